This is an optimization exercise on Yosys and OpenROAD, whose aim is small area, not a production implementation. Where RTL was checked, it was by simulation tests only, not by an equivalence proof against the original. Runs are listed by start time; runs that overlapped did not see each other's results, and the first one shown may already differ from the original design. Not every run is shown, and edits may drop behaviour that the tests do not exercise. Function not checked in run 1: the RTL went through the layout flow alone. In runs 3 to 13 the design's own scripts or RTL, not TritonCTS, make the clock network. The clock input has no modelled driver; a real chip could not lean on it and would need a root buffer or a full tree.

--- design/flow/design.v ---
module ssdd(in, out);
	input [3:0] in;
	output reg [6:0] out;
	always @(in)
		case (in)
			4'h0: out = 7'b1000000;
			4'h1: out = 7'b1111001;
			4'h2: out = 7'b0100100;
			4'h3: out = 7'b0110000;
			4'h4: out = 7'b0011001;
			4'h5: out = 7'b0010010;
			4'h6: out = 7'b0000010;
			4'h7: out = 7'b1111000;
			4'h8: out = 7'b0000000;
			4'h9: out = 7'b0011000;
			default: out = 7'bxxxxxxx;
		endcase
endmodule
module ssdd6(in, out);
	input [2:0] in;
	output reg [6:0] out;
	always @(in)
		case (in)
			3'd0: out = 7'b1000000;
			3'd1: out = 7'b1111001;
			3'd2: out = 7'b0100100;
			3'd3: out = 7'b0110000;
			3'd4: out = 7'b0011001;
			3'd5: out = 7'b0010010;
			default: out = 7'bxxxxxxx;
		endcase
endmodule
module clock_24hr(clk, rst, tick, sw0, sw1, sw2, sw3, btn0, btn1, btn2, ssd3, ssd2, ssd1, ssd0, alarm_set, leds);
	input clk;
	input rst;
	input tick;
	input sw0, sw1, sw2, sw3;
	input btn0, btn1, btn2;
	output [6:0] ssd0, ssd1, ssd2, ssd3;
	output alarm_set;
	output [9:0] leds;
	reg [6:0] cs;            
	reg [3:0] su;            
	reg [2:0] st;            
	reg [3:0] mu;            
	reg [2:0] mt;            
	reg [3:0] hu;            
	reg [1:0] ht;            
	reg [3:0] amu;
	reg [2:0] amt;
	reg [3:0] ahu;
	reg [1:0] aht;
	reg ring, o0, o1, en1, led;
	reg [1:0] y;             
	assign alarm_set = ~sw3;
	assign leds = {10{led}};
	wire cs_wrap = cs[6] & cs[5] & cs[1] & cs[0];    
	wire cs98    = cs[6] & cs[5] & cs[1] & ~cs[0];   
	wire [6:0] cs_n = cs_wrap ? 7'd0 : cs + 7'd1;
	wire su9 = su[3] & su[0];
	wire st5 = st[2] & st[0];
	wire c_s = cs_wrap & su9;             
	wire c_m = c_s & st5;                 
	wire [3:0] su_n = cs_wrap ? (su9 ? 4'd0 : su + 4'd1) : su;
	wire [2:0] st_n = c_s ? (st5 ? 3'd0 : st + 3'd1) : st;
	wire setm = y[1];
	wire add_m = setm & ~btn0 & o0;
	wire add_h = setm & (btn0 == o0) & ~btn1 & o1;
	wire o0_n = setm ? btn0 : o0;
	wire o1_n = (setm & (btn0 == o0)) ? btn1 : o1;
	function [6:0] incm;         
		input [6:0] m;
		begin
			if (m[3:0] == 4'd9) incm = {(m[6:4] == 3'd5) ? 3'd0 : m[6:4] + 3'd1, 4'd0};
			else incm = {m[6:4], m[3:0] + 4'd1};
		end
	endfunction
	function [5:0] inch;         
		input [5:0] h;
		begin
			if (h[5:4] == 2'd2 && h[3:0] == 4'd3) inch = 6'd0;
			else if (h[3:0] == 4'd9) inch = {h[5:4] + 2'd1, 4'd0};
			else inch = {h[5:4], h[3:0] + 4'd1};
		end
	endfunction
	wire tC = ~y[0];
	wire [6:0] tm0 = {mt, mu};
	wire [5:0] th0 = {ht, hu};
	wire tm0_wrap = (mt == 3'd5) & (mu == 4'd9);
	wire [6:0] tm1 = (tC & add_m) ? incm(tm0) : tm0;
	wire [5:0] th1 = (tC & ((add_m & tm0_wrap) | add_h)) ? inch(th0) : th0;
	wire tm1_wrap = (tm1[6:4] == 3'd5) & (tm1[3:0] == 4'd9);
	wire [6:0] tm2 = c_m ? incm(tm1) : tm1;
	wire [5:0] th2 = (c_m & tm1_wrap) ? inch(th1) : th1;
	wire aD = y[0];
	wire [6:0] am0 = {amt, amu};
	wire [5:0] ah0 = {aht, ahu};
	wire am0_wrap = (amt == 3'd5) & (amu == 4'd9);
	wire [6:0] am1 = (aD & add_m) ? incm(am0) : am0;
	wire [5:0] ah1 = (aD & ((add_m & am0_wrap) | add_h)) ? inch(ah0) : ah0;
	wire match = (st_n == 3'd0) & (su_n == 4'd0) & (tm2 == am1) & (th2 == ah1);
	wire ring_n = (ring | (sw3 & match)) & btn0 & btn1 & btn2;
	reg [1:0] Y;
	always @(*) begin
		case (y)
			2'd0: Y = sw0 ? 2'd1 : sw1 ? 2'd2 : sw2 ? 2'd3 : 2'd0;
			2'd1: Y = sw0 ? 2'd1 : 2'd0;
			2'd2: Y = sw1 ? 2'd2 : 2'd0;
			default: Y = sw2 ? 2'd3 : 2'd0;
		endcase
	end
	always @(posedge clk) begin
		en1 <= tick & cs98;
		if (rst) begin
			cs <= 7'd0; su <= 4'd0; st <= 3'd0; mu <= 4'd0; mt <= 3'd0; hu <= 4'd0; ht <= 2'd0;
			amu <= 4'd0; amt <= 3'd0; ahu <= 4'd0; aht <= 2'd0;
			ring <= 1'b0; o0 <= 1'b1; o1 <= 1'b1; y <= 2'd0; led <= 1'b0;
		end else begin
			if (en1) led <= ring & ~led;
			if (tick) begin
				cs <= cs_n;
				su <= su_n; st <= st_n;
				{mt, mu} <= tm2; {ht, hu} <= th2;
				{amt, amu} <= am1; {aht, ahu} <= ah1;
				ring <= ring_n;
				o0 <= o0_n; o1 <= o1_n;
				y <= Y;
			end
		end
	end
	reg [2:0] d3; reg [3:0] d2; reg [2:0] d1; reg [3:0] d0;
	always @(*) begin
		case (y)
			2'd1: begin d3 = mt; d2 = mu; d1 = st; d0 = su; end
			2'd3: begin d3 = {1'b0, aht}; d2 = ahu; d1 = amt; d0 = amu; end
			default: begin d3 = {1'b0, ht}; d2 = hu; d1 = mt; d0 = mu; end
		endcase
	end
	ssdd6 seg3 (d3, ssd3);
	ssdd  seg2 (d2, ssd2);
	ssdd6 seg1 (d1, ssd1);
	ssdd  seg0 (d0, ssd0);
endmodule
--- design/flow/run.sh ---
#!/bin/bash
# synth_recipe.tcl (not shown) runs the flow's synth.tcl, then flattens the netlist and writes it again
# the make line also repeats each setting of config.mk as NAME=value (left out here)
make -C /OpenROAD-flow-scripts/flow DESIGN_CONFIG=/design/flow/config.mk WORK_HOME=/design/flow/orfs CLKGATE_MAP_FILE= SYNTH_SCRIPT=/design/flow/synth_recipe.tcl finish
--- design/flow/config.mk ---
export PLATFORM = sky130hd
export DESIGN_NAME = clock_24hr
export DESIGN_NICKNAME = clock_24hr
export VERILOG_FILES = /design/flow/design.v
export SDC_FILE = /design/flow/constraint.sdc
export NUM_CORES = 4
export LEC_CHECK = 0
export ABC_AREA = 1
export CAP_MARGIN = 20
export CORE_MARGIN = 2
export CORE_UTILIZATION = 40
export SLEW_MARGIN = 20
--- design/flow/constraint.sdc ---
create_clock -name core_clock -period 600.0 [get_ports {clk}]
set_input_delay 120.0000 -clock core_clock [delete_from_list [all_inputs] [get_ports {clk}]]
set_output_delay 120.0000 -clock core_clock [all_outputs]
set_load 0.01 [all_outputs]
==> results.cfg, run 1 <==
[clocking]
cts-resized-gates = 0
clock_path_buffers = 2
root_buffer = clkbuf_16
post-cts-setup-buffers = 0
htreeDepth = 2
clkLatencyLatePin_ps = 300
numCtsBuffers = 5
cts_tree = built
cts_hold_buf = 0
cts_sinks = 47
path_clk_slew_ps = 80

[min_path]
hp-start = en1$_DFF_P_
hold_class = reg2reg
min_path_cells = 1

[timing]
final.setup_skew_ps = 10.5
grt_setup_unrepaired = false
fmax_mhz = 4.15
tns_ps = 0
hold_violations = 0
tightest_slew_ps = 1030
finalSetupViolCount = 0
worst_hold_slack_ps = 449
fin_crit_sh_pct = 40.2
min_period_ps = 241030
max_slew_margin_pct = 31.5
finalMaxSlewViolations = 0

[drt]
drt-initial-drc-count = 313
vias_per_cell = 5.26
vias = 4791
ant_nets = 0
routed_wl_um = 12400
drc = 0
firstDrtPassIters = 5
wire_per_inst_um = 13.6

[outcome]
status = complete, no violations

[global_routing]
antenna_found_initial = 0
grt_pass1_vias = 4374
grt_util_all_layers_pct = 20.4
grt_first_pass_wirelength_um = 21200
grt_max_degree = 45
grt.overflow.total = 0

[floorplanning]
row_count = 38
start_util_pct = 41.5
die_w_um = 111
io-pin-count = 49
die_area_um2 = 12300
die_h_um = 111
coreArea_um2 = 11000

[worst_setup_path]
path_common_cell = clkdlybuf4s50_1
r2r_slack_ps = 596580
critPathLaunch = sw3
cp-end-kind = output pin
r2r_cells = 17
critPathMaxStageDelay_ps = 520
crit_type = in2out
r2r_start = y[0]$_SDFFE_PP0P_
worstPathRequired_ps = 480000
cpLargestDelayFamily = buffers and inverters
path_cells = clkdlybuf4s50_1 > inv_1 > clkdlybuf4s50_1
crit_path_top_delay_cell = clkdlybuf4s50_1
r2r-end = ring$_SDFFE_PP0P_
cp.buffers_inverters = 3
setup.worst_path.end = alarm_set
worstSetupPathDepth = 3
worstPathMaxFanout = 2
cp-start-kind = primary input
critPathArrivalTime_ps = 121030

[layout]
fin_nets = 805
layout-drive-gt1-share_pct = 7.13
mostFrequentLayoutCell = nand2_1
final_cell_mix = 169 x nand2_1, 116 x inv_1, 70 x nand3_1
fin_cells = 911
area_growth_pct = 13.5
n_antenna_cell = 0

[synth]
syn_inst = 746
ys_warn_count = 3
ys_seq_area_share_pct = 20.7
async_reset_ff_share_pct = 0
avgSynthCellArea_um2 = 6.10
synth_edf_count = 0
syn_area_um2 = 4550
synth.ff_latch_count = 47
synth_cell_types = 47
syn-num-nets = 781
synth_top_flop_cell = dfxtp_1

[place]
port_buffers = 48
place.gp.congestion = 0.857
dp_cells = 903
dp_hpwl_um = 9580

[job]
cap_violations = 0
[flip-flops by register name, indices dropped and copies added, names as in the netlist, 2 cells and up]
register,cells
aht,2
ahu,4
amt,3
amu,4
cs,7
ht,2
hu,4
mt,3
mu,4
st,3
su,4
y,2
[final cells by class]
class,count,area (um^2)
timing repair buffer,50,495
tap,140,175
multi-input combinational,542,2940
clock buffer,5,125
inverter,124,470
clock inverter,3,23.8
sequential,47,941
fill,1136,5810
[kinds of logic (layout without fill, tap and decap cells)]
| logic type | after synthesis | in the layout | synth area share [%] |
|---|---|---|---|
| simple gates | 367 | 367 | 38.2 |
| buf+inv | 157 | 182 | 14.8 |
| compound gates | 144 | 144 | 18.3 |
| flops | 47 | 47 | 20.7 |
| fa+ha+maj | 25 | 25 | 6.87 |
| xor+xnor | 6 | 6 | 1.15 |
[metal layers]
metal / part of all wire, % / vias to the layer above / wire length [um] / global-route usage, %
met2: 45 / 119 / 5530 / 33.4
met4: 1.1 / 0 / 130 / 4.17
li1: - / 2480 / - / -
met3: 4.6 / 15 / 568 / 2.62
met5: 0 / - / 0 / 0
met1: 50 / 2177 / 6150 / 29.0
[worst reg2reg max path, stage by stage (launching register included)]
cell     delay (ps)
dfxtp_1         450
inv_1           620
nand3_1         370
nand2_1         170
nand2_1          60
inv_1            70
ha_1            250
nand2_4          70
nor2_4          130
nand2_1         170
nand3_1         210
or2_2           150
nand3_1          50
nor2_1          110
nand3_1          90
nor2_1          130
nand3_2         130
a21oi_2         120
[synthesized netlist by cell type (2+ instances only)]
library cell  count  area share (%)
a211oi_1          3            0.49
a21oi_1          52             5.7
a221oi_1          3            0.58
a22oi_1           8             1.3
buf_2             2            0.22
buf_4            15             2.5
clkbuf_1         12            0.99
clkinv_1          2            0.16
dfxtp_1          47              21
ha_1             25             6.9
inv_1           116             9.6
inv_2             5            0.41
nand2_1         169              14
nand2_2          12             1.6
nand2_4           4            0.99
nand3_1          70             7.7
nand3_2           2            0.44
nand3_4           3             1.2
nand3b_1          3            0.49
nand4_1          18             2.5
nor2_1           59             4.9
nor2_2            6            0.82
nor2_4            4            0.99
nor3_1           10             1.1
o211ai_1          7             1.2
o21a_1            7             1.2
o21ai_0          49             5.4
o21ai_1           2            0.22
o21bai_1          2            0.33
o22ai_1           6            0.82
or2_2             3            0.41
xor2_1            5            0.96
[worst min path at each step]
stage	endpoint	slack, ps
after global routing	led$_SDFFE_PP0P_	480
after detailed placement	led$_SDFFE_PP0P_	430
after CTS	led$_SDFFE_PP0P_	450
after floorplan	led$_SDFFE_PP0P_	420
final	led$_SDFFE_PP0P_	450
after global placement	led$_SDFFE_PP0P_	430
[metrics by stage]
stage          setup WS [ps]  cell area (um^2)  utilization [%]
6_report              358970              5170             47.1
5_1_grt               358930              5170             47.1
4_1_cts               358970              5170             47.1
3_5_place_dp          358970              5020             45.7
3_3_place_gp          359000              5020             45.7
2_1_floorplan         359930              4550                -
Power of run 1 is not shown: the default activity estimate is doubtful for this run.
==> run 2, diff against run 1 <==
--- a/design/flow/design.v
+++ b/design/flow/design.v
@@ -50,7 +50,7 @@
 	reg [2:0] amt;
 	reg [3:0] ahu;
 	reg [1:0] aht;
-	reg ring, o0, o1, en1, led;
+	reg rp, rs, o0, o1, en1, led;
 	reg [1:0] y;             
 	assign alarm_set = ~sw3;
 	assign leds = {10{led}};
@@ -84,22 +84,30 @@
 		end
 	endfunction
 	wire tC = ~y[0];
-	wire [6:0] tm0 = {mt, mu};
-	wire [5:0] th0 = {ht, hu};
-	wire tm0_wrap = (mt == 3'd5) & (mu == 4'd9);
-	wire [6:0] tm1 = (tC & add_m) ? incm(tm0) : tm0;
-	wire [5:0] th1 = (tC & ((add_m & tm0_wrap) | add_h)) ? inch(th0) : th0;
-	wire tm1_wrap = (tm1[6:4] == 3'd5) & (tm1[3:0] == 4'd9);
-	wire [6:0] tm2 = c_m ? incm(tm1) : tm1;
-	wire [5:0] th2 = (c_m & tm1_wrap) ? inch(th1) : th1;
+	wire [1:0] am_t = {1'b0, c_m} + {1'b0, tC & add_m};
+	wire [4:0] mus = mu + am_t;
+	wire mu_c = mus >= 5'd10;
+	wire [3:0] mu_n = mu_c ? mus - 5'd10 : mus[3:0];
+	wire mt5 = (mt == 3'd5);
+	wire mt_c = mu_c & mt5;
+	wire [2:0] mt_n = mu_c ? (mt5 ? 3'd0 : mt + 3'd1) : mt;
+	wire [1:0] ah_t = {1'b0, mt_c} + {1'b0, tC & add_h};
+	wire [4:0] hus = hu + ah_t;
+	wire h_wrap = (ht == 2'd2) & (hus >= 5'd4);
+	wire hu_c = hus >= 5'd10;
+	wire [3:0] hu_n = h_wrap ? hus - 5'd4 : hu_c ? hus - 5'd10 : hus[3:0];
+	wire [1:0] ht_n = h_wrap ? 2'd0 : hu_c ? ht + 2'd1 : ht;
+	wire [6:0] tm2 = {mt_n, mu_n};
+	wire [5:0] th2 = {ht_n, hu_n};
 	wire aD = y[0];
 	wire [6:0] am0 = {amt, amu};
 	wire [5:0] ah0 = {aht, ahu};
 	wire am0_wrap = (amt == 3'd5) & (amu == 4'd9);
 	wire [6:0] am1 = (aD & add_m) ? incm(am0) : am0;
 	wire [5:0] ah1 = (aD & ((add_m & am0_wrap) | add_h)) ? inch(ah0) : ah0;
-	wire match = (st_n == 3'd0) & (su_n == 4'd0) & (tm2 == am1) & (th2 == ah1);
-	wire ring_n = (ring | (sw3 & match)) & btn0 & btn1 & btn2;
+	wire nobtn = btn0 & btn1 & btn2;
+	wire match = (st == 3'd0) & (su == 4'd0) & ({mt, mu} == {amt, amu}) & ({ht, hu} == {aht, ahu});
+	wire ring = rp | (rs & match);
 	reg [1:0] Y;
 	always @(*) begin
 		case (y)
@@ -114,7 +122,7 @@
 		if (rst) begin
 			cs <= 7'd0; su <= 4'd0; st <= 3'd0; mu <= 4'd0; mt <= 3'd0; hu <= 4'd0; ht <= 2'd0;
 			amu <= 4'd0; amt <= 3'd0; ahu <= 4'd0; aht <= 2'd0;
-			ring <= 1'b0; o0 <= 1'b1; o1 <= 1'b1; y <= 2'd0; led <= 1'b0;
+			rp <= 1'b0; rs <= 1'b0; o0 <= 1'b1; o1 <= 1'b1; y <= 2'd0; led <= 1'b0;
 		end else begin
 			if (en1) led <= ring & ~led;
 			if (tick) begin
@@ -122,7 +130,7 @@
 				su <= su_n; st <= st_n;
 				{mt, mu} <= tm2; {ht, hu} <= th2;
 				{amt, amu} <= am1; {aht, ahu} <= ah1;
-				ring <= ring_n;
+				rp <= ring & nobtn; rs <= sw3 & nobtn;
 				o0 <= o0_n; o1 <= o1_n;
 				y <= Y;
 			end
--- a/design/flow/config.mk
+++ b/design/flow/config.mk
@@ -9,4 +9,5 @@
 export CAP_MARGIN = 20
 export CORE_MARGIN = 2
 export CORE_UTILIZATION = 40
+export CTS_BUF_LIST = sky130_fd_sc_hd__clkbuf_8
 export SLEW_MARGIN = 20
==> run 2 against run 1 <==
Still clean on timing, DRC and antenna. Area after synthesis is 23% lower. Wire length is 27% lower. Critical path depth did not move. Synthesized cell count down 28%. Via count shrank 28%. Flip-flop and latch count up 1. Global-route usage shrank 0.71 points. Clock-buffer cell count stayed put. Sequential share of layout area up 5.3 points. Non-clock buffer count fell by 1. Largest cell class unchanged.
==> results.cfg, run 2 <==
[clocking]
cts_sinks = 48
htreeDepth = 2
cts_hold_buf = 0
post-cts-setup-buffers = 0
clock_path_buffers = 2
path_clk_slew_ps = 100
cts-resized-gates = 0
clkLatencyLatePin_ps = 320
numCtsBuffers = 5
root_buffer = clkbuf_8
cts_tree = built

[layout]
max_flop_register = cs
layout-drive-gt1-share_pct = 5.07
fillCellCount = 872
n_antenna_cell = 0
largest_reg_flops = 7
mostFrequentLayoutCell = nand2_1
area_growth_pct = 17.0
final_cell_mix = 118 x nand2_1, 70 x inv_1, 64 x nor2_1
fin_nets = 603

[synth]
synth_edf_count = 0
yosys.area.top_type = dfxtp_1
syn-num-nets = 572
async_reset_ff_share_pct = 0
yosysTopAreaCellShare_pct = 27.5
ys_top_cells_by_area = dfxtp_1 28%, nand2_1 13%, inv_1 7.5%
avgSynthCellArea_um2 = 6.47
ys_seq_area_share_pct = 27.5
synth_commonest_cells = 118 x nand2_1, 70 x inv_1, 64 x nor2_1
ys_warn_count = 3
synthMostInstantiatedCell = nand2_1
synth_top_flop_cell = dfxtp_1
syn_area_um2 = 3490
synth_cell_types = 39
syn_inst = 540
synth.ff_latch_count = 48

[timing]
hold_violations = 0
finalSetupViolCount = 0
max_slew_margin_pct = 42.9
tns_ps = 0
fmax_mhz = 4.15
fin_crit_sh_pct = 40.2
min_period_ps = 241000
grt_setup_unrepaired = false
final.setup_skew_ps = 9.81
finalMaxSlewViolations = 0
tightest_slew_ps = 852

[floorplanning]
io-pin-count = 49
start_util_pct = 40.7
die_h_um = 97.5
coreArea_um2 = 8590
die_w_um = 97.5
die_area_um2 = 9500
row_count = 34

[global_routing]
grt_pass1_vias = 3385
grt_first_pass_wirelength_um = 15700
grt_max_degree = 36
grt_util_all_layers_pct = 19.7
antenna_found_initial = 0
grt.overflow.total = 0

[min_path]
hold_class = reg2reg

[place]
port_buffers = 48
dp_hpwl_um = 6860
place.gp.congestion = 0.901

[worst_setup_path]
worstPathRequired_ps = 480000
cp-end-kind = output pin
worstPathMaxFanout = 2
crit_type = in2out
critPathArrivalTime_ps = 121000
cp-start-kind = primary input

[drt]
drt-initial-drc-count = 130
wire_per_inst_um = 13.3
vias_per_cell = 5.07
firstDrtPassIters = 4
drc = 0
routed_wl_um = 9030
ant_nets = 0
vias = 3447

[outcome]
status = complete, no violations

[job]
cap_violations = 0
-- run 2: cell types whose count changed after synthesis, sizes merged, moves of 5 or more --
| cell | change |
|---|---|
| inv | -45 |
| o211ai | -6 |
| o21ai | -11 |
| clkbuf | -5 |
| ha | -5 |
| o221ai | +7 |
| nand4 | -6 |
| nor3b | +5 |
| a22oi | -6 |
| nand3 | -38 |
| nand2 | -64 |
| a21oi | -17 |
| o21a | -7 |
-- run 2: cell families after synthesis --
| kind of cell | share of synthesized area (%) |
|---|---|
| AO/OA/AOI/OAI | 16.1 |
| flip-flops | 27.5 |
| XOR/XNOR | 2.76 |
| buffers and inverters | 12.6 |
| AND/OR/NAND/NOR | 32.8 |
| adder cells (fa/ha/maj) | 8.31 |
-- run 2: layout make-up --
| cell class | count | area, um^2 | share of cell area [%] |
|---|---|---|---|
| clock buffers | 5 | 68.8 | 1.68 |
| clock inverters | 3 | 47.5 | 1.16 |
| inverters | 78 | 293 | 7.16 |
| multi-input cells | 389 | 2090 | 51.2 |
| flip-flops and latches | 48 | 961 | 23.5 |
| well taps | 108 | 135 | 3.31 |
| repair buffers | 49 | 488 | 11.9 |
-- run 2: worst paths after layout --
kind / startpoint / to / slack [ps] / cells after the start
worst max register to register: y[0]$_SDFFE_PP0P_ / ht[0]$_SDFFE_PP0P_ / 595150 / 25
worst max-delay path: sw3 / alarm_set / 359010 / 3
worst min register to register: rp$_SDFFE_PP0P_ / rp$_SDFFE_PP0P_ / 490 / 2
worst min-delay path: rp$_SDFFE_PP0P_ / rp$_SDFFE_PP0P_ / 490 / 2
-- run 2: layer usage --
layer | GRT usage, % | part of all wire, % | vias to the layer above
li1 | - | - | 1813
met1 | 25.4 | 47 | 1558
met2 | 34.1 | 48 | 63
met3 | 3.24 | 3.8 | 13
met4 | 5.56 | 1.5 | 0
met5 | 0 | 0 | -
-- run 2: worst max-delay path, cell delays in order --
cell and delay [ps]:
clkdlybuf4s50_1 400, inv_1 70, clkdlybuf4s50_1 530
-- run 2: per-stage QoR --
stage | util (%) | std cells | hold slack [ps] | setup slack [ps] | area [um^2]
floorplan | - | 540 | 448 | 359920 | 3490
global placement | 46.2 | 672 | 457 | 359010 | 3970
global route | 47.6 | 680 | 511 | 358950 | 4090
finish | 47.6 | 680 | 487 | 359010 | 4090
CTS | 47.6 | 680 | 490 | 359000 | 4090
detailed placement | 46.2 | 672 | 468 | 359000 | 3970
Power of run 2 is not shown: the default activity estimate is doubtful for this run.
==> run 3, diff against run 2 <==
==> design/flow/flow/run.sh (new file) <==
#!/bin/bash
# Own layout flow: the standard synthesis, then the combinational logic between
# the registers re-mapped by ABC for area (registers kept as they are, by name
# and cell), then the standard layout with single-size port buffers.
set -euo pipefail
W=$(pwd)
F=$W/flow
R=$W/orfs/results/$FLOW_PLATFORM/clock_24hr/base
LIB=$FLOW_HOME/platforms/sky130hd/lib/sky130_fd_sc_hd__tt_025C_1v80.lib
YOSYS=$FLOW_HOME/../tools/install/yosys/bin/yosys

# 1. standard synthesis (the standard flow's script, unchanged)
bash standard.sh "$R/1_2_yosys.v" > "$W/1_standard_synth.log" 2>&1
cp "$R/1_2_yosys.v" "$W/standard_1_2_yosys.v"

# 2. re-map the combinational cells; flip-flops stay as black boxes
DONT_USE=""
for c in $(sed -n '/^export DONT_USE_CELLS/,/^$/p' "$FLOW_HOME/platforms/sky130hd/config.mk" | grep -o 'sky130_fd_sc_hd__[a-z0-9_]*'); do
  DONT_USE="$DONT_USE -dont_use $c"
done
cat > "$W/remap.ys" <<EOY
read_liberty -ignore_miss_func $LIB
blackbox sky130_fd_sc_hd__dfxtp_1
read_verilog $W/standard_1_2_yosys.v
hierarchy -top $FLOW_TOP
flatten
opt_clean
tee -o $W/remap_before.txt stat -liberty $LIB
abc -script $F/remap.abc -liberty $LIB $DONT_USE
opt_clean
write_verilog -noattr -nohex -nodec $W/remapped_raw.v
design -reset
read_liberty -lib $LIB
read_verilog $W/remapped_raw.v
hierarchy -top $FLOW_TOP
setundef -zero
splitnets
opt_clean -purge
hilomap -singleton -hicell sky130_fd_sc_hd__conb_1 HI -locell sky130_fd_sc_hd__conb_1 LO
insbuf -buf sky130_fd_sc_hd__buf_1 A X
opt_clean -purge
check -assert -mapped
tee -o $W/remap_after.txt stat -liberty $LIB
write_verilog -noattr -nohex -nodec $W/remapped.v
EOY
"$YOSYS" -s "$W/remap.ys" > "$W/2_remap.log" 2>&1
cp "$W/remapped.v" "$R/1_2_yosys.v"

# 3. the standard placement from the re-mapped netlist, with single-size port buffers
export BUFFER_PORTS_ARGS="-buffer_cell sky130_fd_sc_hd__buf_1"
bash standard.sh place > "$W/3_place.log" 2>&1

# 4. clock buffers in place of CTS
RESULTS=$R CLKBUF=${CLKBUF:-sky130_fd_sc_hd__clkbuf_8} CLKBUF_N=${CLKBUF_N:-3} \
  openroad -no_init -exit "$F/clock.tcl" > "$W/4_clock.log" 2>&1
cp "$R/3_place.sdc" "$R/4_cts.sdc"

# 5. the rest of the standard flow
bash standard.sh finish > "$W/5_finish.log" 2>&1
==> design/flow/flow/clock.tcl (new file) <==
# Clock buffering in place of CTS: the flip-flops are split by position into
# CLKBUF_N groups, each driven by one CLKBUF cell fed from the clock port.
set R $::env(RESULTS)
read_db $R/3_place.odb
set block [ord::get_db_block]
set master [[ord::get_db] findMaster $::env(CLKBUF)]
set n $::env(CLKBUF_N)
set clk [$block findNet clk]
set lst {}
foreach it [$clk getITerms] {
  set inst [$it getInst]
  set box [$inst getBBox]
  lappend lst [list [expr {([$box xMin] + [$box xMax]) / 2}] [expr {([$box yMin] + [$box yMax]) / 2}] $it]
}
set lst [lsort -integer -index 0 $lst]
set per [expr {int(ceil([llength $lst] / double($n)))}]
for {set g 0} {$g < $n} {incr g} {
  set grp [lrange $lst [expr {$g * $per}] [expr {($g + 1) * $per - 1}]]
  if {[llength $grp] == 0} { continue }
  set grp [lsort -integer -index 1 $grp]
  set sx 0; set sy 0
  foreach e $grp { incr sx [lindex $e 0]; incr sy [lindex $e 1] }
  set cx [expr {$sx / [llength $grp]}]
  set cy [expr {$sy / [llength $grp]}]
  set net [odb::dbNet_create $block clknet_$g]
  $net setSigType CLOCK
  set buf [odb::dbInst_create $block $master clkbuf_$g]
  $buf setLocation $cx $cy
  $buf setPlacementStatus PLACED
  foreach e $grp {
    set it [lindex $e 2]
    $it disconnect
    $it connect $net
  }
  [$buf findITerm A] connect $clk
  [$buf findITerm X] connect $net
  puts "clock group $g: [llength $grp] sinks, buffer at $cx $cy"
}
global_connect
detailed_placement
check_placement -verbose
write_db $R/4_1_cts.odb
==> design/flow/flow/remap.abc (new file) <==
strash
balance
rewrite
refactor
balance
rewrite
rewrite -z
balance
refactor -z
rewrite -z
balance
&get -n
&deepsyn -T 60
&put
balance
rewrite
refactor
balance
rewrite
rewrite -z
balance
refactor -z
rewrite -z
balance
dch -f
amap
==> design/flow/standard.sh (new file) <==
#!/bin/bash
# synth_recipe.tcl (not shown) runs the flow's synth.tcl, then flattens the netlist and writes it again
# the make line also repeats each setting of config.mk as NAME=value (left out here)
make -C /OpenROAD-flow-scripts/flow DESIGN_CONFIG=/design/flow/config.mk WORK_HOME=/design/flow/orfs CLKGATE_MAP_FILE= SYNTH_SCRIPT=/design/flow/synth_recipe.tcl "${@:-finish}"
removed: design/flow/run.sh
==> run 3 against run 2 <==
Still clean on timing, DRC and antenna. Area after synthesis fell by 24%. Flip-flop and latch count did not move. First-iteration DRC count up 66%. Global-route usage down 0.32 points. Cell area fell by 30%. Synthesized cell count decreased by 28%. Hold slack got worse by 24 ps. Final cell count is 29% lower. Worst setup slack better by 740 ps. Die area is 23% lower. Maximum frequency increased by 0.31%. Wire length down 22%. Critical endpoint unchanged. Largest cell class unchanged.
==> results.cfg, run 3 <==
[worst_setup_path]
worstPathRequired_ps = 480000
cp.buffers_inverters = 3
cpLargestDelayFamily = buffers and inverters
worstSetupPathDepth = 3
r2r_start = y[0]$_SDFFE_PP0P_
crit_type = in2out
r2r_cells = 18
crit_path_top_delay_cell = buf_1
critPathLaunch = sw3
critPathArrivalTime_ps = 120260
critPathMaxStageDelay_ps = 120
r2r_slack_ps = 596070
path_common_cell = buf_1
worstPathMaxFanout = 2
cp-end-kind = output pin
cp-start-kind = primary input
r2r-end = aht[1]$_SDFFE_PP0P_
path_cells = buf_1 > clkinv_1 > buf_1

[layout]
area_growth_pct = 7.41
fin_nets = 417
final_cell_mix = 67 x nor2_1, 52 x clkinv_1, 48 x dfxtp_1, 48 x buf_1, 31 x nand2_1
n_antenna_cell = 0
mostFrequentLayoutCell = nor2_1
layout-drive-gt1-share_pct = 1.48
max_flop_register = cs
largest_reg_flops = 7

[global_routing]
grt.overflow.total = 0
antenna_found_initial = 0
grt_max_degree = 31
grt_first_pass_wirelength_um = 11900
grt_util_all_layers_pct = 19.4
grt_pass1_vias = 2468

[timing]
finalMaxSlewViolations = 0
max_slew_margin_pct = 54.0
hold_violations = 0
final.setup_skew_ps = 16.2
fin_crit_sh_pct = 40.0
setup_slack_ps = 359740
min_period_ps = 240260
tightest_slew_ps = 690
fmax_mhz = 4.16
tns_ps = 0
grt_setup_unrepaired = false
finalSetupViolCount = 0

[outcome]
status = complete, no violations

[place]
place.gp.congestion = 0.860
place_ws_ps = 359740
dp_hpwl_um = 5250
port_buffers = 48

[drt]
ant_nets = 0
drt-initial-drc-count = 216
drc = 0
routed_wl_um = 7020
wire_per_inst_um = 14.6
vias_per_cell = 5.61
vias = 2702
firstDrtPassIters = 5

[min_path]
min_path_cells = 1
hold_end = en1$_DFF_P_
hp-start = cs[0]$_SDFFE_PP0P_
hold_class = reg2reg

[floorplanning]
start_util_pct = 41.8
die_w_um = 85.7
io-pin-count = 49
row_count = 29
die_area_um2 = 7340
coreArea_um2 = 6390
die_h_um = 85.7

[clocking]
path_clk_slew_ps = 110
clkLatencyLatePin_ps = 170

[synth]
syn-num-nets = 399
ys_warn_count = 3
syn_inst = 389
syn_area_um2 = 2670
avgSynthCellArea_um2 = 6.86

[job]
cap_violations = 0
-- run 3: worst register-to-register path: stages (launching register included) --
cell	delay (ps)
dfxtp_1	480
clkinv_1	490
nor2_1	280
buf_4	250
nand2_1	110
nor2_1	190
nand2_1	140
nor4_1	380
nor2b_1	240
nand2_1	110
o22ai_1	160
nand2_1	120
nor2_1	210
nor2_1	90
nand2_1	90
nor2_1	70
nand2_1	90
clkinv_1	80
a221oi_1	270
-- run 3: metal layers --
layer / vias to the layer above / part of all wire (%) / wire (um) / track usage [%]
met5: - / 0 / 0 / 0
met4: 0 / 0.97 / 68 / 2.60
met3: 6 / 6.6 / 463 / 1.25
met2: 99 / 45 / 3160 / 32.3
met1: 1204 / 47 / 3330 / 28.4
li1: 1393 / - / - / -
-- run 3: cell type report --
type | instances | area [um^2]
Buffer | 3 | 41.3
Fill cell | 657 | 3520
Inverter | 52 | 195
Multi-Input combinational cell | 251 | 1370
Sequential cell | 48 | 961
Tap cell | 77 | 96.3
Timing Repair Buffer | 51 | 203
-- run 3: worst max-delay path by stage --
stage,to,slack [ps]
after floorplan,alarm_set,359910
after global placement,alarm_set,359740
after detailed placement,alarm_set,359740
after global routing,alarm_set,359720
final,alarm_set,359740
-- run 3: stage by stage --
step	std cells	cell area (um^2)	hold slack, ps	utilization, %
final	482	2870	463	44.9
after global routing	482	2870	479	44.9
after detailed placement	479	2830	443	44.2
after global placement	479	2830	438	44.2
after floorplan	389	2670	413	-
Power of run 3 is not shown: the default activity estimate is doubtful for this run.
==> run 4, diff against run 3 <==
--- a/design/flow/flow/run.sh
+++ b/design/flow/flow/run.sh
@@ -51,7 +51,7 @@
 bash standard.sh place > "$W/3_place.log" 2>&1
 
 # 4. clock buffers in place of CTS
-RESULTS=$R CLKBUF=${CLKBUF:-sky130_fd_sc_hd__clkbuf_8} CLKBUF_N=${CLKBUF_N:-3} \
+RESULTS=$R CLKBUF=${CLKBUF:-sky130_fd_sc_hd__clkbuf_8} CLKBUF_NX=${CLKBUF_NX:-2} CLKBUF_NY=${CLKBUF_NY:-2} \
   openroad -no_init -exit "$F/clock.tcl" > "$W/4_clock.log" 2>&1
 cp "$R/3_place.sdc" "$R/4_cts.sdc"
 
==> design/flow/flow/clock.tcl (replaced) <==
# Clock buffering in place of CTS: the flip-flops are split by position into
# CLKBUF_NX x CLKBUF_NY groups, each driven by one CLKBUF cell fed from the
# clock port.
set R $::env(RESULTS)
read_db $R/3_place.odb
set block [ord::get_db_block]
set master [[ord::get_db] findMaster $::env(CLKBUF)]
set clk [$block findNet clk]
set lst {}
foreach it [$clk getITerms] {
  set inst [$it getInst]
  set box [$inst getBBox]
  lappend lst [list [expr {([$box xMin] + [$box xMax]) / 2}] [expr {([$box yMin] + [$box yMax]) / 2}] $it]
}
# CLKBUF_NX strips by x, each split into CLKBUF_NY groups by y
set nx $::env(CLKBUF_NX)
set ny $::env(CLKBUF_NY)
proc chunks {l k} {
  set out {}
  set n [llength $l]
  for {set i 0} {$i < $k} {incr i} {
    lappend out [lrange $l [expr {($i * $n) / $k}] [expr {(($i + 1) * $n) / $k - 1}]]
  }
  return $out
}
set groups {}
foreach strip [chunks [lsort -integer -index 0 $lst] $nx] {
  foreach grp [chunks [lsort -integer -index 1 $strip] $ny] { lappend groups $grp }
}
set g 0
foreach grp $groups {
  if {[llength $grp] == 0} { continue }
  set sx 0; set sy 0
  foreach e $grp { incr sx [lindex $e 0]; incr sy [lindex $e 1] }
  set cx [expr {$sx / [llength $grp]}]
  set cy [expr {$sy / [llength $grp]}]
  set net [odb::dbNet_create $block clknet_$g]
  $net setSigType CLOCK
  set buf [odb::dbInst_create $block $master clkbuf_$g]
  $buf setLocation $cx $cy
  $buf setPlacementStatus PLACED
  foreach e $grp {
    set it [lindex $e 2]
    $it disconnect
    $it connect $net
  }
  [$buf findITerm A] connect $clk
  [$buf findITerm X] connect $net
  puts "clock group $g: [llength $grp] sinks, buffer at $cx $cy"
  incr g
}
global_connect
detailed_placement
check_placement -verbose
write_db $R/4_1_cts.odb
==> run 4 against run 3 <==
Die area did not move. Via count barely moved. Core utilization rose by 0.22 points. Flip-flop and latch count did not move. Cell area rose by 0.48%. Worst setup slack did not move. Sequential share of layout area fell by 0.16 points. Global-route usage fell by 0.12 points. Wire length fell by 0.17%. Largest cell class unchanged. Highest routed layer unchanged.
==> results.cfg, run 4 <==
[synth]
syn_area_um2 = 2670
syn-num-nets = 399
ys_warn_count = 3
avgSynthCellArea_um2 = 6.86
syn_inst = 389

[floorplanning]
start_util_pct = 41.8
die_h_um = 85.7
row_count = 29
die_area_um2 = 7340
die_w_um = 85.7
coreArea_um2 = 6390
io-pin-count = 49

[drt]
routed_wl_um = 7010
wire_per_inst_um = 14.5
drt-initial-drc-count = 241
met3_length_um = 412
vias_per_cell = 5.60
ant_nets = 0
drc = 0
met1_length_um = 3390
routed.top_layer = met4
firstDrtPassIters = 5
met2_length_um = 3120
vias = 2704

[timing]
grt_setup_unrepaired = false
final.setup_skew_ps = 10.1
hold_violations = 0
fmax_mhz = 4.16
fin_crit_sh_pct = 40.0
min_period_ps = 240260
tightest_slew_ps = 670
max_slew_margin_pct = 55.3
finalSetupViolCount = 0
tns_ps = 0
worst_hold_slack_ps = 457
finalMaxSlewViolations = 0

[global_routing]
grt.overflow.total = 0
antenna_found_initial = 0
grt_util_all_layers_pct = 19.3
grt_max_degree = 31
grt_first_pass_wirelength_um = 11800
grt_pass1_vias = 2463

[layout]
layout-drive-gt1-share_pct = 1.72
register_area_um2 = 961
final_cell_mix = 67 x nor2_1, 52 x clkinv_1, 48 x dfxtp_1, 48 x buf_1, 31 x nand2_1
max_flop_register = cs
fin_cells = 483
largest_reg_flops = 7
multi_input_area_um2 = 1370
fin_nets = 418
n_antenna_cell = 0
mostFrequentLayoutCell = nor2_1
fillCellCount = 650
area_growth_pct = 7.92

[worst_setup_path]
cp-start-kind = primary input
worstPathMaxFanout = 2
cp-end-kind = output pin
worstPathRequired_ps = 480000
r2r_slack_ps = 596090
critPathArrivalTime_ps = 120260
r2r_cells = 18
crit_type = in2out

[place]
dp_hpwl_um = 5250
place.gp.congestion = 0.860
dp_cells = 479
port_buffers = 48

[min_path]
hold_class = reg2reg
min_path_cells = 1

[outcome]
status = complete, no violations

[job]
cap_violations = 0

[clocking]
clkLatencyLatePin_ps = 150
path_clk_slew_ps = 80
[run 4: final timing paths]
kind,start,to
worst max-delay path,sw3,alarm_set
worst min-delay path,cs[0]$_SDFFE_PP0P_,en1$_DFF_P_
worst max register to register,y[0]$_SDFFE_PP0P_,aht[1]$_SDFFE_PP0P_
worst min register to register,cs[0]$_SDFFE_PP0P_,en1$_DFF_P_
[run 4: area by class of cell]
cell class              count  share of cell area [%]
plain buffers               4                    1.91
inverters                  52                    6.78
multi-input cells         251                    47.6
flip-flops and latches     48                    33.4
well taps                  77                    3.34
repair buffers             51                    7.04
[run 4: layer usage]
metal / up-vias / global-route usage (%)
li1: 1399 / -
met4: 0 / 2.31
met1: 1212 / 28.4
met2: 83 / 31.9
met5: - / 0
met3: 10 / 1.35
[run 4: per-stage QoR]
stage               setup slack (ps)  util, %  area, um^2
global placement              359740     44.2        2830
finish                        359740     45.1        2880
global route                  359720     45.1        2880
floorplan                     359910        -        2670
detailed placement            359740     44.2        2830
[run 4: worst max-delay path: stages]
cell      delay, ps
buf_1            70
clkinv_1         60
buf_1           120
Power of run 4 is not shown: the default activity estimate is doubtful for this run.
==> run 5, diff against run 4 <==
==> design/flow/design.v (replaced) <==
module ssdd(in, out);
	input [3:0] in;
	output reg [6:0] out;
	always @(in)
		case (in)
			4'h0: out = 7'b1000000;
			4'h1: out = 7'b1111001;
			4'h2: out = 7'b0100100;
			4'h3: out = 7'b0110000;
			4'h4: out = 7'b0011001;
			4'h5: out = 7'b0010010;
			4'h6: out = 7'b0000010;
			4'h7: out = 7'b1111000;
			4'h8: out = 7'b0000000;
			4'h9: out = 7'b0011000;
			default: out = 7'bxxxxxxx;
		endcase
endmodule
module ssdd6(in, out);
	input [2:0] in;
	output reg [6:0] out;
	always @(in)
		case (in)
			3'd0: out = 7'b1000000;
			3'd1: out = 7'b1111001;
			3'd2: out = 7'b0100100;
			3'd3: out = 7'b0110000;
			3'd4: out = 7'b0011001;
			3'd5: out = 7'b0010010;
			default: out = 7'bxxxxxxx;
		endcase
endmodule
module clock_24hr(clk, rst, tick, sw0, sw1, sw2, sw3, btn0, btn1, btn2, ssd3, ssd2, ssd1, ssd0, alarm_set, leds);
	input clk;
	input rst;
	input tick;
	input sw0, sw1, sw2, sw3;
	input btn0, btn1, btn2;
	output [6:0] ssd0, ssd1, ssd2, ssd3;
	output alarm_set;
	output [9:0] leds;
	reg [6:0] cs;            
	reg [5:0] sec;           
	reg [5:0] mn;            
	reg [4:0] hr;            
	reg [5:0] amn;           
	reg [4:0] ahr;           
	reg rp, rs, o0, o1, en1, led;
	reg [1:0] y;             
	assign alarm_set = ~sw3;
	assign leds = {10{led}};
	wire cs_wrap = cs[6] & cs[5] & cs[1] & cs[0];    
	wire cs98    = cs[6] & cs[5] & cs[1] & ~cs[0];   
	wire [6:0] cs_n = cs_wrap ? 7'd0 : cs + 7'd1;
	wire sec59 = (sec == 6'd59);
	wire c_m = cs_wrap & sec59;           
	wire [5:0] sec_n = cs_wrap ? (sec59 ? 6'd0 : sec + 6'd1) : sec;
	wire setm = y[1];
	wire add_m = setm & ~btn0 & o0;
	wire add_h = setm & (btn0 == o0) & ~btn1 & o1;
	wire o0_n = setm ? btn0 : o0;
	wire o1_n = (setm & (btn0 == o0)) ? btn1 : o1;
	wire tC = ~y[0];
	wire [1:0] am_t = {1'b0, c_m} + {1'b0, tC & add_m};
	wire [6:0] mns = mn + am_t;
	wire mn_c = mns >= 7'd60;
	wire [5:0] mn_n = mn_c ? mns - 7'd60 : mns[5:0];
	wire [1:0] ah_t = {1'b0, mn_c} + {1'b0, tC & add_h};
	wire [5:0] hrs = hr + ah_t;
	wire [4:0] hr_n = (hrs >= 6'd24) ? hrs - 6'd24 : hrs[4:0];
	wire aD = y[0];
	wire amn59 = (amn == 6'd59);
	wire [5:0] amn_n = (aD & add_m) ? (amn59 ? 6'd0 : amn + 6'd1) : amn;
	wire [4:0] ahr_n = (aD & ((add_m & amn59) | add_h)) ? ((ahr == 5'd23) ? 5'd0 : ahr + 5'd1) : ahr;
	wire nobtn = btn0 & btn1 & btn2;
	wire match = (sec == 6'd0) & (mn == amn) & (hr == ahr);
	wire ring = rp | (rs & match);
	reg [1:0] Y;
	always @(*) begin
		case (y)
			2'd0: Y = sw0 ? 2'd1 : sw1 ? 2'd2 : sw2 ? 2'd3 : 2'd0;
			2'd1: Y = sw0 ? 2'd1 : 2'd0;
			2'd2: Y = sw1 ? 2'd2 : 2'd0;
			default: Y = sw2 ? 2'd3 : 2'd0;
		endcase
	end
	always @(posedge clk) begin
		en1 <= tick & cs98;
		if (rst) begin
			cs <= 7'd0; sec <= 6'd0; mn <= 6'd0; hr <= 5'd0; amn <= 6'd0; ahr <= 5'd0;
			rp <= 1'b0; rs <= 1'b0; o0 <= 1'b1; o1 <= 1'b1; y <= 2'd0; led <= 1'b0;
		end else begin
			if (en1) led <= ring & ~led;
			if (tick) begin
				cs <= cs_n;
				sec <= sec_n;
				mn <= mn_n; hr <= hr_n;
				amn <= amn_n; ahr <= ahr_n;
				rp <= ring & nobtn; rs <= sw3 & nobtn;
				o0 <= o0_n; o1 <= o1_n;
				y <= Y;
			end
		end
	end
	wire [5:0] left  = (y == 2'd1) ? mn : {1'b0, y[0] ? ahr : hr};
	wire [5:0] right = (y == 2'd1) ? sec : (y[0] ? amn : mn);
	wire [2:0] d3, d1;
	wire [3:0] d2, d0;
	bin2bcd b2l (left, d3, d2);
	bin2bcd b2r (right, d1, d0);
	ssdd6 seg3 (d3, ssd3);
	ssdd  seg2 (d2, ssd2);
	ssdd6 seg1 (d1, ssd1);
	ssdd  seg0 (d0, ssd0);
endmodule
module bin2bcd(in, tens, units);
	input [5:0] in;
	output [2:0] tens;
	output [3:0] units;
	assign tens = in / 10;
	assign units = in % 10;
endmodule
==> run 5 against run 4 <==
Still clean on timing, DRC and antenna. Sequential share of layout area decreased by 2.7 points. Maximum frequency hardly changed. Wire length shrank 10%. Die area shrank 2.1%. Flip-flop and latch count shrank 5. Area after synthesis decreased by 2.3%. First-iteration DRC count is 5.8% lower. Core utilization down 0.67 points. Critical path depth is the same. Worst setup slack improved by 2.0 ps. Synthesized cell count up 3.9%.
==> results.cfg, run 5 <==
[outcome]
status = complete, no violations

[place]
dpl_cell_area_um2 = 2750
port_buffers = 48
place.gp.congestion = 0.870
dp_hpwl_um = 4790

[timing]
fmax_mhz = 4.16
min_period_ps = 240260
final.setup_skew_ps = 14.2
hold_violations = 0
tightest_slew_ps = 953
grt_setup_unrepaired = false
finalSetupViolCount = 0
finalMaxSlewViolations = 0
max_slew_margin_pct = 36.2
fin_crit_sh_pct = 40.0
tns_ps = 0

[worst_setup_path]
worstPathMaxFanout = 2
r2r_cells = 20
critPathArrivalTime_ps = 120250
critPathMaxStageDelay_ps = 120
cp-start-kind = primary input
r2r-end = hr[3]$_SDFFE_PP0P_
r2r_start = cs[1]$_SDFFE_PP0P_
crit_type = in2out
worstPathRequired_ps = 480000
path_common_cell = buf_1
cp-end-kind = output pin
crit_path_top_delay_cell = buf_1
r2r_slack_ps = 596230
path_cells = buf_1 > clkinv_1 > buf_1

[drt]
routed_wl_um = 6280
drt-initial-drc-count = 227
ant_nets = 0
drc = 0
vias = 2671
wire_per_inst_um = 12.7
vias_per_cell = 5.39
firstDrtPassIters = 4

[min_path]
min_path_cells = 1
hp-start = cs[0]$_SDFFE_PP0P_
hold_class = reg2reg
hold_end = en1$_DFF_P_

[layout]
layout-drive-gt1-share_pct = 1.19
final_cell_mix = 88 x nor2_1, 65 x clkinv_1, 48 x buf_1
design_area_um2 = 2810
mostFrequentLayoutCell = nor2_1
max_flop_register = cs
fin_nets = 431
multi_input_area_um2 = 1360
fillCellCount = 664
register_area_um2 = 861
n_antenna_cell = 0
area_growth_pct = 7.53
largest_reg_flops = 7

[global_routing]
grt_max_degree = 28
grt.overflow.total = 0
antenna_found_initial = 0
grt_first_pass_wirelength_um = 10600
grt_pass1_vias = 2315
grt_util_all_layers_pct = 17.0

[floorplanning]
die_w_um = 84.8
die_h_um = 84.8
coreArea_um2 = 6310
row_count = 29
start_util_pct = 41.3
die_area_um2 = 7180
io-pin-count = 49

[synth]
syn_inst = 404
avgSynthCellArea_um2 = 6.46
ys_warn_count = 3
syn_area_um2 = 2610
syn-num-nets = 414

[clocking]
path_clk_slew_ps = 80
clkLatencyLatePin_ps = 140

[job]
cap_violations = 0
run 5: critical path: cells and delay by family:
family	cells	cell delay, ps
buffers and inverters	3	250
run 5: how the worst max path moves through the flow:
stage          startpoint        end  slack, ps  cells past startpoint
2_1_floorplan         sw3  alarm_set     359910                      1
3_3_place_gp          sw3  alarm_set     359740                      3
3_5_place_dp          sw3  alarm_set     359740                      3
5_1_grt               sw3  alarm_set     359720                      3
6_report              sw3  alarm_set     359750                      3
run 5: cell type report:
class | count | area share, %
plain buffers | 4 | 1.96
flip-flops and latches | 43 | 30.7
inverters | 65 | 8.70
well taps | 77 | 3.43
repair buffers | 49 | 6.69
multi-input cells | 258 | 48.5
run 5: metrics by stage:
stage          std cells  hold slack, ps  utilization [%]  setup slack [ps]
3_5_place_dp         492             451             43.6            359740
6_report             496             450             44.4            359750
2_1_floorplan        404             426                -            359910
5_1_grt              496             472             44.4            359720
3_3_place_gp         492             456             43.6            359740
run 5: layer usage:
layer / track usage, % / vias to the layer above / wire [um]
li1: - / 1395 / -
met4: 2.60 / 0 / 82
met3: 1.77 / 7 / 350
met5: 0 / - / 0
met1: 24.3 / 1202 / 3130
met2: 28.3 / 67 / 2710
Power of run 5 is not shown: the default activity estimate is doubtful for this run.
==> run 6, diff against run 5 <==
--- a/design/flow/flow/run.sh
+++ b/design/flow/flow/run.sh
@@ -48,10 +48,11 @@
 
 # 3. the standard placement from the re-mapped netlist, with single-size port buffers
 export BUFFER_PORTS_ARGS="-buffer_cell sky130_fd_sc_hd__buf_1"
+export PRE_GLOBAL_PLACE_TCL="$F/pre_gpl.tcl"
 bash standard.sh place > "$W/3_place.log" 2>&1
 
 # 4. clock buffers in place of CTS
-RESULTS=$R CLKBUF=${CLKBUF:-sky130_fd_sc_hd__clkbuf_8} CLKBUF_NX=${CLKBUF_NX:-2} CLKBUF_NY=${CLKBUF_NY:-2} \
+RESULTS=$R CLKBUF=${CLKBUF:-sky130_fd_sc_hd__clkbuf_4} CLKBUF_NX=${CLKBUF_NX:-2} CLKBUF_NY=${CLKBUF_NY:-2} \
   openroad -no_init -exit "$F/clock.tcl" > "$W/4_clock.log" 2>&1
 cp "$R/3_place.sdc" "$R/4_cts.sdc"
 
==> design/flow/flow/pre_gpl.tcl (new file) <==
# Global placement runs without timing-driven mode (the clock period is far
# longer than any path), so remove synthesis's pass-through buffers here, as
# the timing-driven mode would.
remove_buffers
--- a/design/flow/config.mk
+++ b/design/flow/config.mk
@@ -8,6 +8,6 @@
 export ABC_AREA = 1
 export CAP_MARGIN = 20
 export CORE_MARGIN = 2
-export CORE_UTILIZATION = 40
-export CTS_BUF_LIST = sky130_fd_sc_hd__clkbuf_8
+export CORE_UTILIZATION = 70
+export GPL_TIMING_DRIVEN = 0
 export SLEW_MARGIN = 20
==> run 6 against run 5 <==
Still clean. Via count rose by 2.0%. Core utilization rose by 31 points. Die area fell by 41%. Maximum frequency barely moved. Cell area fell by 2.4%. Wire length fell by 6.8%. Flip-flop and latch count did not move. Worst setup slack got worse by 25 ps. Clock skew rose by 2.9 ps. Largest cell class unchanged. Highest routed layer unchanged.
==> results.cfg, run 6 <==
[outcome]
status = complete, no violations

[drt]
firstDrtPassIters = 5
wire_per_inst_um = 12.6
routed_wl_um = 5850
vias_per_cell = 5.85
drc = 0
vias = 2724
ant_nets = 0
drt-initial-drc-count = 171

[timing]
hold_violations = 0
max_slew_margin_pct = 41.5
final.setup_skew_ps = 17.0
tns_ps = 0
finalSetupViolCount = 0
finalMaxSlewViolations = 0
min_period_ps = 240280
fin_crit_sh_pct = 40.0
fmax_mhz = 4.16
tightest_slew_ps = 877
grt_setup_unrepaired = false

[place]
port_buffers = 48
dp_hpwl_um = 4490
place.gp.congestion = 0.928

[synth]
syn_area_um2 = 2610
ys_warn_count = 3
syn-num-nets = 414
syn_inst = 404
avgSynthCellArea_um2 = 6.46

[layout]
area_growth_pct = 4.94
fillCellCount = 315
n_antenna_cell = 0
layout-drive-gt1-share_pct = 1.20
largest_reg_flops = 7
max_flop_register = cs
final_cell_mix = 88 x nor2_1, 65 x clkinv_1, 47 x buf_1
register_area_um2 = 861
multi_input_area_um2 = 1360
fin_nets = 430
mostFrequentLayoutCell = nor2_1

[worst_setup_path]
worstPathMaxFanout = 2
r2r_start = cs[1]$_SDFFE_PP0P_
r2r-end = hr[3]$_SDFFE_PP0P_
cp-end-kind = output pin
worstPathRequired_ps = 480000
crit_type = in2out
r2r_cells = 20
r2r_slack_ps = 596380
cp-start-kind = primary input
critPathArrivalTime_ps = 120280

[clocking]
path_clk_slew_ps = 100
clkLatencyLatePin_ps = 180

[job]
cap_violations = 0

[floorplanning]
io-pin-count = 49
coreArea_um2 = 3630
die_h_um = 65.0
row_count = 22
start_util_pct = 71.8
die_area_um2 = 4230
die_w_um = 65.0

[global_routing]
grt_max_degree = 28
grt_pass1_vias = 2366
grt.overflow.total = 0
grt_util_all_layers_pct = 28.4
grt_first_pass_wirelength_um = 9910
antenna_found_initial = 0

[min_path]
min_path_cells = 1
hold_end = en1$_DFF_P_
hp-start = cs[0]$_SDFFE_PP0P_
hold_class = reg2reg
run 6: critical path: stages:
cell and delay [ps]:
buf_1 70, clkinv_1 80, buf_1 130
run 6: how the worst max path moves through the flow:
stage / startpoint / endpoint / slack (ps) / cells after the start
2_1_floorplan: sw3 / alarm_set / 359910 / 1
5_1_grt: sw3 / alarm_set / 359650 / 3
6_report: sw3 / alarm_set / 359720 / 3
3_5_place_dp: sw3 / alarm_set / 359720 / 3
3_3_place_gp: sw3 / alarm_set / 359730 / 3
run 6: per-stage QoR:
| stage | std cells | hold slack, ps | worst slack, ps | util [%] | instance area, um^2 |
|---|---|---|---|---|---|
| 2_1_floorplan | 404 | 426 | 359910 | - | 2610 |
| 3_3_place_gp | 462 | 446 | 359730 | 74.5 | 2710 |
| 3_5_place_dp | 462 | 456 | 359720 | 74.5 | 2710 |
| 5_1_grt | 466 | 498 | 359650 | 75.3 | 2740 |
| 6_report | 466 | 476 | 359720 | 75.3 | 2740 |
run 6: cell type report:
class	instances	share of cell area, %
well taps	48	2.19
flip-flops and latches	43	31.4
repair buffers	48	6.63
plain buffers	4	1.10
multi-input cells	258	49.7
inverters	65	8.91
run 6: routing by layer:
layer	GRT usage (%)	part of all wire [%]	up-vias
met5	0	0	-
met4	3.39	0.51	0
li1	-	-	1395
met3	1.91	7.9	3
met2	51.7	47	104
met1	38.0	45	1222
Power of run 6 is not shown: the default activity estimate is doubtful for this run.
==> run 7, diff against run 6 <==
--- a/design/flow/flow/run.sh
+++ b/design/flow/flow/run.sh
@@ -52,7 +52,7 @@
 bash standard.sh place > "$W/3_place.log" 2>&1
 
 # 4. clock buffers in place of CTS
-RESULTS=$R CLKBUF=${CLKBUF:-sky130_fd_sc_hd__clkbuf_4} CLKBUF_NX=${CLKBUF_NX:-2} CLKBUF_NY=${CLKBUF_NY:-2} \
+RESULTS=$R CLKBUF=${CLKBUF:-sky130_fd_sc_hd__clkbuf_8} CLKBUF_NX=${CLKBUF_NX:-3} CLKBUF_NY=${CLKBUF_NY:-1} \
   openroad -no_init -exit "$F/clock.tcl" > "$W/4_clock.log" 2>&1
 cp "$R/3_place.sdc" "$R/4_cts.sdc"
 
==> run 7 against run 6 <==
Worst setup slack got worse by 11 ps. Clock skew decreased by 4.5 ps. Via count decreased by 1.4%. Critical path type unchanged.
==> results.cfg, run 7 <==
[worst_setup_path]
worstPathMaxFanout = 2
cpLargestDelayFamily = buffers and inverters
cp-end-kind = output pin
path_common_cell = buf_1
critPathArrivalTime_ps = 120290
critPathMaxStageDelay_ps = 140
cp-start-kind = primary input
crit_type = in2out
worstPathRequired_ps = 480000
path_cells = buf_1 > clkinv_1 > buf_1
crit_path_top_delay_cell = buf_1
cp.buffers_inverters = 3

[layout]
layout-drive-gt1-share_pct = 0.959
largest_reg_flops = 7
mostFrequentLayoutCell = nor2_1
n_antenna_cell = 0
final_cell_mix = 88 x nor2_1, 65 x clkinv_1, 47 x buf_1
fillCellCount = 312
multi_input_area_um2 = 1360
area_growth_pct = 5.37
fin_nets = 429
max_flop_register = cs
register_area_um2 = 861

[synth]
syn-num-nets = 414
avgSynthCellArea_um2 = 6.46
syn_inst = 404
syn_area_um2 = 2610
ys_warn_count = 3

[timing]
finalMaxSlewViolations = 0
max_slew_margin_pct = 42.7
fin_crit_sh_pct = 40.0
finalSetupViolCount = 0
final.setup_skew_ps = 12.5
tightest_slew_ps = 860
fmax_mhz = 4.16
grt_setup_unrepaired = false
min_period_ps = 240290
tns_ps = 0
hold_violations = 0

[floorplanning]
die_w_um = 65.0
start_util_pct = 71.8
die_h_um = 65.0
io-pin-count = 49
die_area_um2 = 4230
row_count = 22
coreArea_um2 = 3630

[drt]
routed_wl_um = 5870
wire_per_inst_um = 12.6
vias = 2687
ant_nets = 0
drc = 0
drt-initial-drc-count = 157
firstDrtPassIters = 6
vias_per_cell = 5.78

[min_path]
hold_class = reg2reg

[global_routing]
grt.overflow.total = 0
grt_pass1_vias = 2369
antenna_found_initial = 0
grt_util_all_layers_pct = 28.5
grt_first_pass_wirelength_um = 9960
grt_max_degree = 28

[place]
port_buffers = 48
dp_hpwl_um = 4490
place.gp.congestion = 0.928

[job]
cap_violations = 0

[clocking]
clkLatencyLatePin_ps = 150
path_clk_slew_ps = 80

[outcome]
status = complete, no violations
[run 7: per-layer routing]
metal | vias to the layer above | part of all wire, % | global-route usage (%)
met5 | - | 0 | 0
met2 | 82 | 48 | 53.1
met4 | 0 | 0.60 | 2.86
met1 | 1211 | 45 | 37.7
li1 | 1390 | - | -
met3 | 4 | 6.1 | 1.22
[run 7: worst paths after layout]
check / start / slack (ps) / depth (start not counted) / to
max: sw3 / 359710 / 3 / alarm_set
min: cs[0]$_SDFFE_PP0P_ / 470 / 1 / en1$_DFF_P_
max reg2reg: cs[1]$_SDFFE_PP0P_ / 596400 / 20 / hr[3]$_SDFFE_PP0P_
min reg2reg: cs[0]$_SDFFE_PP0P_ / 470 / 1 / en1$_DFF_P_
[run 7: metrics by stage]
| stage | instances | hold slack, ps | instance area [um^2] | utilization [%] | worst slack [ps] |
|---|---|---|---|---|---|
| 6_report | 465 | 471 | 2750 | 75.7 | 359710 |
| 2_1_floorplan | 404 | 426 | 2610 | - | 359910 |
| 5_1_grt | 465 | 494 | 2750 | 75.7 | 359650 |
| 3_5_place_dp | 462 | 456 | 2710 | 74.5 | 359720 |
| 3_3_place_gp | 462 | 446 | 2710 | 74.5 | 359730 |
[run 7: final cells by class]
cell class                      instances  share of cell area (%)
Multi-Input combinational cell        258                    49.5
Sequential cell                        43                    31.3
Inverter                               65                    8.88
Timing Repair Buffer                   48                    6.60
Tap cell                               48                    2.18
Buffer                                  3                    1.50
Power of run 7 is not shown: the default activity estimate is doubtful for this run.
==> run 8, diff against run 7 <==
--- a/design/flow/design.v
+++ b/design/flow/design.v
@@ -61,13 +61,14 @@
 	wire o0_n = setm ? btn0 : o0;
 	wire o1_n = (setm & (btn0 == o0)) ? btn1 : o1;
 	wire tC = ~y[0];
-	wire [1:0] am_t = {1'b0, c_m} + {1'b0, tC & add_m};
-	wire [6:0] mns = mn + am_t;
-	wire mn_c = mns >= 7'd60;
-	wire [5:0] mn_n = mn_c ? mns - 7'd60 : mns[5:0];
-	wire [1:0] ah_t = {1'b0, mn_c} + {1'b0, tC & add_h};
-	wire [5:0] hrs = hr + ah_t;
-	wire [4:0] hr_n = (hrs >= 6'd24) ? hrs - 6'd24 : hrs[4:0];
+	wire bm = tC & add_m, bh = tC & add_h;
+	wire mn59 = (mn == 6'd59);
+	wire [5:0] mn1 = bm ? (mn59 ? 6'd0 : mn + 6'd1) : mn;
+	wire mn1_59 = (mn1 == 6'd59);
+	wire [5:0] mn_n = c_m ? (mn1_59 ? 6'd0 : mn1 + 6'd1) : mn1;
+	wire hr23 = (hr == 5'd23);
+	wire [4:0] hr1 = (bh | (bm & mn59)) ? (hr23 ? 5'd0 : hr + 5'd1) : hr;
+	wire [4:0] hr_n = (c_m & mn1_59) ? ((hr1 == 5'd23) ? 5'd0 : hr1 + 5'd1) : hr1;
 	wire aD = y[0];
 	wire amn59 = (amn == 6'd59);
 	wire [5:0] amn_n = (aD & add_m) ? (amn59 ? 6'd0 : amn + 6'd1) : amn;
--- a/design/flow/flow/run.sh
+++ b/design/flow/flow/run.sh
@@ -18,20 +18,23 @@
 for c in $(sed -n '/^export DONT_USE_CELLS/,/^$/p' "$FLOW_HOME/platforms/sky130hd/config.mk" | grep -o 'sky130_fd_sc_hd__[a-z0-9_]*'); do
   DONT_USE="$DONT_USE -dont_use $c"
 done
-cat > "$W/remap.ys" <<EOY
+# ABC's deepsyn is randomised: map with several seeds in parallel, keep the smallest
+remap() {
+  local S=$1
+  sed "s/@SEED@/$S/" "$F/remap.abc" > "$W/remap_$S.abc"
+  cat > "$W/remap_$S.ys" <<EOY
 read_liberty -ignore_miss_func $LIB
 blackbox sky130_fd_sc_hd__dfxtp_1
 read_verilog $W/standard_1_2_yosys.v
 hierarchy -top $FLOW_TOP
 flatten
 opt_clean
-tee -o $W/remap_before.txt stat -liberty $LIB
-abc -script $F/remap.abc -liberty $LIB $DONT_USE
+abc -script $W/remap_$S.abc -liberty $LIB $DONT_USE
 opt_clean
-write_verilog -noattr -nohex -nodec $W/remapped_raw.v
+write_verilog -noattr -nohex -nodec $W/remapped_raw_$S.v
 design -reset
 read_liberty -lib $LIB
-read_verilog $W/remapped_raw.v
+read_verilog $W/remapped_raw_$S.v
 hierarchy -top $FLOW_TOP
 setundef -zero
 splitnets
@@ -40,10 +43,22 @@
 insbuf -buf sky130_fd_sc_hd__buf_1 A X
 opt_clean -purge
 check -assert -mapped
-tee -o $W/remap_after.txt stat -liberty $LIB
-write_verilog -noattr -nohex -nodec $W/remapped.v
+tee -o $W/remap_after_$S.txt stat -liberty $LIB
+write_verilog -noattr -nohex -nodec $W/remapped_$S.v
 EOY
-"$YOSYS" -s "$W/remap.ys" > "$W/2_remap.log" 2>&1
+  "$YOSYS" -s "$W/remap_$S.ys" > "$W/2_remap_$S.log" 2>&1
+}
+pids=""
+for S in 1 2 3 4; do remap $S & pids="$pids $!"; done
+for p in $pids; do wait $p; done
+best=""; bestarea=""
+for S in 1 2 3 4; do
+  a=$(grep -o "Chip area for module .*: [0-9.]*" "$W/remap_after_$S.txt" | awk '{print $NF}')
+  echo "seed $S: $a" >> "$W/2_remap_choice.log"
+  if [[ -z "$best" ]] || awk -v x="$a" -v y="$bestarea" 'BEGIN{exit !(x < y)}'; then best=$S; bestarea=$a; fi
+done
+echo "kept seed $best" >> "$W/2_remap_choice.log"
+cp "$W/remapped_$best.v" "$W/remapped.v"
 cp "$W/remapped.v" "$R/1_2_yosys.v"
 
 # 3. the standard placement from the re-mapped netlist, with single-size port buffers
--- a/design/flow/flow/remap.abc
+++ b/design/flow/flow/remap.abc
@@ -10,7 +10,7 @@
 rewrite -z
 balance
 &get -n
-&deepsyn -T 60
+&deepsyn -T 60 -S @SEED@
 &put
 balance
 rewrite
==> run 8 against run 7 <==
Synthesized cell count fell by 7.7%. Sequential share of layout area rose by 1.3 points. Global-route usage grew 0.15 points. Register-to-register slack better by 110 ps. Still clean on timing, DRC and antenna. First-iteration DRC count is 33% higher.
==> results.cfg, run 8 <==
[outcome]
status = complete, no violations

[global_routing]
met1_usage_pct = 38.9
gr-usage-met2_pct = 51.1
grt_busiest_layer = met2
grt_pass1_vias = 2322
grt.overflow.total = 0
grt_util_all_layers_pct = 28.6
antenna_found_initial = 0
grt_first_pass_wirelength_um = 9920
grtUsageMet3_pct = 1.94
grt_max_degree = 19

[drt]
drc = 0
ant_nets = 0
vias_per_cell = 5.95
routed_wl_um = 5480
firstDrtPassIters = 5
wire_per_inst_um = 12.7
vias = 2572
drt-initial-drc-count = 209

[min_path]
hold_end = en1$_DFF_P_
hold_class = reg2reg
min_path_cells = 2
hp-start = cs[1]$_SDFFE_PP0P_

[timing]
tightest_slew_ps = 867
grt_setup_unrepaired = false
max_slew_margin_pct = 42.0
fin_crit_sh_pct = 40.0
finalSetupViolCount = 0
fmax_mhz = 4.16
tns_ps = 0
final.setup_skew_ps = 13.5
finalMaxSlewViolations = 0
hold_violations = 0
min_period_ps = 240270

[place]
port_buffers = 48
dpl_cell_area_um2 = 2600
dp_cells = 429
place.gp.congestion = 0.877
dp_hpwl_um = 4190

[layout]
final_cell_mix = 71 x nor2_1, 48 x buf_1, 45 x clkinv_1
mostFrequentLayoutCell = nor2_1
area_growth_pct = 5.45
max_flop_register = cs
fillCellCount = 268
design_area_um2 = 2640
fin_cells = 432
fin_nets = 398
largest_reg_flops = 7
n_antenna_cell = 0
multi_input_area_um2 = 1330
layout-drive-gt1-share_pct = 0.777
register_area_um2 = 861

[worst_setup_path]
worstPathMaxFanout = 2
crit_type = in2out
cp-start-kind = primary input
cp-end-kind = output pin
r2r-end = hr[4]$_SDFFE_PP0P_
crit_path_top_delay_cell = buf_1
r2r_start = cs[0]$_SDFFE_PP0P_
r2r_slack_ps = 596510
path_cells = buf_1 > clkinv_1 > buf_1
path_common_cell = buf_1
critPathArrivalTime_ps = 120270
r2r_cells = 15
worstPathRequired_ps = 480000
critPathMaxStageDelay_ps = 120

[synth]
avgSynthCellArea_um2 = 6.71
syn_area_um2 = 2500
ys_warn_count = 3
syn_inst = 373
syn-num-nets = 383

[clocking]
clkLatencyLatePin_ps = 150
path_clk_slew_ps = 90

[floorplanning]
coreArea_um2 = 3390
io-pin-count = 49
row_count = 21
start_util_pct = 73.8
die_h_um = 63.8
die_area_um2 = 4070
die_w_um = 63.8

[job]
cap_violations = 0
## run 8: cell types whose count changed in the layout (fill, tap and decap cells not counted), sizes merged, moves of 3 or more
cell | previous run | this run
o21a | 8 | 5
nor4 | 7 | 4
o22ai | 14 | 11
or2 | 4 | 8
or4 | 0 | 3
a21oi | 17 | 23
nor2 | 88 | 71
a2111oi | 3 | 0
nor3 | 12 | 16
clkinv | 65 | 45
nand2 | 26 | 21
## run 8: worst max-delay path by stage
stage / from / cells past startpoint / slack (ps) / end
finish: sw3 / 3 / 359730 / alarm_set
global route: sw3 / 3 / 359710 / alarm_set
global placement: sw3 / 3 / 359740 / alarm_set
detailed placement: sw3 / 3 / 359720 / alarm_set
floorplan: sw3 / 1 / 359910 / alarm_set
## run 8: layout make-up
| cell class | instances | area share [%] |
|---|---|---|
| Sequential cell | 43 | 32.6 |
| Buffer | 3 | 1.57 |
| Multi-Input combinational cell | 247 | 50.4 |
| Inverter | 45 | 6.40 |
| Tap cell | 46 | 2.18 |
| Timing Repair Buffer | 48 | 6.83 |
## run 8: worst max-delay path, delay by kind of cell
family,cells,cell delay [ps]
buf+inv,3,270
## run 8: per-layer routing
layer | share of wire [%] | routed length, um
met1 | 44 | 2400
met2 | 48 | 2640
met3 | 6.4 | 353
met4 | 1.5 | 80
met5 | 0 | 0
## run 8: through the flow
step	util (%)	hold WS (ps)	setup WS, ps
final	77.8	467	359730
after global routing	77.8	501	359710
after detailed placement	76.6	464	359720
after global placement	76.6	456	359740
after floorplan	-	428	359910
Power of run 8 is not shown: the default activity estimate is doubtful for this run.
==> run 9, diff against run 8 <==
--- a/design/flow/flow/run.sh
+++ b/design/flow/flow/run.sh
@@ -36,6 +36,7 @@
 read_liberty -lib $LIB
 read_verilog $W/remapped_raw_$S.v
 hierarchy -top $FLOW_TOP
+tee -o $W/remap_after_$S.txt stat -liberty $LIB
 setundef -zero
 splitnets
 opt_clean -purge
@@ -43,7 +44,6 @@
 insbuf -buf sky130_fd_sc_hd__buf_1 A X
 opt_clean -purge
 check -assert -mapped
-tee -o $W/remap_after_$S.txt stat -liberty $LIB
 write_verilog -noattr -nohex -nodec $W/remapped_$S.v
 EOY
   "$YOSYS" -s "$W/remap_$S.ys" > "$W/2_remap_$S.log" 2>&1
--- a/design/flow/flow/remap.abc
+++ b/design/flow/flow/remap.abc
@@ -23,4 +23,4 @@
 rewrite -z
 balance
 dch -f
-amap
+amap -m
==> run 9 against run 8 <==
Die area decreased by 0.33%. Core utilization decreased by 0.26 points. Critical endpoint unchanged. Worst setup slack got worse by 17 ps. Largest cell class unchanged. Area after synthesis decreased by 0.35%. Final cell count increased by 0.69%. Still clean on timing, DRC and antenna.
==> results.cfg, run 9 <==
[worst_setup_path]
cp-start-kind = primary input
cp-end-kind = output pin
crit_type = in2out
cpLargestDelayFamily = buffers and inverters
path_common_cell = buf_1
cp.buffers_inverters = 3
crit_path_top_delay_cell = buf_1
r2r_slack_ps = 596300
path_cells = buf_1 > clkinv_1 > buf_1
critPathMaxStageDelay_ps = 130
worstPathRequired_ps = 480000
worstPathMaxFanout = 2
critPathArrivalTime_ps = 120290

[floorplanning]
coreArea_um2 = 3390
die_h_um = 63.7
start_util_pct = 73.5
row_count = 21
die_area_um2 = 4050
die_w_um = 63.7
io-pin-count = 49

[outcome]
status = complete, no violations

[drt]
ant_nets = 0
drt-initial-drc-count = 136
vias = 2583
firstDrtPassIters = 5
routed_wl_um = 5570
drc = 0
vias_per_cell = 5.94
wire_per_inst_um = 12.8

[place]
dp_hpwl_um = 4250
port_buffers = 48
dp_cells = 432
place.gp.congestion = 0.872
dpl_cell_area_um2 = 2590

[global_routing]
grt_first_pass_wirelength_um = 9780
grt_max_degree = 19
grt_util_all_layers_pct = 28.5
grt_pass1_vias = 2257
antenna_found_initial = 0
grt.overflow.total = 0

[synth]
syn_inst = 376
syn-num-nets = 386
avgSynthCellArea_um2 = 6.63
syn_area_um2 = 2490
ys_warn_count = 3

[timing]
min_period_ps = 240290
hold_violations = 0
grt_setup_unrepaired = false
finalMaxSlewViolations = 0
tns_ps = 0
tightest_slew_ps = 852
fin_crit_sh_pct = 40.0
finalSetupViolCount = 0
final.setup_skew_ps = 8.02
fmax_mhz = 4.16
max_slew_margin_pct = 43.0

[layout]
fillCellCount = 268
max_flop_register = cs
layout-drive-gt1-share_pct = 0.771
fin_nets = 401
final_cell_mix = 72 x nor2_1, 48 x buf_1, 46 x clkinv_1
fin_cells = 435
design_area_um2 = 2630
fin_util_pct = 77.6
mostFrequentLayoutCell = nor2_1
n_antenna_cell = 0
largest_reg_flops = 7
area_growth_pct = 5.47

[clocking]
clkLatencyLatePin_ps = 150
path_clk_slew_ps = 90

[min_path]
hold_class = reg2reg

[job]
cap_violations = 0
run 9: path summary, 6_finish.rpt:
path,from,to,cells past startpoint
min reg2reg,cs[0]$_SDFFE_PP0P_,en1$_DFF_P_,1
max reg2reg,y[1]$_SDFFE_PP0P_,hr[4]$_SDFFE_PP0P_,16
min,cs[0]$_SDFFE_PP0P_,en1$_DFF_P_,1
max,sw3,alarm_set,3
run 9: area by class of cell:
type	instances	area [um^2]	share of cell area, %
inverters	46	173	6.57
multi-input cells	249	1320	50.1
flip-flops and latches	43	861	32.7
plain buffers	3	41.3	1.57
well taps	46	57.6	2.19
repair buffers	48	180	6.85
run 9: per-stage QoR:
step	setup WS, ps	hold slack (ps)
floorplan	359910	428
global placement	359740	455
detailed placement	359710	462
global route	359710	513
finish	359710	470
run 9: per-layer routing:
metal	global-route usage (%)	up-vias	wire length, um
li1	-	1317	-
met1	38.3	1150	2550
met2	52.0	108	2570
met3	1.96	8	388
met4	2.72	0	57
met5	0	-	0
Power of run 9 is not shown: the default activity estimate is doubtful for this run.
==> run 10, diff against run 9 <==
==> design/flow/design.v (replaced) <==
module ssdd(in, out);
	input [3:0] in;
	output [6:0] out;
	assign out[0] = (~in[0] & ~in[1] & in[2]) | (in[0] & ~in[1] & ~in[2] & ~in[3]);
	assign out[1] = (~in[0] & in[1] & in[2]) | (in[0] & ~in[1] & in[2]);
	assign out[2] = (~in[0] & in[1] & ~in[2]);
	assign out[3] = (in[0] & ~in[1] & ~in[2]) | (~in[0] & ~in[1] & in[2]) | (in[0] & in[1] & in[2]);
	assign out[4] = (in[0]) | (~in[1] & in[2]);
	assign out[5] = (in[1] & ~in[2]) | (in[0] & in[1]) | (in[0] & ~in[2] & ~in[3]);
	assign out[6] = (~in[1] & ~in[2] & ~in[3]) | (in[0] & in[1] & in[2]);
endmodule
module ssdd6(in, out);
	input [2:0] in;
	output [6:0] out;
	assign out[0] = (~in[0] & in[2]) | (in[0] & ~in[1] & ~in[2]);
	assign out[1] = (in[0] & in[2]);
	assign out[2] = (~in[0] & in[1]);
	assign out[3] = (~in[0] & in[2]) | (in[0] & ~in[1] & ~in[2]);
	assign out[4] = (in[0]) | (in[2]);
	assign out[5] = (in[1]) | (in[0] & ~in[2]);
	assign out[6] = (~in[1] & ~in[2]);
endmodule
module inc10(in, out);
	input [3:0] in;
	output [3:0] out;
	assign out[0] = (~in[0]);
	assign out[1] = (~in[0] & in[1]) | (in[0] & ~in[1] & ~in[3]);
	assign out[2] = (~in[0] & in[2]) | (~in[1] & in[2]) | (in[0] & in[1] & ~in[2]);
	assign out[3] = (~in[0] & in[3]) | (in[0] & in[1] & in[2]);
endmodule
module inc6(in, out);
	input [2:0] in;
	output [2:0] out;
	assign out[0] = (~in[0]);
	assign out[1] = (~in[0] & in[1]) | (in[0] & ~in[1] & ~in[2]);
	assign out[2] = (~in[0] & in[2]) | (in[0] & in[1]);
endmodule
module hour2dig(in, out);
	input [4:0] in;
	output [6:0] out;
	assign out[0] = (in[0]);
	assign out[1] = (in[1] & ~in[3] & ~in[4]) | (in[1] & in[2] & ~in[3]) | (~in[1] & ~in[2] & in[4]) | (~in[1] & in[2] & in[3]);
	assign out[2] = (in[1] & in[2] & ~in[4]) | (~in[1] & ~in[2] & in[4]) | (in[2] & ~in[3] & ~in[4]);
	assign out[3] = (in[1] & ~in[2] & in[4]) | (~in[1] & ~in[2] & in[3]);
	assign out[4] = (~in[2] & in[4]) | (in[2] & in[3]) | (in[1] & in[3]);
	assign out[5] = (in[2] & in[4]);
	assign out[6] = 1'b0;
endmodule
module clock_24hr(clk, rst, tick, sw0, sw1, sw2, sw3, btn0, btn1, btn2, ssd3, ssd2, ssd1, ssd0, alarm_set, leds);
	input clk;
	input rst;
	input tick;
	input sw0, sw1, sw2, sw3;
	input btn0, btn1, btn2;
	output [6:0] ssd0, ssd1, ssd2, ssd3;
	output alarm_set;
	output [9:0] leds;
	reg [6:0] cs;            
	reg [3:0] su, mu;        
	reg [2:0] st, mt;        
	reg [4:0] hr;            
	reg [3:0] amu;           
	reg [2:0] amt;           
	reg [4:0] ahr;           
	reg rp, rs, o0, o1, en1, led;
	reg [1:0] y;             
	assign alarm_set = ~sw3;
	assign leds = {10{led}};
	wire [3:0] su_i, mu_i, amu_i, mu1_i;
	wire [2:0] st_i, mt_i, amt_i, mt1_i;
	inc10 i_su (su, su_i);
	inc6  i_st (st, st_i);
	wire cs_wrap = cs[6] & cs[5] & cs[1] & cs[0];    
	wire cs98    = cs[6] & cs[5] & cs[1] & ~cs[0];   
	wire [6:0] cs_n = cs_wrap ? 7'd0 : cs + 7'd1;
	wire su9 = (su == 4'd9);
	wire st5 = (st == 3'd5);
	wire c_s = cs_wrap & su9;             
	wire c_m = c_s & st5;                 
	wire [3:0] su_n = cs_wrap ? (su9 ? 4'd0 : su_i) : su;
	wire [2:0] st_n = c_s ? (st5 ? 3'd0 : st_i) : st;
	wire setm = y[1];
	wire add_m = setm & ~btn0 & o0;
	wire add_h = setm & (btn0 == o0) & ~btn1 & o1;
	wire o0_n = setm ? btn0 : o0;
	wire o1_n = (setm & (btn0 == o0)) ? btn1 : o1;
	wire bm = ~y[0] & add_m, bh = ~y[0] & add_h;
	inc10 i_mu (mu, mu_i);
	inc6  i_mt (mt, mt_i);
	wire mu9 = (mu == 4'd9), mt5 = (mt == 3'd5);
	wire [3:0] mu1 = bm ? (mu9 ? 4'd0 : mu_i) : mu;
	wire [2:0] mt1 = (bm & mu9) ? (mt5 ? 3'd0 : mt_i) : mt;
	wire bhr = bh | (bm & mu9 & mt5);
	wire [4:0] hr1 = bhr ? ((hr == 5'd23) ? 5'd0 : hr + 5'd1) : hr;
	inc10 i_mu1 (mu1, mu1_i);
	inc6  i_mt1 (mt1, mt1_i);
	wire mu19 = (mu1 == 4'd9), mt15 = (mt1 == 3'd5);
	wire chr = c_m & mu19 & mt15;
	wire [3:0] mu_n = c_m ? (mu19 ? 4'd0 : mu1_i) : mu1;
	wire [2:0] mt_n = (c_m & mu19) ? (mt15 ? 3'd0 : mt1_i) : mt1;
	wire [4:0] hr_n = chr ? ((hr1 == 5'd23) ? 5'd0 : hr1 + 5'd1) : hr1;
	wire am = y[0] & add_m, ah = y[0] & add_h;
	inc10 i_amu (amu, amu_i);
	inc6  i_amt (amt, amt_i);
	wire amu9 = (amu == 4'd9), amt5 = (amt == 3'd5);
	wire [3:0] amu_n = am ? (amu9 ? 4'd0 : amu_i) : amu;
	wire [2:0] amt_n = (am & amu9) ? (amt5 ? 3'd0 : amt_i) : amt;
	wire ahinc = ah | (am & amu9 & amt5);
	wire [4:0] ahr_n = ahinc ? ((ahr == 5'd23) ? 5'd0 : ahr + 5'd1) : ahr;
	wire nobtn = btn0 & btn1 & btn2;
	wire match = (su == 4'd0) & (st == 3'd0) & (mu == amu) & (mt == amt) & (hr == ahr);
	wire ring = rp | (rs & match);
	reg [1:0] Y;
	always @(*) begin
		case (y)
			2'd0: Y = sw0 ? 2'd1 : sw1 ? 2'd2 : sw2 ? 2'd3 : 2'd0;
			2'd1: Y = sw0 ? 2'd1 : 2'd0;
			2'd2: Y = sw1 ? 2'd2 : 2'd0;
			default: Y = sw2 ? 2'd3 : 2'd0;
		endcase
	end
	always @(posedge clk) begin
		en1 <= tick & cs98;
		if (rst) begin
			cs <= 7'd0;
			su <= 4'd0; st <= 3'd0; mu <= 4'd0; mt <= 3'd0; hr <= 5'd0;
			amu <= 4'd0; amt <= 3'd0; ahr <= 5'd0;
			rp <= 1'b0; rs <= 1'b0; o0 <= 1'b1; o1 <= 1'b1; y <= 2'd0; led <= 1'b0;
		end else begin
			if (en1) led <= ring & ~led;
			if (tick) begin
				cs <= cs_n;
				su <= su_n; st <= st_n;
				mu <= mu_n; mt <= mt_n; hr <= hr_n;
				amu <= amu_n; amt <= amt_n; ahr <= ahr_n;
				rp <= ring & nobtn; rs <= sw3 & nobtn;
				o0 <= o0_n; o1 <= o1_n;
				y <= Y;
			end
		end
	end
	wire isB = ~y[1] & y[0], isD = y[1] & y[0];
	wire [2:0] ht;
	wire [3:0] hu;
	hour2dig h2d (isD ? ahr : hr, {ht, hu});
	wire [2:0] d3 = isB ? mt : ht;
	wire [3:0] d2 = isB ? mu : hu;
	wire [2:0] d1 = isB ? st : isD ? amt : mt;
	wire [3:0] d0 = isB ? su : isD ? amu : mu;
	ssdd6 seg3 (d3, ssd3);
	ssdd  seg2 (d2, ssd2);
	ssdd6 seg1 (d1, ssd1);
	ssdd  seg0 (d0, ssd0);
endmodule
==> run 10 against run 9 <==
Still clean on timing, DRC and antenna. Via count decreased by 3.8%. Global-route usage increased by 0.70 points. Final cell count decreased by 4.4%. Hold slack about the same. Maximum frequency about the same. Critical path type unchanged.
==> results.cfg, run 10 <==
[worst_setup_path]
path_common_cell = buf_1
crit_path_top_delay_cell = buf_1
r2r_start = cs[1]$_SDFFE_PP0P_
cpLargestDelayFamily = buffers and inverters
cp.buffers_inverters = 3
worstPathMaxFanout = 2
crit_type = in2out
cp-start-kind = primary input
r2r-end = hr[4]$_SDFFE_PP0P_
cp-end-kind = output pin
r2r_cells = 19
critPathMaxStageDelay_ps = 130
critPathArrivalTime_ps = 120280
worstPathRequired_ps = 480000
path_cells = buf_1 > clkinv_1 > buf_1
r2r_slack_ps = 596010

[min_path]
hp-start = cs[0]$_SDFFE_PP0P_
min_path_cells = 1
hold_class = reg2reg
hold_end = en1$_DFF_P_

[global_routing]
grt_pass1_vias = 2245
grt_util_all_layers_pct = 29.2
antenna_found_initial = 0
grt_max_degree = 26
grt.overflow.total = 0
grt_first_pass_wirelength_um = 9740

[floorplanning]
io-pin-count = 49
coreArea_um2 = 3340
die_area_um2 = 3960
row_count = 21
die_w_um = 62.9
die_h_um = 62.9
start_util_pct = 72.9

[synth]
syn_inst = 357
ys_warn_count = 1
syn_area_um2 = 2430
syn-num-nets = 367
avgSynthCellArea_um2 = 6.81

[timing]
tns_ps = 0
final.setup_skew_ps = 13.6
grt_setup_unrepaired = false
max_slew_margin_pct = 49.3
finalMaxSlewViolations = 0
fin_crit_sh_pct = 40.0
tightest_slew_ps = 757
fmax_mhz = 4.16
hold_violations = 0
min_period_ps = 240280
finalSetupViolCount = 0

[drt]
ant_nets = 0
met3_length_um = 383
drt-initial-drc-count = 302
vias = 2486
firstDrtPassIters = 8
routed.top_layer = met4
vias_per_cell = 5.98
met2_length_um = 2890
drc = 0
wire_per_inst_um = 13.8
routed_wl_um = 5760
met1_length_um = 2430

[place]
place.gp.congestion = 0.861
dp_hpwl_um = 4320
port_buffers = 48
dpl_cell_area_um2 = 2530

[layout]
fin_util_pct = 77.0
area_growth_pct = 5.66
final_cell_mix = 68 x nor2_1, 47 x buf_1, 46 x dfxtp_1
largest_reg_flops = 7
multi_input_area_um2 = 1210
n_antenna_cell = 0
fillCellCount = 269
register_area_um2 = 921
mostFrequentLayoutCell = nor2_1
layout-drive-gt1-share_pct = 1.08
design_area_um2 = 2570
reg.largest.list = cs: 7 flops, ahr: 5 flops, hr: 5 flops
max_flop_register = cs
fin_nets = 382

[outcome]
status = complete, no violations

[clocking]
path_clk_slew_ps = 90
clkLatencyLatePin_ps = 160

[job]
cap_violations = 0
==> run 10: metrics by stage <==
| stage | hold WS (ps) | cells | setup slack [ps] |
|---|---|---|---|
| 5_1_grt | 509 | 416 | 359700 |
| 3_3_place_gp | 456 | 413 | 359730 |
| 3_5_place_dp | 447 | 413 | 359710 |
| 2_1_floorplan | 427 | 357 | 359910 |
| 6_report | 470 | 416 | 359720 |
==> run 10: layer usage <==
layer	GRT usage (%)	up-vias
li1	-	1264
met1	36.0	1106
met2	56.5	107
met3	1.62	9
met4	4.17	0
met5	0	-
==> run 10: final cells by class <==
class / instances / area share [%]
repair buffers: 48 / 7.06
flip-flops and latches: 46 / 35.9
plain buffers: 3 / 1.61
inverters: 41 / 5.99
multi-input cells: 232 / 47.2
well taps: 46 / 2.24
==> run 10: worst max-delay path by stage <==
stage	startpoint	to	slack, ps	cells after the start
floorplan	sw3	alarm_set	359910	1
global placement	sw3	alarm_set	359730	3
detailed placement	sw3	alarm_set	359710	3
global route	sw3	alarm_set	359700	3
finish	sw3	alarm_set	359720	3
Power of run 10 is not shown: the default activity estimate is doubtful for this run.
==> run 11, diff against run 10 <==
--- a/design/flow/flow/run.sh
+++ b/design/flow/flow/run.sh
@@ -48,11 +48,13 @@
 EOY
   "$YOSYS" -s "$W/remap_$S.ys" > "$W/2_remap_$S.log" 2>&1
 }
-pids=""
-for S in 1 2 3 4; do remap $S & pids="$pids $!"; done
-for p in $pids; do wait $p; done
+for round in 0 1; do
+  pids=""
+  for k in 1 2 3 4; do remap $((round * 4 + k)) & pids="$pids $!"; done
+  for p in $pids; do wait $p; done
+done
 best=""; bestarea=""
-for S in 1 2 3 4; do
+for S in 1 2 3 4 5 6 7 8; do
   a=$(grep -o "Chip area for module .*: [0-9.]*" "$W/remap_after_$S.txt" | awk '{print $NF}')
   echo "seed $S: $a" >> "$W/2_remap_choice.log"
   if [[ -z "$best" ]] || awk -v x="$a" -v y="$bestarea" 'BEGIN{exit !(x < y)}'; then best=$S; bestarea=$a; fi
==> run 11 against run 10 <==
Cell area stayed put. Wire length stayed put. Synthesized cell count stayed put. Via count stayed put. Final cell count stayed put. Global-route usage stayed put. Critical path type unchanged. Worst setup slack stayed put.
==> results.cfg, run 11 <==
[drt]
vias = 2486
drc = 0
drt-initial-drc-count = 302
routed_wl_um = 5760
wire_per_inst_um = 13.8
ant_nets = 0
firstDrtPassIters = 8
vias_per_cell = 5.98

[worst_setup_path]
crit_type = in2out
worstPathMaxFanout = 2
cp-end-kind = output pin
worstPathRequired_ps = 480000
critPathArrivalTime_ps = 120280
cp-start-kind = primary input

[timing]
tightest_slew_ps = 757
fmax_mhz = 4.16
min_period_ps = 240280
fin_crit_sh_pct = 40.0
grt_setup_unrepaired = false
finalMaxSlewViolations = 0
max_slew_margin_pct = 49.3
tns_ps = 0
finalSetupViolCount = 0
final.setup_skew_ps = 13.6
hold_violations = 0

[synth]
ys_warn_count = 1
syn_area_um2 = 2430
syn-num-nets = 367
syn_inst = 357
avgSynthCellArea_um2 = 6.81

[layout]
fin_nets = 382
max_flop_register = cs
largest_reg_flops = 7
n_antenna_cell = 0
fillCellCount = 269
final_cell_mix = 68 x nor2_1, 47 x buf_1, 46 x dfxtp_1
area_growth_pct = 5.66
mostFrequentLayoutCell = nor2_1
reg.largest.list = cs: 7 flops, ahr: 5 flops, hr: 5 flops
layout-drive-gt1-share_pct = 1.08

[global_routing]
grt_max_degree = 26
antenna_found_initial = 0
grt_util_all_layers_pct = 29.2
grt.overflow.total = 0
grt_first_pass_wirelength_um = 9740
grt_pass1_vias = 2245

[clocking]
clkLatencyLatePin_ps = 160
path_clk_slew_ps = 90

[floorplanning]
io-pin-count = 49
start_util_pct = 72.9
row_count = 21
coreArea_um2 = 3340
die_h_um = 62.9
die_w_um = 62.9
die_area_um2 = 3960

[outcome]
status = complete, no violations

[place]
dp_hpwl_um = 4320
port_buffers = 48
place.gp.congestion = 0.861

[job]
cap_violations = 0

[min_path]
hold_class = reg2reg
==> run 11: metal layers <==
layer | share of wire (%) | track usage (%) | vias up
li1 | - | - | 1264
met1 | 42 | 36.0 | 1106
met2 | 50 | 56.5 | 107
met3 | 6.7 | 1.62 | 9
met4 | 1.0 | 4.17 | 0
met5 | 0 | 0 | -
==> run 11: final timing paths <==
path / slack (ps) / from / to / depth (start not counted)
worst max register to register: 596010 / cs[1]$_SDFFE_PP0P_ / hr[4]$_SDFFE_PP0P_ / 19
worst min register to register: 470 / cs[0]$_SDFFE_PP0P_ / en1$_DFF_P_ / 1
worst max-delay path: 359720 / sw3 / alarm_set / 3
worst min-delay path: 470 / cs[0]$_SDFFE_PP0P_ / en1$_DFF_P_ / 1
==> run 11: critical path, stage by stage <==
cell and delay [ps]:
buf_1 80, clkinv_1 70, buf_1 130
==> run 11: final cells by class <==
type	instances	area (um^2)	share of cell area, %
Buffer	3	41.3	1.61
Timing Repair Buffer	48	181	7.06
Multi-Input combinational cell	232	1210	47.2
Sequential cell	46	921	35.9
Inverter	41	154	5.99
Tap cell	46	57.6	2.24
==> run 11: per-stage QoR <==
stage	cell area (um^2)	utilization (%)	worst slack (ps)	hold WS [ps]	instances
global placement	2530	75.7	359730	456	413
finish	2570	77.0	359720	470	416
global route	2570	77.0	359700	509	416
floorplan	2430	-	359910	427	357
detailed placement	2530	75.7	359710	447	413
Power of run 11 is not shown: the default activity estimate is doubtful for this run.
==> run 12, diff against run 11 <==
--- a/design/flow/flow/run.sh
+++ b/design/flow/flow/run.sh
@@ -69,7 +69,7 @@
 bash standard.sh place > "$W/3_place.log" 2>&1
 
 # 4. clock buffers in place of CTS
-RESULTS=$R CLKBUF=${CLKBUF:-sky130_fd_sc_hd__clkbuf_8} CLKBUF_NX=${CLKBUF_NX:-3} CLKBUF_NY=${CLKBUF_NY:-1} \
+RESULTS=$R CLKBUF=${CLKBUF:-sky130_fd_sc_hd__clkbuf_4} CLKBUF_NX=${CLKBUF_NX:-2} CLKBUF_NY=${CLKBUF_NY:-2} \
   openroad -no_init -exit "$F/clock.tcl" > "$W/4_clock.log" 2>&1
 cp "$R/3_place.sdc" "$R/4_cts.sdc"
 
--- a/design/flow/config.mk
+++ b/design/flow/config.mk
@@ -8,6 +8,6 @@
 export ABC_AREA = 1
 export CAP_MARGIN = 20
 export CORE_MARGIN = 2
-export CORE_UTILIZATION = 70
+export CORE_UTILIZATION = 80
 export GPL_TIMING_DRIVEN = 0
 export SLEW_MARGIN = 20
==> run 12 against run 11 <==
Still clean on timing, DRC and antenna. Area after synthesis unchanged. Maximum frequency about the same. First-iteration DRC count decreased by 5.6%. Register-to-register slack got worse by 100 ps. Synthesized cell count unchanged. Flip-flop and latch count unchanged.
==> results.cfg, run 12 <==
[clocking]
clkLatencyLatePin_ps = 180
path_clk_slew_ps = 110

[floorplanning]
die_h_um = 59.1
io-pin-count = 49
die_w_um = 59.1
start_util_pct = 81.6
die_area_um2 = 3500
coreArea_um2 = 2980
row_count = 20

[timing]
finalMaxSlewViolations = 0
fin_crit_sh_pct = 40.0
grt_setup_unrepaired = false
hold_violations = 0
finalSetupViolCount = 0
tns_ps = 0
min_period_ps = 240270
fmax_mhz = 4.16
tightest_slew_ps = 1110
max_slew_margin_pct = 26.2
final.setup_skew_ps = 9.73

[synth]
ys_warn_count = 1
syn_area_um2 = 2430
syn-num-nets = 367
avgSynthCellArea_um2 = 6.81
syn_inst = 357

[global_routing]
antenna_found_initial = 0
grt.overflow.total = 0
grt_util_all_layers_pct = 33.3
grt_first_pass_wirelength_um = 9340
grt_pass1_vias = 2143
grt_max_degree = 26

[layout]
fillCellCount = 190
largest_reg_flops = 7
reg.largest.list = cs: 7 flops, ahr: 5 flops, hr: 5 flops
n_antenna_cell = 0
max_flop_register = cs
final_cell_mix = 68 x nor2_1, 48 x buf_1, 46 x dfxtp_1
fin_nets = 383
layout-drive-gt1-share_pct = 1.08
area_growth_pct = 4.48
mostFrequentLayoutCell = nor2_1

[place]
dp_hpwl_um = 4450
port_buffers = 48
place.gp.congestion = 0.896

[worst_setup_path]
path_common_cell = buf_1
critPathArrivalTime_ps = 120270
crit_path_top_delay_cell = buf_1
cp-start-kind = primary input
critPathMaxStageDelay_ps = 130
crit_type = in2out
worstPathMaxFanout = 2
worstPathRequired_ps = 480000
cp-end-kind = output pin
path_cells = buf_1 > clkinv_1 > buf_1

[drt]
ant_nets = 0
vias = 2575
drt-initial-drc-count = 285
drc = 0
vias_per_cell = 6.37
routed_wl_um = 5890
wire_per_inst_um = 14.6
firstDrtPassIters = 5

[outcome]
status = complete, no violations

[job]
cap_violations = 0

[min_path]
hold_class = reg2reg
run 12: changes by cell type in the layout (fill, tap and decap cells not counted):
| cell | before | now |
|---|---|---|
| clkbuf_2 | 1 | 0 |
| buf_1 | 47 | 48 |
| clkbuf_4 | 0 | 4 |
| clkbuf_8 | 3 | 0 |
run 12: layer usage:
| layer | GRT usage [%] | up-vias | wire, um |
|---|---|---|---|
| met5 | 0 | - | 0 |
| li1 | - | 1259 | - |
| met4 | 6.82 | 0 | 112 |
| met2 | 61.7 | 138 | 2950 |
| met1 | 40.5 | 1163 | 2330 |
| met3 | 5.02 | 15 | 492 |
run 12: layout make-up:
class	count	area [um^2]	share of cell area, %
Buffer	4	30.0	1.18
Inverter	41	154	6.06
Multi-Input combinational cell	232	1210	47.8
Sequential cell	46	921	36.3
Tap cell	33	41.3	1.63
Timing Repair Buffer	48	180	7.09
run 12: path summary, 6_finish.rpt:
kind / startpoint / endpoint / slack (ps) / cells past startpoint
setup / recovery: sw3 / alarm_set / 359730 / 3
hold / removal: cs[0]$_SDFFE_PP0P_ / en1$_DFF_P_ / 470 / 1
setup reg to reg: cs[1]$_SDFFE_PP0P_ / hr[4]$_SDFFE_PP0P_ / 595910 / 19
hold reg to reg: cs[0]$_SDFFE_PP0P_ / en1$_DFF_P_ / 470 / 1
run 12: metrics by stage:
stage / util [%] / hold WS [ps] / cells / setup WS (ps) / instance area (um^2)
6_report: 85.3 / 470 / 404 / 359730 / 2540
5_1_grt: 85.3 / 491 / 404 / 359710 / 2540
3_5_place_dp: 84.3 / 446 / 400 / 359730 / 2510
3_3_place_gp: 84.3 / 453 / 400 / 359730 / 2510
2_1_floorplan: - / 427 / 357 / 359910 / 2430
run 12: critical path: cells and delay by family:
family	cells	cell delay, ps
buf+inv	3	270
Power of run 12 is not shown: the default activity estimate is doubtful for this run.
==> run 13, diff against run 12 <==
--- a/design/flow/design.v
+++ b/design/flow/design.v
@@ -120,13 +120,14 @@
 		endcase
 	end
 	always @(posedge clk) begin
-		en1 <= tick & cs98;
 		if (rst) begin
+			en1 <= 1'b0;
 			cs <= 7'd0;
 			su <= 4'd0; st <= 3'd0; mu <= 4'd0; mt <= 3'd0; hr <= 5'd0;
 			amu <= 4'd0; amt <= 3'd0; ahr <= 5'd0;
 			rp <= 1'b0; rs <= 1'b0; o0 <= 1'b1; o1 <= 1'b1; y <= 2'd0; led <= 1'b0;
 		end else begin
+			en1 <= tick & cs98;
 			if (en1) led <= ring & ~led;
 			if (tick) begin
 				cs <= cs_n;
--- a/design/flow/flow/run.sh
+++ b/design/flow/flow/run.sh
@@ -69,7 +69,7 @@
 bash standard.sh place > "$W/3_place.log" 2>&1
 
 # 4. clock buffers in place of CTS
-RESULTS=$R CLKBUF=${CLKBUF:-sky130_fd_sc_hd__clkbuf_4} CLKBUF_NX=${CLKBUF_NX:-2} CLKBUF_NY=${CLKBUF_NY:-2} \
+RESULTS=$R CLKBUF=${CLKBUF:-sky130_fd_sc_hd__clkbuf_8} CLKBUF_NX=${CLKBUF_NX:-3} CLKBUF_NY=${CLKBUF_NY:-1} \
   openroad -no_init -exit "$F/clock.tcl" > "$W/4_clock.log" 2>&1
 cp "$R/3_place.sdc" "$R/4_cts.sdc"
 
--- a/design/flow/config.mk
+++ b/design/flow/config.mk
@@ -8,6 +8,6 @@
 export ABC_AREA = 1
 export CAP_MARGIN = 20
 export CORE_MARGIN = 2
-export CORE_UTILIZATION = 80
+export CORE_UTILIZATION = 70
 export GPL_TIMING_DRIVEN = 0
 export SLEW_MARGIN = 20
==> run 13 against run 12 <==
Sequential share of layout area shrank 0.61 points. Flip-flop and latch count is the same. First-iteration DRC count shrank 5.3%. Largest cell class unchanged. Global-route usage shrank 5.2 points. Die area grew 14%. Cell area grew 1.7%.
==> results.cfg, run 13 <==
[outcome]
status = complete, no violations

[layout]
max_flop_register = cs
reg.largest.list = cs: 7 flops, ahr: 5 flops, hr: 5 flops
layout-drive-gt1-share_pct = 0.815
area_growth_pct = 5.57
multi_input_area_um2 = 1240
n_antenna_cell = 0
fin_nets = 380
final_cell_mix = 62 x nor2_1, 48 x buf_1, 46 x dfxtp_1
register_area_um2 = 921
mostFrequentLayoutCell = nor2_1
largest_reg_flops = 7
fillCellCount = 276

[timing]
hold_violations = 0
min_period_ps = 240260
finalSetupViolCount = 0
tns_ps = 0
fmax_mhz = 4.16
worst_hold_slack_ps = 481
grt_setup_unrepaired = false
finalMaxSlewViolations = 0
setup_slack_ps = 359740
final.setup_skew_ps = 8.95
max_slew_margin_pct = 26.0
tightest_slew_ps = 1110
fin_crit_sh_pct = 40.0

[worst_setup_path]
r2r_cells = 21
critPathLaunch = sw3
path_cells = buf_1 > clkinv_1 > buf_1
cp-start-kind = primary input
worstPathRequired_ps = 480000
crit_path_top_delay_cell = buf_1
critPathMaxStageDelay_ps = 130
worstPathMaxFanout = 2
r2r-end = hr[4]$_SDFFE_PP0P_
r2r_start = cs[0]$_SDFFE_PP0P_
path_common_cell = buf_1
critPathArrivalTime_ps = 120260
r2r_slack_ps = 595450
crit_type = in2out
cp-end-kind = output pin
setup.worst_path.end = alarm_set

[global_routing]
grt_pass1_vias = 2140
grt_max_degree = 23
grt.overflow.total = 0
antenna_found_initial = 0
grt_util_all_layers_pct = 28.1
grt_first_pass_wirelength_um = 9510

[floorplanning]
die_w_um = 63.1
coreArea_um2 = 3340
die_h_um = 63.1
die_area_um2 = 3990
row_count = 21
start_util_pct = 73.3
io-pin-count = 49

[synth]
avgSynthCellArea_um2 = 6.89
ys_warn_count = 1
syn_inst = 355
syn-num-nets = 365
syn_area_um2 = 2450

[drt]
drc = 0
routed_wl_um = 5460
vias = 2508
ant_nets = 0
firstDrtPassIters = 5
vias_per_cell = 6.06
wire_per_inst_um = 13.2
drt-initial-drc-count = 270

[clocking]
path_clk_slew_ps = 90
clkLatencyLatePin_ps = 150

[job]
cap_violations = 0

[place]
place_ws_ps = 359740
dp_hpwl_um = 4020
place.gp.congestion = 0.866
port_buffers = 48

[min_path]
hold_class = reg2reg
hp-start = cs[6]$_SDFFE_PP0P_
==> run 13: cell types whose count changed in the layout (fill, tap and decap cells not counted), moves of 3 or more <==
cell,change
clkbuf_8,+3
nor2_1,-6
a211oi_1,-3
a221oi_1,-3
nor2b_1,+3
clkbuf_4,-4
or2_0,+5
nand2_1,+3
a21oi_1,-8
==> run 13: per-layer routing <==
metal | vias up | global-route usage [%] | share of wire, %
met5 | - | 0 | 0
met1 | 1132 | 40.7 | 45
met3 | 10 | 1.61 | 8.4
met2 | 116 | 47.5 | 45
met4 | 0 | 3.89 | 1.2
li1 | 1250 | - | -
==> run 13: cell type report <==
class / instances / share of cell area [%]
Tap cell: 46 / 2.23
Inverter: 39 / 5.67
Sequential cell: 46 / 35.6
Multi-Input combinational cell: 232 / 47.9
Buffer: 3 / 1.60
Timing Repair Buffer: 48 / 6.97
==> run 13: stage by stage <==
step	instances	area, um^2	utilization [%]
6_report	414	2580	77.4
5_1_grt	414	2580	77.4
3_5_place_dp	411	2540	76.2
3_3_place_gp	411	2540	76.2
2_1_floorplan	355	2450	-
==> run 13: worst min path at each step <==
stage	end	slack [ps]	depth (start not counted)
after floorplan	rs$_SDFFE_PP0P_	440	2
after detailed placement	cs[6]$_SDFFE_PP0P_	460	2
after global placement	cs[6]$_SDFFE_PP0P_	450	2
final	cs[6]$_SDFFE_PP0P_	480	2
after global routing	rs$_SDFFE_PP0P_	500	2
==> run 13: critical path, delay by kind of cell <==
kind | cells | cell delay [ps]
buf+inv | 3 | 270
Power of run 13 is not shown: the default activity estimate is doubtful for this run.

what the ideal ports hide:
No port has a modelled driver above. Below, the same layouts with a new extraction and two added sets of constraints. Step 1 assumes that a clkbuf_16 drives the clock port and a buf_2 every other input. Step 2 adds t to the input delays and takes it off the output delays; t is the mean of the earliest and latest rising clock arrival at the registers after step 1. Input paths then give back, and output paths get back, about the clock's delay inside the block. Slacks: no drivers / after step 1 / after step 2; pairs: no drivers / after step 1.
| run | t, ns | setup slack, ns | latest minus earliest clock arrival (ns) | worst register clock-pin slew, ns | pins driven straight from the clock port |
|---|---|---|---|---|---|
| run 1 | 0.331 | 358.973 / 358.953 / 358.953 | 0.011 / 0.010 | 0.08 / 0.08 | 1 |
| run 2 | 0.341 | 359.005 / 358.978 / 358.978 | 0.010 / 0.010 | 0.10 / 0.10 | 1 |
| run 3 | 0.213 | 359.743 / 359.721 / 359.721 | 0.017 / 0.016 | 0.12 / 0.12 | 3 |
| run 4 | 0.202 | 359.743 / 359.721 / 359.721 | 0.011 / 0.010 | 0.09 / 0.09 | 4 |
| run 5 | 0.192 | 359.745 / 359.723 / 359.723 | 0.015 / 0.014 | 0.08 / 0.08 | 4 |
| run 6 | 0.211 | 359.720 / 359.696 / 359.696 | 0.017 / 0.017 | 0.12 / 0.12 | 4 |
| run 7 | 0.189 | 359.709 / 359.685 / 359.685 | 0.013 / 0.012 | 0.10 / 0.10 | 3 |
| run 8 | 0.192 | 359.728 / 359.704 / 359.704 | 0.014 / 0.013 | 0.09 / 0.09 | 3 |
| run 9 | 0.191 | 359.711 / 359.690 / 359.690 | 0.008 / 0.008 | 0.09 / 0.09 | 3 |
| run 10 | 0.198 | 359.719 / 359.693 / 359.693 | 0.014 / 0.014 | 0.10 / 0.10 | 3 |
| run 11 | 0.198 | 359.719 / 359.693 / 359.693 | 0.014 / 0.014 | 0.10 / 0.10 | 3 |
| run 12 | 0.222 | 359.729 / 359.707 / 359.707 | 0.010 / 0.009 | 0.12 / 0.12 | 4 |
| run 13 | 0.196 | 359.736 / 359.710 / 359.710 | 0.009 / 0.009 | 0.10 / 0.10 | 3 |
After both steps every run listed still meets setup and hold. For run 2, which loses most, drivers alone change the setup slack by -0.027 ns; drivers and shift together by -0.027 ns.
